This design comes from an exercise in tuning for small area on the open sky130 flow, not from production work.
Where RTL was checked, it was by simulation tests only, not by an equivalence proof against the original.
Runs are listed by start time; runs that overlapped did not see each other's results, and the first one shown may already differ from the original design.
Not every run is shown, and edits may drop behaviour that the tests do not exercise.
No functional check of the RTL was part of runs 4 and 13.
Power figures rest on the tool's default switching activity, not on a simulated workload.

==> run.sh <==
#!/bin/bash
# synth_recipe.tcl (not shown) runs the flow's synth.tcl, then flattens the netlist and writes it again
# the make line also repeats each setting of config.mk as NAME=value (left out here)
make -C /OpenROAD-flow-scripts/flow DESIGN_CONFIG=/design/flow/config.mk WORK_HOME=/design/flow/orfs CLKGATE_MAP_FILE= SYNTH_SCRIPT=/design/flow/synth_recipe.tcl finish
==> config.mk <==
export PLATFORM = sky130hd
export DESIGN_NAME = sync_manager
export DESIGN_NICKNAME = sync_manager
export VERILOG_FILES = /design/flow/design.v
export SDC_FILE = /design/flow/constraint.sdc
export NUM_CORES = 4
export LEC_CHECK = 0
export CAP_MARGIN = 20
export CORE_MARGIN = 2
export CORE_UTILIZATION = 40
export SLEW_MARGIN = 20
==> constraint.sdc <==
create_clock -name core_clock -period 10.0 [get_ports {aclk}]
set_input_delay 2.0000 -clock core_clock [delete_from_list [all_inputs] [get_ports {aclk}]]
set_output_delay 2.0000 -clock core_clock [all_outputs]
set_load 0.01 [all_outputs]
==> design.v <==
`timescale 1ns / 1ps
module sync_manager #
(
    parameter integer                       MM_ADDR_WIDTH       = 32,
    parameter integer                       DATA_WIDTH          = 32
)
(
    input  wire                             aclk,
    input  wire                             aresetn,
    output wire [3:0]                       combination,
    input  wire                             request,
    input  wire [4:0]                       log_length,
    input  wire [MM_ADDR_WIDTH-1:0]         base_address,
    input  wire                             reading,
    input  wire                             writing,
    output wire [MM_ADDR_WIDTH-1:0]         read_buffer,
    output wire [MM_ADDR_WIDTH-1:0]         write_buffer
);
    function [MM_ADDR_WIDTH-1:0] buffer_to_factor (input [3:0] value);
        begin
            if (value[0])
                buffer_to_factor = 0;
            else if (value[1])
                buffer_to_factor = 1;
            else if (value[2])
                buffer_to_factor = 2;
            else
                buffer_to_factor = 3;
        end
    endfunction
    localparam                              buffer_1            = 4'b0001, 
                                            buffer_2            = 4'b0010,
                                            buffer_3            = 4'b0100,
                                            buffer_4            = 4'b1000;
    logic  [3:0]                            state_read,         state_read_next;
    logic  [3:0]                            state_ready,        state_ready_next;
    logic  [3:0]                            state_lock,         state_lock_next;
    logic  [3:0]                            state_write,        state_write_next;
    logic  [MM_ADDR_WIDTH-1:0]              read_count,         read_count_next;
    logic  [MM_ADDR_WIDTH-1:0]              write_count,        write_count_next;
    logic                                   lock,               lock_next;
    logic  [MM_ADDR_WIDTH-1:0]              write_factor,       write_factor_next;
    logic  [31:0]                           write_buffer_tmp,   write_buffer_tmp_next;
    wire   [31:0]                           length;
    assign combination                      = state_read | state_ready | state_lock | state_write;
    assign length                           = 1 << log_length;
    assign read_buffer                      = base_address + ((buffer_to_factor(state_read) * (DATA_WIDTH / 8)) << log_length);
    assign write_buffer                     = write_buffer_tmp + ((write_factor * (DATA_WIDTH / 8)) << log_length);
    always_ff @(posedge aclk) begin
        if (~aresetn) begin
            state_read          <= buffer_1;
            state_ready         <= buffer_2;
            state_lock          <= buffer_3;
            state_write         <= buffer_3;
            read_count          <= 0;
            write_count         <= 0;
            lock                <= 0;
            write_factor        <= 0;
            write_buffer_tmp    <= 0;
        end else begin
            state_read          <= state_read_next;
            state_ready         <= state_ready_next;
            state_lock          <= state_lock_next;
            state_write         <= state_write_next;
            read_count          <= read_count_next;
            write_count         <= write_count_next;
            lock                <= lock_next;
            write_factor        <= write_factor_next;
            write_buffer_tmp    <= write_buffer_tmp_next;
        end
    end
    always_comb begin 
        lock_next               = request;
        read_count_next         = read_count;
        write_count_next        = write_count;
        state_read_next         = state_read;
        state_ready_next        = state_ready;
        state_lock_next         = state_lock;
        state_write_next        = state_write;
        if (reading) begin
            if (read_count + 1 >= length) begin
                read_count_next     = 0;
                if (combination[0] == 1'b0)
                    state_write_next = buffer_1;
                else if (combination[1] == 1'b0)
                    state_write_next = buffer_2;
                else if (combination[2] == 1'b0)
                    state_write_next = buffer_3;
                else if (combination[3] == 1'b0)
                    state_write_next = buffer_4;
                else begin
                    state_write_next = state_ready;
                    state_ready_next = state_read;
                end
            end else begin
                read_count_next = read_count + 1;
            end
        end
        write_factor_next       = buffer_to_factor(state_write_next);
        write_buffer_tmp_next   = base_address + read_count_next * (DATA_WIDTH / 8);
        if (writing) begin
            if (write_count + 1 >= length) begin
                write_count_next    = 0;
                state_lock_next     = state_write;
                state_ready_next    = state_lock;
            end else begin
                write_count_next    = write_count + 1;
            end
        end
        if (request) begin
            if (~lock) begin
                state_read_next = state_ready_next;
            end
        end
    end
endmodule
==> impl_results.md, run 1 <==
- Status: no timing/DRC/antenna violations
- Seq/Total Area, Yosys: 19.33%
- Max cap viols: 0
- Fmax achieved: 107.2 MHz
- Hold Violations, Final: 0
- GR Util met1: 32.27%
- Lkg Pwr: slightly above 6 nW
- Latest clock arrival within the worst-skew pair: approximately 0.42 ns
- I/O Pins: 110
- Hold Crit Class: register to register
- Net Count, Synth: ~1,800
- Vias in the first global route: between 10,000 and 15,000
- FFs w/ async S/R, synth: 0%
- Final critical-path share of the clock period: between 90% and 100%
- Core Area: between 20,000 and 30,000 um2
- Critical Path RT: ~8 ns
- Synth warnings: 1
- Global-route wire length before repair: about 57,000 um
- Clk root buf: clkbuf_16
- Final setup viols: 0
- Mean routed wirelength per cell: approximately 18 um
- Ys flop type: dfxtp_1
- Fin nets: 1,851
- Critical Path AT: between 7 and 8 ns
- Max Root-Sink Buffers: 2
- Via Count: 11,630
- Vias per inst: 5.661
- Mapped Area: about 12,000 um2
- Chip Width: between 150 and 200 um
- Syn_area_per_cell: 7.548 um2
- WL final: roughly 36,000 um
- Crit Path Class: input pin to primary output
- RSZ-0062 raised after global routing: no
- Synthesized instance count: 1,578
- # fillers: about 3,000
- Initial core utilization: about two fifths
- Layout cells sized above 1: 4.084%
- Post-detail-place hpwl: about 28,000 um
- VDD IR max: between 80 and 90 uV
- Grt met2 use: approximately 37%
- H-tree level count: 4
- N_diodes: 0
- CTS tree: done
- CTS resizes: 0
- Initial DRC Count: 967
- Min cycle time layout: between 9 and 10 ns
- Crit end category: primary output
- RD Place Congestion: roughly 0.9
- Die Footprint: slightly above 30,000 um2
- Most used routing layer: met2
- Total CTS buffers: 17
- PortBufs: about 110
- Critical path peak fanout: 12
- Grt ovf: 0
- Setup ws final: 0.6673 ns
- Placement Setup Slack: 0.8267 ns
- Met3 Usage GRT: about 3.5%
- Largest net degree at the start of global routing: 65
- Clock transition at the registers of the reported paths: roughly 0.050 ns
- Sink Count: roughly 120
- Pwr/cell area: 109.6 nW/um2
- Drt pass-1 iters: 5
- Antenna violations before repair: 0
- Worst slew pin tran: between 0.7 and 0.8 ns
- CTS Hold Bufs: 0
- TNS Setup: 0 ns
- Distinct cells, synth: 81
- EDFF count, synth: 0
- R2R Setup Slk: 2.19 ns
- Fin. max-slew vios: 0
- Synth-to-layout area growth: 16.96%
- Setup Buffers After CTS: 0
- Site Rows: 63
- Final ANT Viol Nets: 0
- Total track usage: between 20% and 30%
- DRC violation count after routing: 0
- CP startpoint kind: input pin
- Die H: ~180 um
- Layout Skew: ~0.012 ns
- #FFs+latches synth: between 100 and 150
- Slew Limit Headroom: 47.12%
-- layout by cell type (no fill, tap or decap), types with 6 or more instances in the layout --
cell type / n
nor2_1: 169
ha_1: 153
nand2_1: 149
dfxtp_1: 115
a21oi_1: 109
clkdlybuf4s50_1: 108
xnor2_1: 88
o21ai_0: 77
nand3_1: 61
a21o_1: 53
and2_1: 53
xor2_1: 42
nand2b_1: 40
inv_1: 34
and3_1: 26
nand4_1: 26
nor3_1: 26
nor2b_1: 24
o21a_1: 22
or3_1: 20
o31ai_1: 18
clkbuf_16: 17
mux2i_1: 14
a21boi_0: 13
o22ai_1: 13
buf_4: 13
a31oi_1: 10
a211oi_1: 10
o21bai_1: 10
o211ai_1: 9
nor4_1: 9
nand3b_1: 9
or2_2: 8
nor3b_1: 7
or4_1: 6
o2bb2ai_1: 6
-- layer usage --
layer	part of all wire [%]	vias up
met2	45	306
li1	-	5847
met5	0	-
met4	1.4	0
met3	5.4	30
met1	48	5451
-- sequential cells by signal (all words and copies together), names as in the netlist --
name / count
lock: 1
write_buffer_tmp: 32
state_write: 4
state_read: 4
write_factor: 2
write_count: 32
state_lock: 4
read_count: 32
state_ready: 4
-- synth_stat cells (all sizes together), types with 8 or more instances --
library cell  count  area (um2)
a211oi           10       75.07
a21boi           14       105.1
a21o             53       397.9
a21oi           110       554.3
a31oi            10       62.56
and2             53       331.6
and3             27       173.9
buf              12       66.32
clkbuf           55       210.2
dfxtp           115        2302
ha              153        1914
inv              35       131.4
mux2i            14       140.1
nand2           149       559.3
nand2b           40       250.2
nand3            61       305.3
nand3b            9       67.56
nand4            27       183.9
nor2            169       634.4
nor2b            24       150.1
nor3             26       130.1
nor4              9       56.30
o211ai            9       67.56
o21a             22       165.2
o21ai            81       405.4
o21bai           10       75.07
o22ai            13       81.33
o31ai            18       135.1
or2               8       50.05
or3              20       125.1
or4               8       67.56
xnor2            88       770.7
xor2             42       367.9
-- through the flow --
step | utilization (%) | cells | hold WS, ns | cell area [um2] | power, mW
floorplan | - | 1578 | 0.4436 | 11910 | 0.7296
global placement | 45.13 | 2023 | 0.4562 | 13310 | 0.8709
detailed placement | 45.13 | 2023 | 0.4619 | 13310 | 0.8724
CTS | 47.22 | 2054 | 0.4727 | 13920 | 1.534
global route | 47.25 | 2055 | 0.5062 | 13930 | 1.594
finish | 47.25 | 2055 | 0.4707 | 13930 | 1.526
-- worst paths after layout --
check,startpoint,endpoint,cells after the start
max reg2reg,read_count[0],write_buffer_tmp[31],26
max,log_length[2],read_buffer[31],18
min reg2reg,state_write[3],state_write[3],2
min,state_write[3],state_write[3],2
-- kinds of logic after synthesis --
group / after synthesis / synth area share (%)
AND/OR/NAND/NOR: 650 / 27.33
AO/OA/AOI/OAI: 408 / 22.31
XOR/XNOR: 130 / 9.560
multiplexers: 17 / 1.460
buffers and inverters: 102 / 3.425
flip-flops: 115 / 19.33
adder cells (fa/ha/maj): 156 / 16.58
-- worst max-delay path: stages --
cell and delay, ns:
clkdlybuf4s50_1 0.69, nor2b_1 0.28, nor2b_1 0.51, inv_1 0.08, o22ai_1 0.15, nand2b_1 0.16, nor2_1 0.19, ha_1 0.30
o211ai_1 0.18, nand2_1 0.10, a41oi_1 0.50, o211ai_1 0.29, o21ai_1 0.27, a21oi_1 0.14, o41ai_2 0.37, mux2i_1 0.16
a2111oi_2 0.36, clkdlybuf4s50_1 0.60
-- area by class of cell --
cell class | instances | area [um2] | share of cell area [%]
Tap cell | 390 | 488.0 | 3.503
Clock buffer | 21 | 460.4 | 3.305
Inverter | 35 | 131.4 | 0.9431
Timing Repair Buffer | 123 | 1191 | 8.551
Multi-Input combinational cell | 1361 | 9200 | 66.05
Sequential cell | 115 | 2302 | 16.53
Clock inverter | 10 | 156.4 | 1.123
-- power breakdown --
group	internal [mW]	switching, mW
registers	0.478	0.0180
logic	0.158	0.213
clock network	0.427	0.231
==> inputs of run 2 (changes only) <==
==> design.v (replaced) <==
`timescale 1ns / 1ps
module sync_manager #
(
    parameter integer                       MM_ADDR_WIDTH       = 32,
    parameter integer                       DATA_WIDTH          = 32
)
(
    input  wire                             aclk,
    input  wire                             aresetn,
    output wire [3:0]                       combination,
    input  wire                             request,
    input  wire [4:0]                       log_length,
    input  wire [MM_ADDR_WIDTH-1:0]         base_address,
    input  wire                             reading,
    input  wire                             writing,
    output wire [MM_ADDR_WIDTH-1:0]         read_buffer,
    output wire [MM_ADDR_WIDTH-1:0]         write_buffer
);
    logic [1:0]  idx_read, idx_ready, idx_lock, idx_write;
    logic [1:0]  idx_read_n, idx_ready_n, idx_lock_n, idx_write_n;
    logic [30:0] read_count, read_count_n;
    logic [30:0] write_count, write_count_n;
    logic        lock, lock_n;
    logic [1:0]  write_factor, write_factor_n;
    logic [31:0] write_buffer_tmp, write_buffer_tmp_n;
    logic [31:0] therm, onehot;
    always_comb
        for (int i = 0; i < 32; i++) begin
            therm[i]  = (log_length <= i);
            onehot[i] = (log_length == i);
        end
    function automatic [3:0] dec (input [1:0] v);
        dec = 4'b0001 << v;
    endfunction
    assign combination = dec(idx_read) | dec(idx_ready) | dec(idx_lock) | dec(idx_write);
    function automatic [31:0] add_at (input [31:0] base, input [1:0] f, input [31:0] oh);
        logic c, t, g, k;
        begin
            add_at[1:0] = base[1:0];
            c = 1'b0;
            for (int i = 2; i < 32; i++) begin
                t = (f[0] & oh[i-2]) | ((i >= 3) ? (f[1] & oh[i-3]) : 1'b0);
                k = (i >= 3) ? (f[0] & f[1] & oh[i-3] & base[i-1]) : 1'b0;
                g = (t & base[i]) | k;
                add_at[i] = base[i] ^ (t ^ c);
                c = (c & base[i]) | g;
            end
        end
    endfunction
    assign read_buffer  = add_at(base_address, idx_read, onehot);
    assign write_buffer = add_at(write_buffer_tmp, write_factor, onehot);
    logic [31:0] rinc, winc;
    logic        rwrap, wwrap;
    always_comb begin
        logic a;
        a = 1'b1;
        for (int i = 0; i < 31; i++) begin
            rinc[i] = read_count[i] ^ a;
            a = a & read_count[i];
        end
        rinc[31] = a;
        a = 1'b1;
        for (int i = 0; i < 31; i++) begin
            winc[i] = write_count[i] ^ a;
            a = a & write_count[i];
        end
        winc[31] = a;
        rwrap = |(rinc & therm);
        wwrap = |(winc & therm);
    end
    logic rturn, wturn, all_named;
    logic [1:0] free_idx;
    assign rturn     = reading & rwrap;
    assign wturn     = writing & wwrap;
    assign all_named = &combination;
    assign free_idx  = ~combination[0] ? 2'd0 : ~combination[1] ? 2'd1 : ~combination[2] ? 2'd2 : 2'd3;
    always_comb begin
        logic [1:0] ready1;
        idx_write_n = rturn ? (all_named ? idx_ready : free_idx) : idx_write;
        ready1      = (rturn & all_named) ? idx_read : idx_ready;
        idx_lock_n  = wturn ? idx_write : idx_lock;
        idx_ready_n = wturn ? idx_lock : ready1;
        idx_read_n  = (request & ~lock) ? idx_ready_n : idx_read;
        lock_n      = request;
        write_factor_n = idx_write_n;
        read_count_n  = rturn ? 31'd0 : reading ? rinc[30:0] : read_count;
        write_count_n = wturn ? 31'd0 : writing ? winc[30:0] : write_count;
        write_buffer_tmp_n[1:0] = base_address[1:0];
        begin
            logic c;
            c = reading;
            for (int i = 2; i < 32; i++) begin
                write_buffer_tmp_n[i] = base_address[i] ^ (~rturn & (read_count[i-2] ^ c));
                c = (base_address[i] & read_count[i-2]) | ((base_address[i] | read_count[i-2]) & c);
            end
        end
    end
    always_ff @(posedge aclk) begin
        if (~aresetn) begin
            idx_read         <= 2'd0;
            idx_ready        <= 2'd1;
            idx_lock         <= 2'd2;
            idx_write        <= 2'd2;
            read_count       <= 0;
            write_count      <= 0;
            lock             <= 0;
            write_factor     <= 0;
            write_buffer_tmp <= 0;
        end else begin
            idx_read         <= idx_read_n;
            idx_ready        <= idx_ready_n;
            idx_lock         <= idx_lock_n;
            idx_write        <= idx_write_n;
            read_count       <= read_count_n;
            write_count      <= write_count_n;
            lock             <= lock_n;
            write_factor     <= write_factor_n;
            write_buffer_tmp <= write_buffer_tmp_n;
        end
    end
endmodule
--- a/config.mk
+++ b/config.mk
@@ -7,5 +7,6 @@
 export LEC_CHECK = 0
+export ABC_AREA = 1
 export CAP_MARGIN = 20
 export CORE_MARGIN = 2
-export CORE_UTILIZATION = 40
+export CORE_UTILIZATION = 60
 export SLEW_MARGIN = 20
==> run 2 against run 1 <==
Global-route usage grew 7.4 points. Largest cell class unchanged. Cell area decreased by 23%. Synthesized area decreased by 22%. Core utilization increased by 24 points. First-iteration DRC count decreased by 28%. Critical endpoint unchanged. Die area shrank 47%. Combinational power is 6.7% higher. Largest power group is now sequential cells.
==> impl_results.md, run 2 <==
- Layout Skew: 0.01084 ns (-0.001208 ns)
- H-tree level count: 3 (-1)
- Clock transition at the registers of the reported paths: 0.08 ns (+0.03 ns)
- Fin nets: 1,516 (-18%)
- Pwr/cell area: 116.2 nW/um2 (+6.1%)
- Critical Path AT: 7.42 ns (+0.09 ns)
- Grt ovf: 0 (unchanged)
- TNS Setup: 0 ns (unchanged)
- Hold Crit Class: register to register
- Top post-synthesis cells by count: inv_1, nand2_1, nor2_1, dfxtp_1, nand2_2
- Max Root-Sink Buffers: 2 (unchanged)
- Top-count cell post-synth: inv_1
- Hold Slack: 0.4927 ns (+0.02207 ns)
- Synth top area cells: dfxtp_1, ha_1, xnor2_1
- Synth area leader: dfxtp_1
- Net Count, Synth: 1,430 (-19%)
- Largest reg by FF count: write_buffer_tmp
- Synthesized instance count: 1,326 (-16%)
- CTS tree: done
- Ys flop type: dfxtp_1
- Synth top area share: 22.54% (+3.2 points)
- EDFF count, synth: 0 (unchanged)
- DRC violation count after routing: 0 (unchanged)
- PortBufs: 109 (unchanged)
- Min cycle time layout: 9.418 ns (+0.08530 ns)
- Synth-to-layout area growth: 16.54%
- Seq/Total Area, Yosys: 22.54% (+3.2 points)
- FFs w/ async S/R, synth: 0% (unchanged)
- Chip Width: 128.1 um (-27%)
- Die Footprint: 16,410 um2 (-47%)
- CTS Hold Bufs: 0 (unchanged)
- Placed insts: 1,586 (-22%)
- Crit end category: primary output
- Critical path peak fanout: 9 (-3)
- Lkg Pwr: 4.817 nW (-21%)
- Clk root buf: clkbuf_16
- Status: no timing/DRC/antenna violations
- Largest regs: write_buffer_tmp (32), read_count (31), write_count (31)
- Die H: 128.1 um (-27%)
- RD Place Congestion: 0.9024 (-2.1%)
- Fmax achieved: 106.2 MHz (-0.91%)
- Site Rows: 45 (-29%)
- Most frequent cells in the layout: inv_1, nand2_1, nor2_1
- Initial core utilization: 61.00% (+21 points)
- Slew Limit Headroom: 32.50% (-15 points)
- Syn_area_per_cell: 6.967 um2 (-7.7%)
- Total track usage: 30.30% (+7.4 points)
- Layout Cell Area excl Fill: 10,770 um2 (-23%)
- Drt pass-1 iters: 7 (+2)
- RSZ-0062 raised after global routing: no
- Distinct cells, synth: 41 (-49%)
- Hold Violations, Final: 0 (unchanged)
- Core Area: 15,150 um2 (-49%)
- Mapped Area: 9239 um2 (-22%)
- Cell repeated most along the worst path: nand2_2
- Sink Count: 104 (-9.6%)
- Vias per inst: 5.765 (+1.8%)
- Total CTS buffers: 9 (-8)
- Commonest non-fill, non-tap cell in the layout: inv_1
- Worst slew pin tran: 1.013 ns (+0.2266 ns)
- WL final: 25,120 um (-30%)
- Slowest cell on crit path: clkdlybuf4s50_1
- VDD IR max: 92.67 uV (+9.6%)
- CP startpoint kind: input pin
- Global-route wire length before repair: 40,250 um (-29%)
- Max FFs per register: 32
- Fin. max-slew vios: 0 (unchanged)
- Final setup viols: 0 (unchanged)
- Final critical-path share of the clock period: 94.18% (+0.85 points)
- Crit Path Class: input pin to primary output
- Post-Layout Cell Count: 1,607 (-22%)
- Latest clock arrival within the worst-skew pair: 0.37 ns (-0.05 ns)
- Max stage delay on crit path: 0.53 ns (-0.16 ns)
- Vias in the first global route: 8,279 (-21%)
- Mean routed wirelength per cell: 15.63 um (-11%)
- Largest net degree at the start of global routing: 52 (-20%)
- Placed cell area: 10,410 um2 (-22%)
- Antenna violations before repair: 3 (+3)
- Via Count: 9,264 (-20%)
- Layout cells sized above 1: 11.79% (+7.7 points)
- Max cap viols: 0 (unchanged)
- Synth warnings: 1 (unchanged)
- #FFs+latches synth: 104 (-9.6%)
- Critical Path RT: 8.00 ns (about the same)
- Final ANT Viol Nets: 0 (unchanged)
- Final Util: 71.09% (+24 points)
- Initial DRC Count: 692 (-28%)
- Post-detail-place hpwl: 18,470 um (-35%)
- I/O Pins: 110 (unchanged)
## run 2: worst max-delay path: cells and delay by family
family | cells | cell delay, ns
simple gates | 53 | 3.90
compound gates | 2 | 0.36
buf+inv | 3 | 1.10
## run 2: final timing paths
kind / slack, ns / depth (start not counted) / end / startpoint
setup reg to reg: 1.60 / 41 / idx_ready[0] / read_count[0]
hold reg to reg: 0.49 / 2 / write_count[14] / write_count[14]
hold / removal: 0.49 / 2 / write_count[14] / write_count[14]
setup / recovery: 0.58 / 58 / read_buffer[31] / log_length[2]
## run 2: cell families (layout without fill, tap and decap cells)
group                      after synthesis  after routing  synth area share [%]
and+or+nand+nor                        498            498                 25.24
buffers and inverters                  225            316                 10.04
other                                    0              2                     0
AOI/OAI and AO/OA                      306            306                 21.21
DFF                                    104            104                 22.54
muxes                                   11             11                 1.192
adders and majority gates               63             63                 8.505
xor gates and xnor gates               119            119                 11.28
## run 2: routing by layer
metal	vias up	share of wire, %	GRT usage, %
met5	-	0.028	0
met4	2	1.2	7.498
met3	31	6.1	4.758
met2	297	46	49.10
met1	4244	47	42.27
li1	4690	-	-
## run 2: final cells by class
class	instances	area [um2]
antenna	2	5.005
clock buffer	9	225.2
clock inverter	7	83.83
fill	1331	4379
inverter	170	638.1
multi-input combinational	997	6237
sequential	104	2082
tap	188	235.2
timing repair buffer	130	1260
## run 2: where the power goes
| group | internal [mW] | leakage (nW) | total, mW | switching [mW] |
|---|---|---|---|---|
| registers | 0.445 | 0.855 | 0.480 | 0.0354 |
| clock network | 0.180 | 0.151 | 0.374 | 0.194 |
| logic | 0.162 | 3.81 | 0.397 | 0.234 |
| total | 0.787 | 4.82 | 1.25 | 0.464 |
## run 2: metrics by stage
step | setup slack [ns] | power [mW]
4_1_cts | 0.1795 | 1.249
6_report | 0.5820 | 1.251
3_3_place_gp | 0.3242 | 0.8719
5_1_grt | 0.01455 | 1.311
3_5_place_dp | 0.1896 | 0.8777
2_1_floorplan | 1.805 | 0.7281
## run 2: repair_timing
action                                  CTS  global route
endpoints found under the setup margin    0             6
buffers inserted                          0             3
gates resized for setup                   0             7
==> inputs of run 3 (changes only) <==
==> flow/run.sh (new file) <==
#!/bin/bash
# The standard layout, with the ports buffered by the smallest buffer
# (sky130_fd_sc_hd__buf_1) instead of the flow's default pick.
set -euo pipefail
export BUFFER_PORTS_ARGS="-buffer_cell sky130_fd_sc_hd__buf_1"
bash standard.sh > standard.log 2>&1
test -s out/final.def
==> standard.sh (new file) <==
#!/bin/bash
# synth_recipe.tcl (not shown) runs the flow's synth.tcl, then flattens the netlist and writes it again
# the make line also repeats each setting of config.mk as NAME=value (left out here)
make -C /OpenROAD-flow-scripts/flow DESIGN_CONFIG=/design/flow/config.mk WORK_HOME=/design/flow/orfs CLKGATE_MAP_FILE= SYNTH_SCRIPT=/design/flow/synth_recipe.tcl "${@:-finish}"
removed: run.sh
==> run 3 against run 2 <==
Sequential cell count stayed put. Critical endpoint unchanged. Die area stayed put. Non-clock buffer count is 6 lower. Global-route usage is 0.52 points lower. First-iteration DRC count is 4.0% higher. Clock skew is 0.0012 ns higher.
==> impl_results.md, run 3 <==
- Drt pass-1 iters: 5 (-2)
- EDFF count, synth: 0 (unchanged)
- N_diodes: 0 (-2)
- Synth area leader: dfxtp_1
- Fmax achieved: 109.5 MHz (+3.2%)
- Antenna violations before repair: 0 (-3)
- Top post-synthesis cells by count: inv_1, nand2_1, nor2_1, dfxtp_1, nand2_2
- Clk root buf: clkbuf_16
- Placement Setup Slack: 0.7295 ns (+0.5400 ns)
- Site Rows: 45 (unchanged)
- Layout cells sized above 1: 11.55% (-0.23 points)
- CP startpoint kind: input pin
- Chip Width: 128.1 um (unchanged)
- Largest reg by FF count: write_buffer_tmp
- Commonest non-fill, non-tap cell in the layout: inv_1
- Critical path peak fanout: 9 (unchanged)
- Via Count: 9,118 (-1.6%)
- Hold Slack: 0.4945 ns (+0.001765 ns)
- Slew Limit Headroom: 41.57% (+9.1 points)
- Die H: 128.1 um (unchanged)
- FFs w/ async S/R, synth: 0% (unchanged)
- Cell repeated most along the worst path: nand2_2
- Final setup viols: 0 (unchanged)
- Most frequent cells in the layout: inv_1, nand2_1, nor2_1
- Initial DRC Count: 720 (+4.0%)
- Total power: 1.202 mW (-3.9%)
- Setup ws final: 0.8705 ns (+0.2885 ns)
- Critical Path AT: 7.13 ns (-0.29 ns)
- Crit Path Class: input pin to primary output
- Lkg Pwr: 4.464 nW (-7.3%)
- Ys flop type: dfxtp_1
- Total CTS buffers: 9 (unchanged)
- #FFs+latches synth: 104 (unchanged)
- Min cycle time layout: 9.130 ns (-0.2885 ns)
- H-tree level count: 3 (unchanged)
- Net Count, Synth: 1,430 (unchanged)
- Mapped Area: 9239 um2 (unchanged)
- Top-count cell post-synth: inv_1
- Fin nets: 1,510 (-0.40%)
- Vias in the first global route: 7,750 (-6.4%)
- Max cap viols: 0 (unchanged)
- TNS Setup: 0 ns (unchanged)
- Max FFs per register: 32 (unchanged)
- Largest net degree at the start of global routing: 52 (unchanged)
- Syn_area_per_cell: 6.967 um2 (unchanged)
- Global-route wire length before repair: 39,230 um (-2.5%)
- Mean routed wirelength per cell: 15.44 um (-1.2%)
- Total track usage: 29.79% (-0.52 points)
- CTS Hold Bufs: 0 (unchanged)
- Seq/Total Area, Yosys: 22.54% (unchanged)
- Latest clock arrival within the worst-skew pair: 0.37 ns (about the same)
- Post-detail-place hpwl: 18,390 um (-0.44%)
- Max Root-Sink Buffers: 2 (unchanged)
- Hold Violations, Final: 0 (unchanged)
- Synth warnings: 1 (unchanged)
- Initial core utilization: 61.00% (unchanged)
- CTS tree: done
- Critical Path RT: 8.00 ns (about the same)
- Worst slew pin tran: 0.8764 ns (-0.1361 ns)
- Slowest cell on crit path: nor2_4
- Synth top area share: 22.54% (unchanged)
- Synth-to-layout area growth: 8.546%
- Hold Crit Class: register to register
- Pwr/cell area: 119.9 nW/um2 (+3.2%)
- WL final: 24,690 um (-1.7%)
- Vias per inst: 5.702 (-1.1%)
- Fin. max-slew vios: 0 (unchanged)
- Final critical-path share of the clock period: 91.30% (-2.9 points)
- Synthesized instance count: 1,326 (unchanged)
- Crit end category: primary output
- DRC violation count after routing: 0 (unchanged)
- Sink Count: 104 (unchanged)
- Clock transition at the registers of the reported paths: 0.08 ns (about the same)
- Core Area: 15,150 um2 (unchanged)
- RSZ-0062 raised after global routing: no
- Layout Skew: 0.01201 ns (+0.001173 ns)
- Status: no timing/DRC/antenna violations
- Largest regs: write_buffer_tmp (32), read_count (31), write_count (31)
- Die Footprint: 16,410 um2 (unchanged)
- RD Place Congestion: 0.8971 (-0.59%)
- Final Util: 66.21% (-4.9 points)
- Final ANT Viol Nets: 0 (unchanged)
- Distinct cells, synth: 41 (unchanged)
- Grt ovf: 0 (unchanged)
- VDD IR max: 83.33 uV (-10%)
- PortBufs: 109 (unchanged)
- Max stage delay on crit path: 0.28 ns (-0.25 ns)
- I/O Pins: 110 (unchanged)
- Synth top area cells: dfxtp_1, ha_1, xnor2_1
## run 3: cell counts after synthesis
No cell type changed its count.
## run 3: final timing paths
path | from | end | slack [ns] | cells after the start
setup / recovery | log_length[4] | read_buffer[31] | 0.87 | 66
hold reg to reg | write_count[5] | write_count[5] | 0.49 | 2
hold / removal | write_count[5] | write_count[5] | 0.49 | 2
setup reg to reg | read_count[0] | write_buffer_tmp[22] | 1.04 | 41
## run 3: layout make-up
| class | count | area, um2 |
|---|---|---|
| clock buffer | 9 | 225.2 |
| clock inverter | 7 | 91.34 |
| fill | 1435 | 5117 |
| inverter | 170 | 638.1 |
| multi-input combinational | 997 | 6230 |
| sequential | 104 | 2082 |
| tap | 188 | 235.2 |
| timing repair buffer | 124 | 526.8 |
## run 3: through the flow
step / std cells / cell area, um2
after detailed placement: 1579 / 9679
after global placement: 1579 / 9679
after floorplan: 1326 / 9239
after global routing: 1599 / 10030
after CTS: 1595 / 9996
final: 1599 / 10030
## run 3: layer usage
layer	vias to the layer above	wire [um]	global-route usage, %
li1	4683	-	-
met1	4136	11730	42.06
met2	274	11010	47.09
met3	25	1583	5.593
met4	0	362	7.046
met5	-	0	0
## run 3: power breakdown
part | internal [mW] | switching, mW | leakage, nW | total [mW]
clock network | 0.182 | 0.195 | 0.154 | 0.377
logic | 0.114 | 0.231 | 3.45 | 0.345
registers | 0.445 | 0.0354 | 0.855 | 0.480
## run 3: cell families after synthesis
logic type / count (synthesis) / synth area share [%]
simple gates: 498 / 25.24
compound gates: 306 / 21.21
buf+inv: 225 / 10.04
xor+xnor: 119 / 11.28
flops: 104 / 22.54
fa+ha+maj: 63 / 8.505
mux: 11 / 1.192
## run 3: critical path, delay by kind of cell
family | cells | cell delay [ns]
adders and majority gates | 1 | 0.17
and+or+nand+nor | 62 | 4.40
buffers and inverters | 3 | 0.43
## run 3: timing repair
item,4_1_cts,5_1_grt
setup buffers,0,4
gates resized for setup,0,2
endpoints found under the setup margin,0,1
==> inputs of run 4 (changes only) <==
--- a/design.v
+++ b/design.v
@@ -29,3 +29,3 @@
             therm[i]  = (log_length <= i);
-            onehot[i] = (log_length == i);
+            onehot[i] = ({1'b0, log_length} + 6'd2 == i);
         end
@@ -35,13 +35,26 @@
     assign combination = dec(idx_read) | dec(idx_ready) | dec(idx_lock) | dec(idx_write);
+    localparam int SPLIT = 17;
     function automatic [31:0] add_at (input [31:0] base, input [1:0] f, input [31:0] oh);
-        logic c, t, g, k;
+        logic bp, bp1, x, cy, r, q, rs, pb;
         begin
-            add_at[1:0] = base[1:0];
-            c = 1'b0;
-            for (int i = 2; i < 32; i++) begin
-                t = (f[0] & oh[i-2]) | ((i >= 3) ? (f[1] & oh[i-3]) : 1'b0);
-                k = (i >= 3) ? (f[0] & f[1] & oh[i-3] & base[i-1]) : 1'b0;
-                g = (t & base[i]) | k;
-                add_at[i] = base[i] ^ (t ^ c);
-                c = (c & base[i]) | g;
+            bp  = |(base & oh);
+            bp1 = |(base & (oh << 1));
+            x   = f[1] ^ (f[0] & bp);
+            cy  = (f[1] & bp1) | ((f[1] | bp1) & f[0] & bp);
+            r   = 1'b0;
+            q   = 1'b0;
+            rs  = 1'b0;
+            pb  = 1'b1;
+            for (int i = 0; i < 32; i++) begin
+                if (i < 2) begin
+                    r = 1'b0;
+                end else if (i <= SPLIT) begin
+                    r = (r & base[i-1]) | (oh[i-2] & cy);
+                    if (i == SPLIT) rs = r;
+                end else begin
+                    q  = (q & base[i-1]) | (oh[i-2] & cy);
+                    pb = pb & base[i-1];
+                    r  = q | (rs & pb);
+                end
+                add_at[i] = base[i] ^ (r | (oh[i] & f[0]) | ((i >= 1) ? (oh[i-1] & x) : 1'b0));
             end
@@ -51,18 +64,17 @@
     assign write_buffer = add_at(write_buffer_tmp, write_factor, onehot);
-    logic [31:0] rinc, winc;
+    logic [31:0] rinc, winc, ra, wa;
     logic        rwrap, wwrap;
     always_comb begin
-        logic a;
-        a = 1'b1;
+        ra[0] = 1'b1;
+        wa[0] = 1'b1;
         for (int i = 0; i < 31; i++) begin
-            rinc[i] = read_count[i] ^ a;
-            a = a & read_count[i];
+            ra[i+1] = ra[i] & read_count[i];
+            wa[i+1] = wa[i] & write_count[i];
         end
-        rinc[31] = a;
-        a = 1'b1;
         for (int i = 0; i < 31; i++) begin
-            winc[i] = write_count[i] ^ a;
-            a = a & write_count[i];
+            rinc[i] = read_count[i] ^ (reading & ra[i]);
+            winc[i] = write_count[i] ^ (writing & wa[i]);
         end
-        winc[31] = a;
+        rinc[31] = reading & ra[31];
+        winc[31] = writing & wa[31];
         rwrap = |(rinc & therm);
@@ -85,4 +97,4 @@
         write_factor_n = idx_write_n;
-        read_count_n  = rturn ? 31'd0 : reading ? rinc[30:0] : read_count;
-        write_count_n = wturn ? 31'd0 : writing ? winc[30:0] : write_count;
+        read_count_n  = rturn ? 31'd0 : rinc[30:0];
+        write_count_n = wturn ? 31'd0 : winc[30:0];
         write_buffer_tmp_n[1:0] = base_address[1:0];
==> flow/run.sh (replaced) <==
#!/bin/bash
# The standard layout (standard.sh) with two changes:
#  - synthesis: the standard flow's own synthesis script, but ABC maps with flow/abc.script
#    (area-oriented mapping under a delay target) instead of ORFS's area script;
#  - the ports are buffered with the smallest buffer, sky130_fd_sc_hd__buf_1.
# Each tool's full output stays in this folder: standard.log (make) and ORFS's
# per-step logs under orfs/logs/.
set -euo pipefail
W=$(pwd)
cat flow/abc_override.tcl synth_recipe.tcl > my_synth.tcl
export MY_ABC_SCRIPT=$W/flow/abc.script
export BUFFER_PORTS_ARGS="-buffer_cell sky130_fd_sc_hd__buf_1"
bash standard.sh SYNTH_SCRIPT=$W/my_synth.tcl finish > standard.log 2>&1
test -s out/final.def
==> flow/abc.script (new file) <==
strash
dc2
dch -f
map -D 4500
topo
stime -c
==> flow/abc_override.tcl (new file) <==
# Run ABC with this flow's mapping script (MY_ABC_SCRIPT) in place of ORFS's
# abc_area.script; every other argument the standard flow's synthesis gives it is kept.
proc abc {args} {
  set i [lsearch -exact $args -script]
  if {$i >= 0} { lset args [expr {$i + 1}] $::env(MY_ABC_SCRIPT) }
  yosys abc {*}$args
}
==> run 4 against run 3 <==
Clock skew is 0.0022 ns lower. Synthesized cell count is 4.2% higher. Critical path type unchanged. Cell area is 1.2% lower. Still clean. Via count is 20% higher. Core utilization is 5.4 points higher. Non-clock buffer count is 47 higher. Sequential cell count stayed put. Largest power group unchanged. Synthesized area is 8.4% lower.
==> impl_results.md, run 4 <==
- Status: no timing/DRC/antenna violations
- DRC violation count after routing: 0 (unchanged)
- VDD IR max: 107.3 uV (+29%)
- Max stage delay on crit path: 0.28 ns (about the same)
- Mean routed wirelength per cell: 18.83 um (+22%)
- Die Footprint: 15,070 um2 (-8.1%)
- Seq/Total Area, Yosys: 24.60% (+2.1 points)
- Hold Slack: 0.5199 ns (+0.02538 ns)
- Fin nets: 1,613 (+6.8%)
- Clk root buf: clkbuf_16
- CP top delay family: compound AO/OA/AOI/OAI gates
- Placed cell area: 9555 um2 (-1.3%)
- PortBufs: 109 (unchanged)
- Synth warnings: 1 (unchanged)
- Core Area: 13,830 um2 (-8.7%)
- Commonest non-fill, non-tap cell in the layout: nand2_1
- Die H: 122.8 um (-4.2%)
- Placed insts: 1,732 (+9.7%)
- N_diodes: 0 (unchanged)
- Vias in the first global route: 9,616 (+24%)
- Synth top area cells: dfxtp_1, nand2_1, clkinv_1
- Hold Violations, Final: 0 (unchanged)
- Fmax achieved: 103.9 MHz (-5.1%)
- Drt pass-1 iters: 8 (+3)
- Final setup viols: 0 (unchanged)
- I/O Pins: 110 (unchanged)
- Min cycle time layout: 9.625 ns (+0.4956 ns)
- Top-count cell post-synth: nand2_1
- Mapped Area: 8463 um2 (-8.4%)
- Initial core utilization: 61.21% (+0.21 points)
- Vias per inst: 6.261 (+9.8%)
- Setup Buffers After CTS: 0 (unchanged)
- Post-detail-place hpwl: 25,780 um (+40%)
- Total track usage: 43.25% (+13 points)
- Net Count, Synth: 1,431 (+0.070%)
- Pwr/cell area: 107.1 nW/um2 (-11%)
- Max FFs per register: 32 (unchanged)
- Largest regs: write_buffer_tmp (32), read_count (31), write_count (31)
- CTS Hold Bufs: 0 (unchanged)
- H-tree level count: 3 (unchanged)
- Layout Skew: 0.009855 ns (-0.002159 ns)
- Clock transition at the registers of the reported paths: 0.07 ns (about the same)
- Main combinational cell family by area after synthesis: simple AND/OR/NAND/NOR gates
- Final ANT Viol Nets: 0 (unchanged)
- WL final: 32,940 um (+33%)
- Synth top area share: 24.60% (+2.1 points)
- Ys flop type: dfxtp_1
- FFs w/ async S/R, synth: 0% (unchanged)
- Worst slew pin tran: 0.7923 ns (-0.08410 ns)
- Distinct cells, synth: 38 (-7.3%)
- EDFF count, synth: 0 (unchanged)
- Adder-Cell Fraction of Synth Area: 1.035% (-7.5 points)
- CTS tree: done
- Slew Limit Headroom: 46.85% (+5.3 points)
- Setup ws final: 0.3749 ns (-0.4956 ns)
- Chip Width: 122.8 um (-4.2%)
- Critical Path RT: 8.00 ns (about the same)
- Layout cells sized above 1: 6.119% (-5.4 points)
- Synth area leader: dfxtp_1
- Most frequent cells in the layout: nand2_1, clkinv_1, nor2_1
- Slowest cell on crit path: ha_1
- Site Rows: 43 (-4.4%)
- Lkg Pwr: 3.764 nW (-16%)
- Sink Count: 104 (unchanged)
- Via Count: 10,950 (+20%)
- Synth-to-layout area growth: 17.02%
- Layout Cell Area excl Fill: 9903 um2 (-1.2%)
- Total CTS buffers: 9 (unchanged)
- WP buf/inv: 5 (+2)
- Simple-gate area share of the yosys netlist: 29.73% (+4.5 points)
- Crit Path Class: input pin to primary output
- Critical path peak fanout: 5 (-4)
- Largest reg by FF count: write_buffer_tmp
- Initial DRC Count: 1,351 (+88%)
- Crit end category: primary output
- Largest net degree at the start of global routing: 38 (-27%)
- Multiplexer area fraction after synthesis: 0% (-1.2 points)
- Synth Area in Compound Gates: 26.14% (+4.9 points)
- Hold Crit Class: register to register
- Max Root-Sink Buffers: 2 (unchanged)
- Synthesized instance count: 1,382 (+4.2%)
- CP startpoint kind: input pin
- Critical Path AT: 7.63 ns (+0.50 ns)
- #FFs+latches synth: 104 (unchanged)
- Top post-synthesis cells by count: nand2_1, clkinv_1, nor2_1, dfxtp_1, a21oi_1
- Post-synthesis xor/xnor area fraction: 8.072% (-3.2 points)
- Antenna violations before repair: 0 (unchanged)
- RD Place Congestion: 1.119 (+25%)
- Final critical-path share of the clock period: 96.25% (+5.0 points)
- Placement Setup Slack: 0.3249 ns (-0.4047 ns)
- Fin. max-slew vios: 0 (unchanged)
- Grt ovf: 0 (unchanged)
- Max cap viols: 0 (unchanged)
- Global-route wire length before repair: 49,910 um (+27%)
- Syn_area_per_cell: 6.124 um2 (-12%)
- Post-Layout Cell Count: 1,749 (+9.4%)
- Latest clock arrival within the worst-skew pair: 0.37 ns (about the same)
==> run 4: cell types whose count changed after synthesis, sizes merged, moves of 49 or more <==
cell / before / now
nor2: 142 / 211
inv: 168 / 0
xnor2: 82 / 6
clkinv: 2 / 235
ha: 62 / 7
a32oi: 50 / 1
==> run 4: final cells by class <==
cell class / instances / area [um2]
Clock buffer: 11 / 252.7
Clock inverter: 5 / 58.81
Fill cell: 1270 / 3924
Inverter: 235 / 882.1
Multi-Input combinational cell: 1043 / 5508
Sequential cell: 104 / 2082
Tap cell: 180 / 225.2
Timing Repair Buffer: 171 / 894.6
==> run 4: stage by stage <==
step	power (mW)	setup TNS, ns	utilization [%]
floorplan	0.5773	0	-
global placement	0.6801	0	69.11
detailed placement	0.6808	0	69.11
CTS	1.046	0	71.36
global route	1.092	-0.06730	71.62
finish	1.061	0	71.62
==> run 4: cell families after synthesis <==
group,Yosys count
DFF,104
xor gates and xnor gates,78
and+or+nand+nor,613
adders and majority gates,7
buffers and inverters,235
AOI/OAI and AO/OA,345
==> run 4: what timing repair did <==
| action | CTS | global route |
|---|---|---|
| endpoints found under the hold margin | 0 | 0 |
| gates resized for setup | 0 | 7 |
| endpoints found under the setup margin | 0 | 5 |
==> run 4: path summary, 6_finish.rpt <==
path | startpoint | to | slack [ns] | cells past startpoint
max reg2reg | write_count[1] | write_count[8] | 2.75 | 45
min | idx_lock[0] | idx_lock[0] | 0.52 | 2
min reg2reg | idx_lock[0] | idx_lock[0] | 0.52 | 2
max | log_length[1] | read_buffer[31] | 0.37 | 35
==> run 4: routing by layer <==
layer	part of all wire [%]	global-route usage (%)	vias to the layer above
met1	37	53.61	4813
met4	7.5	25.93	0
li1	-	-	5148
met2	43	66.71	762
met3	12	11.85	227
met5	0	0	-
==> run 4: power by group <==
part           internal [mW]  switching [mW]  leakage (nW)
combinational         0.0710           0.174          2.76
sequential             0.425          0.0158         0.849
clock                  0.191           0.184         0.154
==> run 4: worst reg2reg max path: cells and delay by family (launching register included) <==
| family | cells | cell delay, ns |
|---|---|---|
| flops | 1 | 0.38 |
| buf+inv | 13 | 1.70 |
| compound gates | 2 | 0.43 |
| simple gates | 30 | 4.66 |
==> inputs of run 5 (changes only) <==
--- a/design.v
+++ b/design.v
@@ -23,3 +23,4 @@
     logic        lock, lock_n;
-    logic [1:0]  write_factor, write_factor_n;
+    logic        fresh;           
+    logic [1:0]  write_factor;    
     logic [31:0] write_buffer_tmp, write_buffer_tmp_n;
@@ -29,3 +30,3 @@
             therm[i]  = (log_length <= i);
-            onehot[i] = ({1'b0, log_length} + 6'd2 == i);
+            onehot[i] = (i >= 2) && (log_length == 5'(i - 2));
         end
@@ -35,5 +36,4 @@
     assign combination = dec(idx_read) | dec(idx_ready) | dec(idx_lock) | dec(idx_write);
-    localparam int SPLIT = 17;
     function automatic [31:0] add_at (input [31:0] base, input [1:0] f, input [31:0] oh);
-        logic bp, bp1, x, cy, r, q, rs, pb;
+        logic bp, bp1, x, cy, run;
         begin
@@ -43,18 +43,6 @@
             cy  = (f[1] & bp1) | ((f[1] | bp1) & f[0] & bp);
-            r   = 1'b0;
-            q   = 1'b0;
-            rs  = 1'b0;
-            pb  = 1'b1;
+            run = 1'b0;
             for (int i = 0; i < 32; i++) begin
-                if (i < 2) begin
-                    r = 1'b0;
-                end else if (i <= SPLIT) begin
-                    r = (r & base[i-1]) | (oh[i-2] & cy);
-                    if (i == SPLIT) rs = r;
-                end else begin
-                    q  = (q & base[i-1]) | (oh[i-2] & cy);
-                    pb = pb & base[i-1];
-                    r  = q | (rs & pb);
-                end
-                add_at[i] = base[i] ^ (r | (oh[i] & f[0]) | ((i >= 1) ? (oh[i-1] & x) : 1'b0));
+                run = (i >= 3) ? ((run & base[i-1]) | oh[i-2]) : 1'b0;
+                add_at[i] = base[i] ^ ((cy & run) | ((i >= 1) ? (oh[i-1] & x) : 1'b0) | (oh[i] & f[0]));
             end
@@ -62,2 +50,3 @@
     endfunction
+    assign write_factor = {idx_write[1] & ~fresh, idx_write[0]};
     assign read_buffer  = add_at(base_address, idx_read, onehot);
@@ -96,3 +85,2 @@
         lock_n      = request;
-        write_factor_n = idx_write_n;
         read_count_n  = rturn ? 31'd0 : rinc[30:0];
@@ -118,3 +106,3 @@
             lock             <= 0;
-            write_factor     <= 0;
+            fresh            <= 1'b1;
             write_buffer_tmp <= 0;
@@ -128,3 +116,3 @@
             lock             <= lock_n;
-            write_factor     <= write_factor_n;
+            fresh            <= 1'b0;
             write_buffer_tmp <= write_buffer_tmp_n;
==> run 5 against run 4 <==
Clock power hardly changed. Sequential cell count stayed put. Global-route usage is 0.89 points higher. Setup slack better by 0.21 ns. Combinational power is about 20% lower. Count of clock-buffer cells in the layout is 2 lower. Critical endpoint is now write_buffer[31]. Highest routed layer unchanged.
==> impl_results.md, run 5 <==
- Most used routing layer: met2
- Top post-synthesis cells by count: nand2_1, clkinv_1, nor2_1, dfxtp_1, a21oi_1
- Crit. path cell count: 33 (-5.7%)
- Lkg Pwr: 3.541 nW (-5.9%)
- I/O Pins: 110 (unchanged)
- Mapped Area: 7868 um2 (-7.0%)
- Final critical-path share of the clock period: 94.15% (-2.1 points)
- Hold Violations, Final: 0 (unchanged)
- CP startpoint kind: input pin
- Status: no timing/DRC/antenna violations
- Largest reg by FF count: write_buffer_tmp
- Met3 Usage GRT: 10.67% (-1.2 points)
- Net Count, Synth: 1,321 (-7.7%)
- Initial core utilization: 61.84% (+0.63 points)
- Slowest cell on crit path: nor3_1
- Most frequent cells in the layout: nand2_1, clkinv_1, nor2_1
- Placed cell area: 8905 um2 (-6.8%)
- Placed insts: 1,613 (-6.9%)
- Global-route wire length before repair: 48,530 um (-2.8%)
- Fin. max-slew vios: 0 (unchanged)
- Max FFs per register: 32 (unchanged)
- Ys flop type: dfxtp_1
- Distinct cells, synth: 30 (-21%)
- R2R Setup Slk: 2.63 ns (-0.12 ns)
- Largest net degree at the start of global routing: 37 (-2.6%)
- Total CTS buffers: 9 (unchanged)
- Setup ws final: 0.5848 ns (+0.2100 ns)
- Vias per inst: 6.223 (-0.61%)
- Placement Setup Slack: -0.05128 ns (-0.3762 ns)
- Grt ovf: 0 (unchanged)
- Crit Path Class: input pin to primary output
- Synth area leader: dfxtp_1
- FFs w/ async S/R, synth: 0% (unchanged)
- Initial DRC Count: 1,195 (-12%)
- Fin nets: 1,498 (-7.1%)
- Grt met2 use: 69.91% (+3.2 points)
- Reg-to-reg startpoint: write_count[0]
- Commonest non-fill, non-tap cell in the layout: nand2_1
- Max Root-Sink Buffers: 2 (unchanged)
- Critical Path RT: 8.00 ns (about the same)
- N_diodes: 0 (unchanged)
- Layout cells sized above 1: 6.374% (+0.26 points)
- Syn_area_per_cell: 6.161 um2 (+0.61%)
- Critical path peak fanout: 13 (+8)
- Site Rows: 41 (-4.7%)
- Drt pass-1 iters: 6 (-2)
- CP startpoint: log_length[3]
- Worst slew pin tran: 1.011 ns (+0.2185 ns)
- Die H: 118.5 um (-3.5%)
- TNS Setup: 0 ns (unchanged)
- Layout Cell Area excl Fill: 9243 um2 (-6.7%)
- Max cap viols: 0 (unchanged)
- Synth top area share: 26.46% (+1.9 points)
- Top-count cell post-synth: nand2_1
- Synth top area cells: dfxtp_1, nand2_1, clkinv_1
- Critical Path AT: 7.42 ns (-0.21 ns)
- R2R cell count: 41 (-8.9%)
- Die Footprint: 14,040 um2 (-6.8%)
- Synth warnings: 1 (unchanged)
- CTS Hold Bufs: 0 (unchanged)
- WL final: 31,730 um (-3.7%)
- Mean routed wirelength per cell: 19.46 um (+3.3%)
- Synth-to-layout area growth: 17.48%
- H-tree level count: 3 (unchanged)
- EDFF count, synth: 0 (unchanged)
- Largest regs: write_buffer_tmp (32), read_count (31), write_count (31)
- Vias in the first global route: 9,324 (-3.0%)
- Pwr/cell area: 109.5 nW/um2 (+2.2%)
- Chip Width: 118.5 um (-3.5%)
- Seq/Total Area, Yosys: 26.46% (+1.9 points)
- Via Count: 10,150 (-7.3%)
- Max stage delay on crit path: 0.46 ns (+0.18 ns)
- CP top delay family: compound AO/OA/AOI/OAI gates
- Layout Skew: 0.01550 ns (+0.005644 ns)
- Total track usage: 44.14% (+0.89 points)
- Post-Layout Cell Count: 1,631 (-6.7%)
- Crit end category: primary output
- Clk root buf: clkbuf_16
- Slew Limit Headroom: 32.52% (-14 points)
- PortBufs: 109 (unchanged)
- Min cycle time layout: 9.415 ns (-0.2100 ns)
- CP endpoint: write_buffer[31]
- Post-detail-place hpwl: 24,700 um (-4.2%)
- #FFs+latches synth: 104 (unchanged)
- Final ANT Viol Nets: 0 (unchanged)
- RD Place Congestion: 1.093 (-2.4%)
- Fmax achieved: 106.2 MHz (+2.2%)
- DRC violation count after routing: 0 (unchanged)
- WP buf/inv: 5 (unchanged)
- Clock transition at the registers of the reported paths: 0.07 ns (about the same)
- Antenna violations before repair: 1 (+1)
- GR Util met1: 54.39% (+0.78 points)
- # fillers: 1,155 (-9.1%)
- CTS tree: done
- Final setup viols: 0 (unchanged)
- VDD IR max: 133.4 uV (+24%)
- Hold Crit Class: register to register
- Latest clock arrival within the worst-skew pair: 0.37 ns (about the same)
- Sink Count: 104 (unchanged)
- Synthesized instance count: 1,277 (-7.6%)
- Core Area: 12,720 um2 (-8.0%)
- RR Endpoint: write_count[18]
-- run 5: cell types whose count changed after synthesis, moves of 6 or more --
cell | before | now
o22ai_1 | 57 | 48
nand2_1 | 269 | 232
o2111ai_1 | 13 | 5
o21ai_0 | 78 | 94
nand3_1 | 77 | 67
clkinv_1 | 235 | 216
nor2_1 | 211 | 198
xnor2_1 | 6 | 12
a21oi_1 | 87 | 95
-- run 5: worst min-delay path, cell delays in order, from the launching register on --
cell     delay [ns]
dfxtp_1        0.33
nand2_1        0.07
a21oi_1        0.05
-- run 5: repair_timing --
| item | 4_1_cts | 5_1_grt |
|---|---|---|
| resized for setup | 1 | 28 |
| endpoints found under the setup margin | 1 | 17 |
| buffers inserted | 0 | 2 |
| pin swaps | 0 | 3 |
-- run 5: cell type report --
type	instances	area [um2]	area share [%]
Clock inverter	7	81.33	0.8799
Timing Repair Buffer	170	867.1	9.381
Multi-Input combinational cell	953	4961	53.68
Clock buffer	9	225.2	2.437
Tap cell	172	215.2	2.328
Sequential cell	104	2082	22.53
Inverter	216	810.8	8.772
-- run 5: metrics by stage --
stage	power [mW]	util (%)	hold WS [ns]
floorplan	0.5468	-	0.4567
global placement	0.6341	69.99	0.4776
detailed placement	0.6356	69.99	0.4822
CTS	0.9969	72.40	0.4927
global route	1.032	72.65	0.5492
finish	1.012	72.65	0.4927
-- run 5: worst min-delay path by stage --
stage | startpoint | to | depth (start not counted)
after floorplan | idx_ready[0] | idx_write[0] | 2
final | idx_ready[0] | idx_write[0] | 2
after global placement | idx_ready[0] | idx_write[0] | 2
after CTS | idx_ready[0] | idx_write[0] | 2
after global routing | idx_ready[0] | idx_write[0] | 2
after detailed placement | idx_ready[0] | idx_write[0] | 2
-- run 5: power by group --
group          internal (mW)  switching (mW)
clock network          0.179           0.195
registers              0.425          0.0166
logic                 0.0570           0.140
-- run 5: metal layers --
layer  share of wire, %  up-vias  wire length (um)
li1                   -     4679                 -
met3                 12      157              3955
met1                 38     4561             12000
met4                6.3        0              2012
met5                  0        -                 0
met2                 43      752             13770
-- run 5: logic make-up (layout without fill, tap and decap cells) --
group	Yosys count	after routing	synth area share, %
compound gates	325	325	25.21
xor+xnor	79	79	8.794
fa+ha+maj	2	2	0.3180
buf+inv	220	402	10.69
flops	104	104	26.46
simple gates	547	547	28.53
==> inputs of run 6 (changes only) <==
==> flow/run.sh (replaced) <==
#!/bin/bash
# The standard layout, with the ports buffered by the smallest buffer
# (sky130_fd_sc_hd__buf_1) instead of the flow's default pick.
set -euo pipefail
export BUFFER_PORTS_ARGS="-buffer_cell sky130_fd_sc_hd__buf_1"
bash standard.sh > standard.log 2>&1
test -s out/final.def
removed: flow/abc.script
removed: flow/abc_override.tcl
==> run 6 against run 5 <==
Sequential power down 1%. Via count down 3.8%. Highest routed layer unchanged. Synthesized area up 9.5%. Die area up 9.1%. Critical path type unchanged. First-iteration DRC count down 4.7%. Core utilization down 5.4 points. Global-route usage down 8.2 points.
==> impl_results.md, run 6 <==
- Status: no timing/DRC/antenna violations
- WL final: 27,410 um (-14%)
- DRC violation count after routing: 0 (unchanged)
- CTS tree: done
- Site Rows: 43 (+4.9%)
- WHS Endpoint: idx_lock[1]
- Worst slew pin tran: 1.003 ns (-0.007919 ns)
- Commonest non-fill, non-tap cell in the layout: nand2_1
- Hold path depth: 2 (unchanged)
- Chip Width: 123.8 um (+4.5%)
- Final ANT Viol Nets: 0 (unchanged)
- Post-detail-place hpwl: 21,170 um (-14%)
- Die Footprint: 15,330 um2 (+9.1%)
- CP top delay family: simple AND/OR/NAND/NOR gates
- Total power: 0.9788 mW (-3.3%)
- Mapped Area: 8612 um2 (+9.5%)
- Total track usage: 35.94% (-8.2 points)
- I/O Pins: 110 (unchanged)
- Clk root buf: clkbuf_16
- Max FFs per register: 32 (unchanged)
- Total CTS buffers: 9 (unchanged)
- Synth area leader: dfxtp_1
- Syn_area_per_cell: 6.134 um2 (-0.44%)
- TNS Setup: 0 ns (unchanged)
- Seq/Total Area, Yosys: 24.18% (-2.3 points)
- Largest net degree at the start of global routing: 40 (+8.1%)
- Hold Crit Class: register to register
- Drt pass-1 iters: 7 (+1)
- Hold Slack: 0.5582 ns (+0.06545 ns)
- CTS Hold Bufs: 0 (unchanged)
- Clock transition at the registers of the reported paths: 0.07 ns (about the same)
- Pwr/cell area: 104.5 nW/um2 (-4.6%)
- Synth warnings: 1 (unchanged)
- Largest regs: write_buffer_tmp (32), read_count (31), write_count (31)
- Latest clock arrival within the worst-skew pair: 0.37 ns (about the same)
- EDFF count, synth: 0 (unchanged)
- Max cap viols: 0 (unchanged)
- Most frequent cells in the layout: nand2_1, inv_1, nor2_1
- Crit end category: primary output
- Critical Path AT: 7.10 ns (-0.32 ns)
- Synth-to-layout area growth: 8.790%
- Layout Skew: 0.009463 ns (-0.006036 ns)
- RSZ-0062 raised after global routing: no
- Via Count: 9,767 (-3.8%)
- Lkg Pwr: 4.287 nW (+21%)
- Global-route wire length before repair: 42,560 um (-12%)
- Layout cells sized above 1: 7.775% (+1.4 points)
- Final setup viols: 0 (unchanged)
- Max stage delay on crit path: 0.24 ns (-0.22 ns)
- Slew Limit Headroom: 32.74% (+0.23 points)
- Slowest cell on crit path: buf_1
- Worst Min Path Start: idx_lock[1]
- Mean routed wirelength per cell: 16.40 um (-16%)
- Largest reg by FF count: write_buffer_tmp
- Net Count, Synth: 1,448 (+9.6%)
- Die H: 123.8 um (+4.5%)
- Min cycle time layout: 9.104 ns (-0.3111 ns)
- Vias per inst: 5.842 (-6.1%)
- Layout Cell Area excl Fill: 9369 um2 (+1.4%)
- Grt ovf: 0 (unchanged)
- Hold Violations, Final: 0 (unchanged)
- Placed cell area: 9037 um2 (+1.5%)
- RR Endpoint: read_count[29]
- Ys flop type: dfxtp_1
- Cell repeated most along the worst path: nand2_1
- Top-count cell post-synth: nand2_1
- Synth top area cells: dfxtp_1, nand2_1, xor2_1
- PortBufs: 109 (unchanged)
- #FFs+latches synth: 104 (unchanged)
- N_diodes: 0 (unchanged)
- FFs w/ async S/R, synth: 0% (unchanged)
- Fin nets: 1,531 (+2.2%)
- Critical Path RT: 8.00 ns (about the same)
- RD Place Congestion: 1.006 (-7.9%)
- Vias in the first global route: 8,327 (-11%)
- Setup Buffers After CTS: 0 (unchanged)
- R2R Setup Slk: 4.39 ns (+1.76 ns)
- Synthesized instance count: 1,404 (+9.9%)
- Fin. max-slew vios: 0 (unchanged)
- Core Area: 13,930 um2 (+9.5%)
- WP buf/inv: 5 (unchanged)
- Max Root-Sink Buffers: 2 (unchanged)
- Initial DRC Count: 1,139 (-4.7%)
- Crit Path Class: input pin to primary output
- Top post-synthesis cells by count: nand2_1, inv_1, nor2_1, dfxtp_1, xor2_1
- Sink Count: 104 (unchanged)
- Fmax achieved: 109.8 MHz (+3.4%)
- Final Util: 67.24% (-5.4 points)
- CTS resizes: 0 (-1)
- Initial core utilization: 61.80% (about the same)
- VDD IR max: 107.5 uV (-19%)
- Distinct cells, synth: 52 (+73%)
- R2R cell count: 41 (unchanged)
- Final critical-path share of the clock period: 91.04% (-3.1 points)
- Antenna violations before repair: 0 (-1)
- Critical path peak fanout: 10 (-3)
- CP startpoint kind: input pin
- Reg-to-reg startpoint: read_count[1]
- H-tree level count: 3 (unchanged)
- Synth top area share: 24.18% (-2.3 points)
[run 6: routing by layer]
layer  share of wire, %  wire length [um]  vias up  GRT usage [%]
li1                   -                 -     4766              -
met1                 43             11820     4384          49.87
met2                 43             11770      526          56.46
met3                 10              2800       91          5.082
met4                3.7              1022        0          13.71
met5                  0                 0        -              0
[run 6: cell type report]
type	count	area [um2]
clock inverters	6	61.31
fillers	1353	4566
repair buffers	116	479.2
inverters	205	774.5
flip-flops and latches	104	2082
clock buffers	10	229.0
well taps	180	225.2
multi-input cells	1051	5518
[run 6: cell families after synthesis]
family / Yosys count / share of synthesized area (%)
simple gates: 700 / 35.04
fa+ha+maj: 2 / 0.2905
compound gates: 263 / 19.83
flops: 104 / 24.18
xor+xnor: 86 / 8.746
buf+inv: 249 / 11.91
[run 6: power breakdown]
group	leakage [nW]	internal (mW)	switching (mW)
clock	0.139	0.176	0.184
sequential	0.849	0.425	0.0120
combinational	3.30	0.0503	0.132
total	4.29	0.651	0.327
[run 6: through the flow]
step / worst slack, ns / instances
after CTS: 0.9509 / 1670
final: 0.8960 / 1672
after global placement: 1.077 / 1654
after detailed placement: 1.003 / 1654
after global routing: 0.04444 / 1672
after floorplan: 2.125 / 1404
[run 6: worst register-to-register path: cells and delay by family (launching register included)]
family	cells	cell delay, ns
AOI/OAI and AO/OA	1	0.12
and+or+nand+nor	32	4.23
buffers and inverters	8	0.79
DFF	1	0.42
[run 6: worst max-delay path by stage]
stage	startpoint	end	slack, ns	cells after the start
final	log_length[4]	read_buffer[31]	0.90	59
after global routing	log_length[4]	read_buffer[31]	0.04	59
after CTS	log_length[0]	read_buffer[31]	0.95	60
after detailed placement	log_length[0]	read_buffer[31]	1.00	60
after global placement	log_length[0]	read_buffer[31]	1.08	60
after floorplan	log_length[4]	read_buffer[30]	2.12	55
==> inputs of run 7 (changes only) <==
==> flow/run.sh (replaced) <==
#!/bin/bash
# The standard layout (standard.sh) with two changes:
#  - synthesis: the standard flow's own synthesis script, but ABC maps with flow/abc.script
#    (area-oriented mapping under a delay target) instead of ORFS's area script;
#  - the ports are buffered with the smallest buffer, sky130_fd_sc_hd__buf_1.
# Each tool's full output stays in this folder: standard.log (make) and ORFS's
# per-step logs under orfs/logs/.
set -euo pipefail
W=$(pwd)
cat flow/abc_override.tcl synth_recipe.tcl > my_synth.tcl
export MY_ABC_SCRIPT=$W/flow/abc.script
export BUFFER_PORTS_ARGS="-buffer_cell sky130_fd_sc_hd__buf_1"
bash standard.sh SYNTH_SCRIPT=$W/my_synth.tcl finish > standard.log 2>&1
test -s out/final.def
==> flow/abc.script (new file) <==
strash
dc2
dch -f
map -D 4500
topo
stime -c
==> flow/abc_override.tcl (new file) <==
# Run ABC with this flow's mapping script (MY_ABC_SCRIPT) in place of ORFS's
# abc_area.script; every other argument the standard flow's synthesis gives it is kept.
proc abc {args} {
  set i [lsearch -exact $args -script]
  if {$i >= 0} { lset args [expr {$i + 1}] $::env(MY_ABC_SCRIPT) }
  yosys abc {*}$args
}
--- a/config.mk
+++ b/config.mk
@@ -11,2 +11,4 @@
 export CORE_UTILIZATION = 60
+export CTS_BUF_LIST = sky130_fd_sc_hd__clkbuf_8
+export GPL_TIMING_DRIVEN = 0
 export SLEW_MARGIN = 20
==> run 7 against run 6 <==
Largest power group unchanged. Register-to-register slack worse by 1.7 ns. Critical path depth is 28 lower. Critical endpoint is now write_buffer[31]. Clock power is 27% lower. First-iteration DRC count is 17% higher. Still clean. Largest cell class unchanged. Maximum frequency is 6.0% lower. Highest routed layer unchanged. Non-clock buffer count is 12 higher.
==> impl_results.md, run 7 <==
- Sequential share of power: 49.2% (+4.5 points)
- Core Area: 12,720 um2 (-8.7%)
- Clock transition at the registers of the reported paths: 0.10 ns (+0.03 ns)
- Ys flop type: dfxtp_1
- Hold path depth: 2 (unchanged)
- Critical path peak fanout: 7 (-3)
- Worst slew pin tran: 1.031 ns (+0.02841 ns)
- Fmax achieved: 103.3 MHz (-6.0%)
- Switching Share: 36.28% (+2.8 points)
- Initial core utilization: 61.84% (about the same)
- Top sig layer: met4
- Met3 Routed Length: 3985 um (+42%)
- Crit Path Class: input pin to primary output
- Total track usage: 41.70% (+5.8 points)
- PortBufs: 109 (unchanged)
- VDD IR max: 108.0 uV (+0.45%)
- Die Footprint: 14,040 um2 (-8.4%)
- CP top delay family: compound AO/OA/AOI/OAI gates
- Clk network pwr share: 29.4% (-7.3 points)
- Final ANT Viol Nets: 0 (unchanged)
- Grt ovf: 0 (unchanged)
- Vias per inst: 6.223 (+6.5%)
- EDFF count, synth: 0 (unchanged)
- Site Rows: 41 (-4.7%)
- Commonest non-fill, non-tap cell in the layout: nand2_1
- Critical Path AT: 7.68 ns (+0.58 ns)
- Most frequent cells in the layout: nand2_1, clkinv_1, nor2_1
- Mean routed wirelength per cell: 19.04 um (+16%)
- FFs w/ async S/R, synth: 0% (unchanged)
- Latest clock arrival within the worst-skew pair: 0.41 ns (+0.04 ns)
- Final setup viols: 0 (unchanged)
- Synth top area cells: dfxtp_1, nand2_1, clkinv_1
- H-tree level count: 3 (unchanged)
- #FFs+latches synth: 104 (unchanged)
- Layout cells sized above 1: 6.845% (-0.93 points)
- Largest reg by FF count: write_buffer_tmp
- Vias in the first global route: 8,801 (+5.7%)
- Slew Limit Headroom: 31.15% (-1.6 points)
- Fin nets: 1,456 (-4.9%)
- Max stage delay on crit path: 0.49 ns (+0.25 ns)
- Total CTS buffers: 9 (unchanged)
- Status: no timing/DRC/antenna violations
- Initial DRC Count: 1,336 (+17%)
- DR WL met2: 13,090 um (+11%)
- Final critical-path share of the clock period: 96.83% (+5.8 points)
- Final Util: 70.55% (+3.3 points)
- Fin. max-slew vios: 0 (unchanged)
- Via Count: 9,889 (+1.2%)
- Synth-to-layout area growth: 14.09%
- Largest net degree at the start of global routing: 37 (-7.5%)
- Synth warnings: 1 (unchanged)
- Hold Violations, Final: 0 (unchanged)
- Layout Skew: 0.01262 ns (+0.003159 ns)
- Internal Power: 0.5723 mW (-12%)
- Hold Crit Class: register to register
- Antenna violations before repair: 0 (unchanged)
- Chip Width: 118.5 um (-4.3%)
- RD Place Congestion: 1.071 (+6.4%)
- WL final: 30,260 um (+10%)
- Met1 Wirelength: 11,590 um (-2.0%)
- Die H: 118.5 um (-4.3%)
- CTS tree: done
- Sink Count: 104 (unchanged)
- Min cycle time layout: 9.683 ns (+0.5793 ns)
- Clk root buf: clkbuf_8
- Max cap viols: 0 (unchanged)
- Cell repeated most along the worst path: o21ai_1
- Drt pass-1 iters: 7 (unchanged)
- NetSw: 0.3258 mW (-0.46%)
- WP buf/inv: 5 (unchanged)
- Hold Slack: 0.4877 ns (-0.07052 ns)
- Syn_area_per_cell: 6.161 um2 (+0.44%)
- Post-detail-place hpwl: 22,820 um (+7.8%)
- Max Root-Sink Buffers: 2 (unchanged)
- Largest regs: write_buffer_tmp (32), read_count (31), write_count (31)
- CTS Hold Bufs: 0 (unchanged)
- Max FFs per register: 32 (unchanged)
- # fillers: 1,156 (-15%)
- Top post-synthesis cells by count: nand2_1, clkinv_1, nor2_1, dfxtp_1, a21oi_1
- Seq/Total Area, Yosys: 26.46% (+2.3 points)
- Critical Path RT: 8.00 ns (about the same)
- Net Count, Synth: 1,321 (-8.8%)
- N_diodes: 0 (unchanged)
- Comb power frac: 21.4% (+2.8 points)
- CP startpoint kind: input pin
- Pwr/cell area: 100.1 nW/um2 (-4.2%)
- Top-count cell post-synth: nand2_1
- Synthesized instance count: 1,277 (-9.0%)
- Distinct cells, synth: 30 (-42%)
- Synth top area share: 26.46% (+2.3 points)
- Slowest cell on crit path: nor2_2
- Synth area leader: dfxtp_1
- R2R cell count: 38 (-7.3%)
- Mapped Area: 7868 um2 (-8.6%)
- I/O Pins: 110 (unchanged)
- Crit. path cell count: 31 (-47%)
- DRC violation count after routing: 0 (unchanged)
- Lkg Pwr: 3.358 nW (-22%)
- Crit end category: primary output
- Global-route wire length before repair: 45,810 um (+7.6%)
run 7: cell count changes in the layout (fill, tap and decap cells not counted), moves of 13 or more:
cell | before | now
o221ai_1 | 54 | 33
nand2_2 | 16 | 3
inv_2 | 16 | 3
buf_4 | 5 | 19
a21oi_1 | 66 | 85
nor2_1 | 141 | 187
a22oi_1 | 1 | 20
nand2_1 | 398 | 229
nor2_2 | 29 | 6
inv_1 | 183 | 1
clkinv_1 | 5 | 208
run 7: per-layer routing:
| metal | vias to the layer above | GRT usage [%] |
|---|---|---|
| met5 | - | 0 |
| met4 | 0 | 21.13 |
| met3 | 152 | 11.29 |
| met2 | 722 | 64.60 |
| met1 | 4407 | 53.22 |
| li1 | 4608 | - |
run 7: what timing repair did:
action,4_1_cts,5_1_grt
cloned,0,0
resized for setup,29,55
pin swaps,0,32
setup buffers,2,12
setup endpoints to repair,17,10
run 7: layout make-up:
cell class | instances | area, um2 | share of cell area [%]
Timing Repair Buffer | 124 | 531.8 | 5.924
Tap cell | 172 | 215.2 | 2.398
Buffer | 4 | 30.03 | 0.3345
Clock buffer | 9 | 123.9 | 1.380
Sequential cell | 104 | 2082 | 23.19
Clock inverter | 7 | 66.31 | 0.7388
Inverter | 216 | 820.8 | 9.144
Multi-Input combinational cell | 953 | 5106 | 56.89
run 7: kinds of logic (layout without fill, tap and decap cells):
family	after synthesis	after routing	share of synthesized area, %
AOI/OAI and AO/OA	325	325	25.21
xor gates and xnor gates	79	79	8.794
adders and majority gates	2	2	0.3180
buffers and inverters	220	360	10.69
DFF	104	104	26.46
and+or+nand+nor	547	547	28.53
run 7: metrics by stage:
step	instance area (um2)	TNS [ns]	power, mW	std cells	setup slack, ns
floorplan	7868	0	0.5468	1277	0.8717
global placement	8492	-13.11	0.6213	1558	-1.284
detailed placement	8511	-11.15	0.6239	1559	-1.264
CTS	8760	0	0.8823	1577	0.03937
global route	8976	-0.1177	0.9220	1589	-0.05126
finish	8976	0	0.8981	1589	0.3167
run 7: path summary, 6_finish.rpt:
path	startpoint	to	slack [ns]
worst max-delay path	log_length[0]	write_buffer[31]	0.32
worst min register to register	idx_ready[0]	idx_write[0]	0.49
worst max register to register	write_count[1]	write_count[6]	2.70
worst min-delay path	idx_ready[0]	idx_write[0]	0.49
run 7: worst min-delay path: stages, from the launching register on:
cell     delay [ns]
dfxtp_1        0.34
nand2_1        0.06
a21oi_1        0.05
run 7: power by group through the flow:
stage                     Clock, mW  Sequential, mW  Combinational, mW
after detailed placement          0           0.450              0.174
after CTS                     0.265           0.440              0.177
after global routing          0.277           0.442              0.203
final                         0.264           0.442              0.192
after floorplan                   0           0.444              0.103
after global placement            0           0.450              0.172
==> inputs of run 8 (changes only) <==
==> flow/abc.script (replaced) <==
strash
dc2
dch -f
&get -n
&nf -R 1000
&put
topo
upsize -D 4500
dnsize -D 4500
stime -c
==> run 8 against run 7 <==
The layout now fails its checks (setup timing). Routed wire length fell by 6.9%. Clock skew is 0.010 ns higher. Global-route usage is 0.80 points lower. Maximum frequency decreased by 11%. Via count fell by 9.4%. Largest cell class unchanged. Highest routed layer unchanged.
==> impl_results.md, run 8 <==
- Fin nets: 1,198 (-18%)
- Via Count: 8,957 (-9.4%)
- Mapped Area: 7596 um2 (-3.5%)
- Antenna violations before repair: 0 (unchanged)
- Setup ws final: -0.8543 ns (-1.171 ns)
- Worst Min Path Start: write_count[30]
- Grt ovf: 0 (unchanged)
- Vias in the first global route: 7,879 (-10%)
- #FFs+latches synth: 104 (unchanged)
- Site Rows: 41 (unchanged)
- Fmax achieved: 92.13 MHz (-11%)
- Distinct cells, synth: 57 (+90%)
- Register area: 2085 um2 (+0.12%)
- R2R Setup Slk: 0.45 ns (-2.25 ns)
- VDD IR max: 104.6 uV (-3.1%)
- H-tree level count: 3 (unchanged)
- Pwr/cell area: 101.4 nW/um2 (+1.4%)
- Fin. max-slew vios: 0 (unchanged)
- Post-detail-place hpwl: 19,870 um (-13%)
- Critical Path RT: 10.35 ns (+2.35 ns)
- Total track usage: 40.90% (-0.80 points)
- WHS Endpoint: write_count[30]
- Total CTS buffers: 9 (unchanged)
- Max Root-Sink Buffers: 2 (unchanged)
- Ys flop type: dfxtp_1
- N_diodes: 0 (unchanged)
- Crit Path Class: input pin to register
- Synth warnings: 1 (unchanged)
- Max stage delay on crit path: 0.35 ns (-0.14 ns)
- Mean routed wirelength per cell: 21.16 um (+11%)
- Worst slew pin tran: 1.121 ns (+0.08963 ns)
- Violated checks: setup timing
- Top post-synthesis cells by count: nor2_1, dfxtp_1, nand2_1, xnor2_1, a21oi_1
- Synthesized instance count: 990 (-22%)
- CTS tree: done
- Area of the multi-input gates: 5525 um2 (+8.2%)
- Synth-to-layout area growth: 20.31%
- Clk root buf: clkbuf_8
- FFs w/ async S/R, synth: 0% (unchanged)
- Seq/Total Area, Yosys: 27.41% (+0.95 points)
- Initial DRC Count: 1,492 (+12%)
- Placement Setup Slack: -1.390 ns (-0.1265 ns)
- CTS Hold Bufs: 0 (unchanged)
- Most frequent cells in the layout: nor2_1, dfxtp_1, buf_1
- Largest regs: write_buffer_tmp (32), read_count (31), write_count (31)
- RSZ-0062 raised after global routing: yes
- Final ANT Viol Nets: 0 (unchanged)
- Cell repeated most along the worst path: maj3_2
- Synth top area share: 27.41% (+0.95 points)
- Largest reg by FF count: write_buffer_tmp
- WL final: 28,160 um (-6.9%)
- Synth area leader: dfxtp_1
- Core Area: 12,470 um2 (-2.0%)
- Final setup viols: 5 (+5)
- Slew Limit Headroom: 24.99% (-6.2 points)
- Critical path peak fanout: 3 (-4)
- Layout Cell Area excl Fill: 9139 um2 (+1.8%)
- Placed cell area: 8418 um2 (-1.1%)
- Slowest cell on crit path: maj3_2
- Final critical-path share of the clock period: 108.5% (+12 points)
- RD Place Congestion: 0.9916 (-7.4%)
- Hold path depth: 2 (unchanged)
- Max cap viols: 0 (unchanged)
- Net Count, Synth: 1,034 (-22%)
- Critical Path AT: 11.21 ns (+3.53 ns)
- Reg-to-reg startpoint: read_count[0]
- Syn_area_per_cell: 7.673 um2 (+25%)
- Commonest non-fill, non-tap cell in the layout: nor2_1
- Die Footprint: 13,580 um2 (-3.3%)
- CP startpoint: reading
- RR Endpoint: write_buffer_tmp[31]
- Post-Layout Cell Count: 1,331 (-16%)
- EDFF count, synth: 0 (unchanged)
- CP startpoint kind: input pin
- Die H: 116.5 um (-1.7%)
- Initial core utilization: 60.94% (-0.91 points)
- Min cycle time layout: 10.85 ns (+1.171 ns)
- Global-route wire length before repair: 42,210 um (-7.8%)
- Layout Skew: 0.02284 ns (+0.01022 ns)
- I/O Pins: 110 (unchanged)
- Sink Count: 104 (unchanged)
- Crit end category: register
- Layout cells sized above 1: 13.89% (+7.0 points)
- Hold Crit Class: register to register
- # fillers: 1,031 (-11%)
- DRC violation count after routing: 0 (unchanged)
- Chip Width: 116.5 um (-1.7%)
- Clock transition at the registers of the reported paths: 0.11 ns (about the same)
- Vias per inst: 6.730 (+8.1%)
- Synth top area cells: dfxtp_1, xnor2_1, nor2_1
- Max FFs per register: 32 (unchanged)
- Total power: 0.9271 mW (+3.2%)
- Hold Violations, Final: 0 (unchanged)
- Placed insts: 1,281 (-18%)
- Status: complete, but fails checks
- Latest clock arrival within the worst-skew pair: 0.41 ns (about the same)
- Drt pass-1 iters: 13 (+6)
- Lkg Pwr: 3.509 nW (+4.5%)
- PortBufs: 109 (unchanged)
- R2R cell count: 46 (+21%)
- Largest net degree at the start of global routing: 39 (+5.4%)
- Top-count cell post-synth: nor2_1
## run 8: routing by layer
| metal | vias up | GRT usage (%) | routed length, um |
|---|---|---|---|
| met4 | 0 | 19.68 | 1506 |
| met2 | 703 | 62.64 | 12200 |
| met3 | 132 | 8.147 | 3526 |
| met5 | - | 0 | 0 |
| li1 | 4056 | - | - |
| met1 | 4066 | 55.33 | 10930 |
## run 8: report_power, final
part	switching (mW)	total (mW)	internal, mW
clock	0.166	0.287	0.121
combinational	0.125	0.193	0.0676
sequential	0.0220	0.447	0.425
## run 8: critical path: cells and delay by family
family	cells	cell delay (ns)
fa+ha+maj	16	5.32
simple gates	16	1.91
compound gates	14	1.88
buf+inv	1	0.10
## run 8: cells by family (layout without fill, tap and decap cells)
logic type	after synthesis	count (layout)	share of synthesized area (%)
and+or+nand+nor	369	369	22.25
AOI/OAI and AO/OA	326	326	30.92
xor gates and xnor gates	116	116	13.38
DFF	104	104	27.41
buffers and inverters	53	222	2.817
adders and majority gates	18	18	2.701
muxes	4	4	0.5271
## run 8: final cells by class
type / instances / area share [%]
clock buffers: 9 / 1.355
well taps: 172 / 2.355
plain buffers: 4 / 0.3286
inverters: 49 / 2.040
flip-flops and latches: 104 / 22.81
multi-input cells: 833 / 60.46
clock inverters: 7 / 0.9721
repair buffers: 153 / 9.680
## run 8: worst max-delay path by stage
stage                                      end  slack, ns  cells after the start
after CTS                 write_buffer_tmp[31]      -0.77                     47
after detailed placement  write_buffer_tmp[31]      -1.39                     47
after global routing      write_buffer_tmp[31]      -1.31                     47
final                     write_buffer_tmp[31]      -0.85                     47
after global placement         read_buffer[30]      -1.72                     18
after floorplan           write_buffer_tmp[31]      -0.63                     46
## run 8: timing repair
item,in CTS,in global routing
gates resized for setup,47,42
buffers inserted,18,17
pin swaps,20,46
setup endpoints to repair,17,16
## run 8: per-stage QoR
step	util [%]	hold slack [ns]	setup TNS (ns)
4_1_cts	71.16	0.5566	-1.411
3_3_place_gp	65.96	0.5149	-33.83
5_1_grt	73.31	0.6064	-4.603
3_5_place_dp	67.53	0.5321	-10.83
6_report	73.31	0.5614	-1.953
2_1_floorplan	-	0.4763	-0.9354
==> inputs of run 9 (changes only) <==
==> flow/abc.script (replaced) <==
strash
dc2
dch -f
map -D 4500
topo
stime -c
--- a/config.mk
+++ b/config.mk
@@ -10,3 +10,3 @@
 export CORE_MARGIN = 2
-export CORE_UTILIZATION = 60
+export CORE_UTILIZATION = 70
 export CTS_BUF_LIST = sky130_fd_sc_hd__clkbuf_8
==> run 9 against run 8 <==
The run now finishes clean. Critical path type is now input pin to primary output. Clock power increased by 5%. Sequential power fell by 1%. Global-route usage increased by 6.9 points. Via count increased by 13%. Clock skew down 0.010 ns. Combinational power fell by 2%. Setup slack better by 1.2 ns. Non-clock buffer count decreased by 34. Largest power group unchanged. Cell area fell by 2.8%. Hold slack worse by 0.061 ns.
==> impl_results.md, run 9 <==
- Sink Count: 104 (unchanged)
- Seq/Total Area, Yosys: 26.46% (-0.95 points)
- Mapped Area: 7868 um2 (+3.6%)
- Hold Crit Class: register to register
- #FFs+latches synth: 104 (unchanged)
- PortBufs: 109 (unchanged)
- Layout Skew: 0.01272 ns (-0.01013 ns)
- Die H: 110.0 um (-5.6%)
- Total power: 0.9322 mW (+0.55%)
- Synth top area cells: dfxtp_1, nand2_1, clkinv_1
- Clk network pwr share: 32.3% (+1.3 points)
- Die Footprint: 12,100 um2 (-11%)
- Comb power frac: 20.3% (-0.5 points)
- H-tree level count: 3 (unchanged)
- Largest net degree at the start of global routing: 37 (-5.1%)
- Slowest cell on crit path: nor2_1
- Min cycle time layout: 9.660 ns (-1.195 ns)
- Largest regs: write_buffer_tmp (32), read_count (31), write_count (31)
- Max stage delay on crit path: 0.47 ns (+0.12 ns)
- Layout cells sized above 1: 5.595% (-8.3 points)
- Total CTS buffers: 9 (unchanged)
- Critical Path RT: 8.00 ns (-2.35 ns)
- Core Area: 10,890 um2 (-13%)
- R2R Setup Slk: 2.56 ns (+2.11 ns)
- Chip Width: 110.0 um (-5.6%)
- WP buf/inv: 4 (+3)
- Global-route wire length before repair: 43,890 um (+4.0%)
- Antenna violations before repair: 0 (unchanged)
- Top post-synthesis cells by count: nand2_1, clkinv_1, nor2_1, dfxtp_1, a21oi_1
- Syn_area_per_cell: 6.161 um2 (-20%)
- Fin. max-slew vios: 0 (unchanged)
- Critical path peak fanout: 18 (+15)
- Fmax achieved: 103.5 MHz (+12%)
- Fin nets: 1,451 (+21%)
- Latest clock arrival within the worst-skew pair: 0.42 ns (about the same)
- CTS tree: done
- Max cap viols: 0 (unchanged)
- Top-count cell post-synth: nand2_1
- Worst slew pin tran: 1.184 ns (+0.06295 ns)
- RD Place Congestion: 1.157 (+17%)
- RSZ-0062 raised after global routing: yes
- Lkg Pwr: 3.338 nW (-4.9%)
- Internal Power: 0.5992 mW (-2.5%)
- Mean routed wirelength per cell: 18.75 um (-11%)
- Commonest non-fill, non-tap cell in the layout: nand2_1
- WL final: 29,130 um (+3.4%)
- Max FFs per register: 32 (unchanged)
- Final ANT Viol Nets: 0 (unchanged)
- Slew Limit Headroom: 20.88% (-4.1 points)
- Largest reg by FF count: write_buffer_tmp
- Critical Path AT: 7.66 ns (-3.55 ns)
- Distinct cells, synth: 30 (-47%)
- Hold Violations, Final: 0 (unchanged)
- Ys flop type: dfxtp_1
- Crit end category: primary output
- Grt ovf: 0 (unchanged)
- FFs w/ async S/R, synth: 0% (unchanged)
- Post-detail-place hpwl: 21,380 um (+7.6%)
- Site Rows: 38 (-7.3%)
- EDFF count, synth: 0 (unchanged)
- Initial DRC Count: 1,862 (+25%)
- Final Util: 81.54% (+8.2 points)
- Initial core utilization: 72.26% (+11 points)
- Switching Share: 35.72% (+2.0 points)
- Total track usage: 47.81% (+6.9 points)
- Synth area leader: dfxtp_1
- Clk root buf: clkbuf_8
- NetSw: 0.3330 mW (+6.5%)
- VDD IR max: 155.6 uV (+49%)
- Status: no timing/DRC/antenna violations
- Vias per inst: 6.521 (-3.1%)
- Synth warnings: 1 (unchanged)
- Synthesized instance count: 1,277 (+29%)
- Drt pass-1 iters: 12 (-1)
- CTS Hold Bufs: 0 (unchanged)
- Most frequent cells in the layout: nand2_1, clkinv_1, nor2_1
- I/O Pins: 110 (unchanged)
- CP startpoint kind: input pin
- Sequential share of power: 47.3% (-1.0 points)
- Vias in the first global route: 8,673 (+10%)
- # fillers: 807 (-22%)
- Synth-to-layout area growth: 12.85%
- Clock transition at the registers of the reported paths: 0.10 ns (about the same)
- Via Count: 10,130 (+13%)
- Crit Path Class: input pin to primary output
- CP top delay family: compound AO/OA/AOI/OAI gates
- Pwr/cell area: 105.0 nW/um2 (+3.5%)
- Cell repeated most along the worst path: a21oi_1
- Max Root-Sink Buffers: 2 (unchanged)
- Synth top area share: 26.46% (-0.95 points)
- Final critical-path share of the clock period: 96.60% (-12 points)
- DRC violation count after routing: 0 (unchanged)
- Net Count, Synth: 1,321 (+28%)
- Final setup viols: 0 (-5)
==> run 9: changes by cell type in the layout (fill, tap and decap cells not counted), sizes merged, moves of 31 or more <==
cell / previous run / this run
a21oi: 57 / 95
nor2: 133 / 198
nand3: 32 / 67
buf: 157 / 119
xor2: 21 / 67
a22oi: 55 / 22
nand2: 97 / 232
clkinv: 43 / 211
o22ai: 5 / 48
xnor2: 95 / 12
o221ai: 3 / 34
a222oi: 38 / 0
==> run 9: worst paths after layout <==
kind                  start         endpoint  depth (start not counted)
max           log_length[4]  read_buffer[31]                         34
min reg2reg    idx_ready[0]     idx_write[0]                          2
min            idx_ready[0]     idx_write[0]                          2
max reg2reg  write_count[0]   write_count[5]                         39
==> run 9: cell type report <==
| class | instances | area [um2] | share of cell area, % |
|---|---|---|---|
| multi-input cells | 953 | 5059 | 56.98 |
| flip-flops and latches | 104 | 2082 | 23.45 |
| inverters | 216 | 818.3 | 9.216 |
| repair buffers | 119 | 493.0 | 5.552 |
| well taps | 140 | 175.2 | 1.973 |
| clock buffers | 9 | 123.9 | 1.395 |
| clock inverters | 7 | 95.09 | 1.071 |
| plain buffers | 4 | 30.03 | 0.3382 |
| diodes | 1 | 2.502 | 0.02818 |
==> run 9: through the flow <==
stage | setup TNS (ns) | worst slack, ns | cell area, um2 | instances | hold WS (ns)
detailed placement | -7.155 | -0.9810 | 8468 | 1527 | 0.4837
global placement | -6.321 | -0.8984 | 8452 | 1526 | 0.4699
global route | -0.1391 | -0.08473 | 8876 | 1552 | 0.5191
floorplan | 0 | 0.8717 | 7868 | 1277 | 0.4567
finish | 0 | 0.3403 | 8879 | 1553 | 0.5007
CTS | 0 | 0.02699 | 8723 | 1543 | 0.4976
==> run 9: repair_timing <==
action                                  CTS  global route
gates resized for setup                  23            48
setup buffers                             0             9
pin swaps                                 0            18
endpoints found under the setup margin   14            11
==> run 9: logic make-up (layout without fill, tap and decap cells) <==
kind of cell    Yosys count  count (layout)  share of synthesized area (%)
compound gates          325             325                          25.21
fa+ha+maj                 2               2                         0.3180
simple gates            547             547                          28.53
xor+xnor                 79              79                          8.794
buf+inv                 220             355                          10.69
flops                   104             104                          26.46
other cells               0               1                              0
==> run 9: routing by layer <==
| metal | wire (um) | track usage (%) | part of all wire [%] |
|---|---|---|---|
| met1 | 10440 | 59.27 | 36 |
| met2 | 12340 | 73.31 | 42 |
| met3 | 4527 | 17.11 | 16 |
| met4 | 1822 | 23.78 | 6.3 |
| met5 | 0 | 0 | 0 |
==> run 9: power by group through the flow <==
stage               combinational (mW)  clock [mW]  sequential, mW
floorplan                        0.103           0           0.444
global placement                 0.168           0           0.449
detailed placement               0.171           0           0.449
CTS                              0.173       0.297           0.440
global route                     0.201       0.310           0.442
finish                           0.189       0.302           0.441
==> run 9: tightest hold or removal path, stage by stage, from the launching register on <==
cell and delay, ns:
dfxtp_1 0.34, nand2_1 0.07, a21oi_1 0.05
==> inputs of run 10 (changes only) <==
--- a/config.mk
+++ b/config.mk
@@ -10,4 +10,5 @@
 export CORE_MARGIN = 2
-export CORE_UTILIZATION = 70
+export CORE_UTILIZATION = 60
 export CTS_BUF_LIST = sky130_fd_sc_hd__clkbuf_8
+export CTS_CLUSTER_SIZE = 30
 export GPL_TIMING_DRIVEN = 0
==> run 10 against run 9 <==
Global-route usage is 6.1 points lower. Die area increased by 16%. Highest routed layer unchanged. Non-clock buffer count increased by 5. Hold slack got worse by 0.013 ns. Largest cell class unchanged. Via count decreased by 2.4%. Clock skew is essentially flat. Register-to-register slack improved by 0.14 ns. Still clean. Cell area grew 1.1%. Power shrank 3.7%. Sequential cell count is the same. Synthesized cell count stayed put.
==> impl_results.md, run 10 <==
- Status: no timing/DRC/antenna violations
- Critical Path AT: 7.68 ns (+0.02 ns)
- Total CTS buffers: 9 (unchanged)
- #FFs+latches synth: 104 (unchanged)
- Initial core utilization: 61.84% (-10 points)
- TNS Setup: 0 ns (unchanged)
- Vias in the first global route: 8,801 (+1.5%)
- Placed cell area: 8511 um2 (+0.50%)
- Fin nets: 1,456 (+0.34%)
- Chip Width: 118.5 um (+7.7%)
- Reg-to-reg startpoint: write_count[1]
- WL final: 30,260 um (+3.9%)
- Vias per inst: 6.223 (-4.6%)
- Clk network pwr share: 29.4% (-2.9 points)
- Net Count, Synth: 1,321 (unchanged)
- Worst slew pin tran: 1.031 ns (-0.1526 ns)
- Final critical-path share of the clock period: 96.83% (+0.24 points)
- Placement Setup Slack: -1.264 ns (-0.2829 ns)
- Slowest cell on crit path: nor2_2
- Fin. max-slew vios: 0 (unchanged)
- Total power: 0.8981 mW (-3.7%)
- Min cycle time layout: 9.683 ns (+0.02361 ns)
- VDD IR max: 108.0 uV (-31%)
- Latest clock arrival within the worst-skew pair: 0.41 ns (about the same)
- Clk root buf: clkbuf_8
- NetSw: 0.3258 mW (-2.2%)
- R2R Setup Slk: 2.70 ns (+0.14 ns)
- R2R cell count: 38 (-2.6%)
- Max Root-Sink Buffers: 2 (unchanged)
- Max FFs per register: 32 (unchanged)
- Clock transition at the registers of the reported paths: 0.10 ns (about the same)
- Synth warnings: 1 (unchanged)
- Mean routed wirelength per cell: 19.04 um (+1.5%)
- PortBufs: 109 (unchanged)
- Via Count: 9,889 (-2.4%)
- Sequential share of power: 49.2% (+1.9 points)
- N_diodes: 0 (-1)
- Hold Violations, Final: 0 (unchanged)
- Synthesized instance count: 1,277 (unchanged)
- Hold Crit Class: register to register
- Die H: 118.5 um (+7.7%)
- I/O Pins: 110 (unchanged)
- CTS Hold Bufs: 0 (unchanged)
- Largest reg by FF count: write_buffer_tmp
- Ys flop type: dfxtp_1
- Top post-synthesis cells by count: nand2_1, clkinv_1, nor2_1, dfxtp_1, a21oi_1
- Commonest non-fill, non-tap cell in the layout: nand2_1
- CP startpoint kind: input pin
- Max cap viols: 0 (unchanged)
- Synth area leader: dfxtp_1
- Initial DRC Count: 1,336 (-28%)
- Hold Slack: 0.4877 ns (-0.01300 ns)
- Slew Limit Headroom: 31.15% (+10 points)
- Cell repeated most along the worst path: o21ai_1
- Lkg Pwr: 3.358 nW (+0.62%)
- Syn_area_per_cell: 6.161 um2 (unchanged)
- H-tree level count: 3 (unchanged)
- CP endpoint: write_buffer[31]
- WP buf/inv: 5 (+1)
- Crit end category: primary output
- Global-route wire length before repair: 45,810 um (+4.4%)
- CP top delay family: compound AO/OA/AOI/OAI gates
- DRC violation count after routing: 0 (unchanged)
- Sink Count: 104 (unchanged)
- Setup ws final: 0.3167 ns (-0.02361 ns)
- Distinct cells, synth: 30 (unchanged)
- Critical path peak fanout: 7 (-11)
- Core Area: 12,720 um2 (+17%)
- Top-count cell post-synth: nand2_1
- RD Place Congestion: 1.071 (-7.4%)
- Fmax achieved: 103.3 MHz (-0.24%)
- Switching Share: 36.28% (+0.56 points)
- Max stage delay on crit path: 0.49 ns (+0.02 ns)
- Synth top area share: 26.46% (unchanged)
- Crit. path cell count: 31 (-8.8%)
- Die Footprint: 14,040 um2 (+16%)
- Antenna violations before repair: 0 (unchanged)
- Seq/Total Area, Yosys: 26.46% (unchanged)
- Critical Path RT: 8.00 ns (about the same)
- Crit Path Class: input pin to primary output
- Post-Layout Cell Count: 1,589 (+2.3%)
- Post-detail-place hpwl: 22,820 um (+6.7%)
- Final setup viols: 0 (unchanged)
- Layout Skew: 0.01262 ns (-0.00009830 ns)
- Synth top area cells: dfxtp_1, nand2_1, clkinv_1
- Mapped Area: 7868 um2 (unchanged)
- Final ANT Viol Nets: 0 (unchanged)
- RR Endpoint: write_count[6]
- Internal Power: 0.5723 mW (-4.5%)
- CTS tree: done
- Most frequent cells in the layout: nand2_1, clkinv_1, nor2_1
- Layout cells sized above 1: 6.845% (+1.3 points)
- EDFF count, synth: 0 (unchanged)
- Pwr/cell area: 100.1 nW/um2 (-4.7%)
- Placed insts: 1,559 (+2.1%)
- Largest regs: write_buffer_tmp (32), read_count (31), write_count (31)
- Layout Cell Area excl Fill: 8976 um2 (+1.1%)
- CP startpoint: log_length[0]
- Final Util: 70.55% (-11 points)
- Drt pass-1 iters: 7 (-5)
- Total track usage: 41.70% (-6.1 points)
- Comb power frac: 21.4% (+1.1 points)
- Site Rows: 41 (+7.9%)
- Grt ovf: 0 (unchanged)
- Largest net degree at the start of global routing: 37 (unchanged)
- Synth-to-layout area growth: 14.09%
- FFs w/ async S/R, synth: 0% (unchanged)
==> run 10: cell types whose count changed in the layout (fill, tap and decap cells not counted), moves of 3 or more <==
cell / delta
clkinv_2: +3
buf_4: +5
a21oi_2: +5
a21oi_1: -5
==> run 10: repair_timing <==
| item | 4_1_cts | 5_1_grt |
|---|---|---|
| setup buffers | 2 | 12 |
| pin swaps | 0 | 32 |
| setup endpoints to repair | 17 | 10 |
| gates resized for setup | 29 | 55 |
==> run 10: cell families after synthesis <==
group	synth area share [%]
and+or+nand+nor	28.53
DFF	26.46
buffers and inverters	10.69
adders and majority gates	0.3180
AOI/OAI and AO/OA	25.21
xor gates and xnor gates	8.794
==> run 10: how the worst min path moves through the flow <==
stage	from	to	slack (ns)	cells after the start
floorplan	idx_ready[0]	idx_write[0]	0.46	2
global placement	idx_ready[0]	idx_write[0]	0.47	2
detailed placement	idx_ready[0]	idx_write[0]	0.47	2
CTS	idx_ready[0]	idx_write[0]	0.49	2
global route	idx_ready[0]	idx_write[0]	0.53	2
finish	idx_ready[0]	idx_write[0]	0.49	2
==> run 10: tightest hold or removal path, cell delays in order (launching register included) <==
cell and delay [ns]:
dfxtp_1 0.34, nand2_1 0.06, a21oi_1 0.05
==> run 10: power groups by stage <==
stage	Sequential, mW	Clock [mW]	Combinational [mW]
after CTS	0.440	0.265	0.177
after global routing	0.442	0.277	0.203
after global placement	0.450	0	0.172
final	0.442	0.264	0.192
after detailed placement	0.450	0	0.174
after floorplan	0.444	0	0.103
==> run 10: per-layer routing <==
metal | up-vias | global-route usage (%) | wire, um
li1 | 4608 | - | -
met1 | 4407 | 53.22 | 11590
met2 | 722 | 64.60 | 13090
met3 | 152 | 11.29 | 3985
met4 | 0 | 21.13 | 1600
met5 | - | 0 | 0
==> run 10: cell type report <==
| cell class | count | area (um2) |
|---|---|---|
| inverters | 216 | 820.8 |
| flip-flops and latches | 104 | 2082 |
| repair buffers | 124 | 531.8 |
| multi-input cells | 953 | 5106 |
| fillers | 1156 | 3746 |
| plain buffers | 4 | 30.03 |
| well taps | 172 | 215.2 |
| clock buffers | 9 | 123.9 |
| clock inverters | 7 | 66.31 |
==> inputs of run 11 (changes only) <==
--- a/flow/run.sh
+++ b/flow/run.sh
@@ -4,3 +4,4 @@
 #    (area-oriented mapping under a delay target) instead of ORFS's area script;
-#  - the ports are buffered with the smallest buffer, sky130_fd_sc_hd__buf_1.
+#  - the ports are buffered with the smallest buffer, sky130_fd_sc_hd__buf_1;
+#  - clock tree synthesis inserts no dummy loads.
 # Each tool's full output stays in this folder: standard.log (make) and ORFS's
@@ -12,2 +13,4 @@
 export BUFFER_PORTS_ARGS="-buffer_cell sky130_fd_sc_hd__buf_1"
+# clock tree: ORFS's default arguments and buffer list, without dummy loads
+export CTS_ARGS="-sink_clustering_enable -repair_clock_nets -buf_list sky130_fd_sc_hd__clkbuf_8 -dont_use_dummy_load"
 bash standard.sh SYNTH_SCRIPT=$W/my_synth.tcl finish > standard.log 2>&1
--- a/config.mk
+++ b/config.mk
@@ -10,5 +10,4 @@
 export CORE_MARGIN = 2
-export CORE_UTILIZATION = 60
+export CORE_UTILIZATION = 70
 export CTS_BUF_LIST = sky130_fd_sc_hd__clkbuf_8
-export CTS_CLUSTER_SIZE = 30
 export GPL_TIMING_DRIVEN = 0
==> run 11 against run 10 <==
Cell count shrank 2.7%. Cell area down 2.0%. First-iteration DRC count rose by 50%. Hold slack better by 0.012 ns. Global-route usage grew 5.8 points. Maximum frequency is 0.45% higher.
==> impl_results.md, run 11 <==
- Worst Min Path Start: idx_ready[0]
- Reg-to-reg startpoint: write_count[0]
- Final Util: 80.79% (+10 points)
- Cell repeated most along the worst path: o21ai_1
- Largest regs: write_buffer_tmp (32), read_count (31), write_count (31)
- Seq/Total Area, Yosys: 26.46% (unchanged)
- Total CTS buffers: 9 (unchanged)
- # fillers: 823 (-29%)
- Critical Path AT: 7.64 ns (-0.04 ns)
- Sink Count: 104 (unchanged)
- Die H: 110.0 um (-7.2%)
- PortBufs: 109 (unchanged)
- Synth top area share: 26.46% (unchanged)
- Clk root buf: clkbuf_8
- Global-route wire length before repair: 43,610 um (-4.8%)
- Critical path peak fanout: 8 (+1)
- Pwr/cell area: 96.80 nW/um2 (-3.3%)
- Setup ws final: 0.3602 ns (+0.04351 ns)
- CP startpoint kind: input pin
- Total track usage: 47.53% (+5.8 points)
- Placed cell area: 8468 um2 (-0.50%)
- Largest reg by FF count: write_buffer_tmp
- Via Count: 10,110 (+2.2%)
- FFs w/ async S/R, synth: 0% (unchanged)
- Max Root-Sink Buffers: 2 (unchanged)
- Distinct cells, synth: 30 (unchanged)
- Vias in the first global route: 8,626 (-2.0%)
- RR Endpoint: write_count[5]
- Final critical-path share of the clock period: 96.40% (-0.44 points)
- Synth top area cells: dfxtp_1, nand2_1, clkinv_1
- Min cycle time layout: 9.640 ns (-0.04351 ns)
- H-tree level count: 3 (unchanged)
- Status: no timing/DRC/antenna violations
- Synthesized instance count: 1,277 (unchanged)
- R2R Setup Slk: 2.56 ns (-0.14 ns)
- Layout cells sized above 1: 5.192% (-1.7 points)
- Total power: 0.8515 mW (-5.2%)
- Hold Crit Class: register to register
- Layout Skew: 0.02884 ns (+0.01622 ns)
- Slew Limit Headroom: 32.81% (+1.7 points)
- Final setup viols: 0 (unchanged)
- Crit Path Class: input pin to primary output
- Site Rows: 38 (-7.3%)
- Fmax achieved: 103.7 MHz (+0.45%)
- #FFs+latches synth: 104 (unchanged)
- Mean routed wirelength per cell: 18.62 um (-2.2%)
- Die Footprint: 12,100 um2 (-14%)
- R2R cell count: 39 (+2.6%)
- N_diodes: 0 (unchanged)
- TNS Setup: 0 ns (unchanged)
- Top post-synthesis cells by count: nand2_1, clkinv_1, nor2_1, dfxtp_1, a21oi_1
- Max stage delay on crit path: 0.25 ns (-0.24 ns)
- Clock transition at the registers of the reported paths: 0.08 ns (-0.02 ns)
- Latest clock arrival within the worst-skew pair: 0.40 ns (about the same)
- Core Area: 10,890 um2 (-14%)
- Post-detail-place hpwl: 21,380 um (-6.3%)
- Synth area leader: dfxtp_1
- CTS Hold Bufs: 0 (unchanged)
- Slowest cell on crit path: xor2_1
- Crit end category: primary output
- WHS Endpoint: idx_write[0]
- DRC violation count after routing: 0 (unchanged)
- Initial core utilization: 72.26% (+10 points)
- Lkg Pwr: 3.299 nW (-1.8%)
- Syn_area_per_cell: 6.161 um2 (unchanged)
- Initial DRC Count: 2,001 (+50%)
- Most frequent cells in the layout: nand2_1, clkinv_1, nor2_1
- Antenna violations before repair: 0 (unchanged)
- Grt ovf: 0 (unchanged)
- RD Place Congestion: 1.157 (+8.0%)
- Final ANT Viol Nets: 0 (unchanged)
- Vias per inst: 6.538 (+5.1%)
- CTS tree: done
- Layout Cell Area excl Fill: 8796 um2 (-2.0%)
- WL final: 28,790 um (-4.9%)
- Fin nets: 1,452 (-0.27%)
- Commonest non-fill, non-tap cell in the layout: nand2_1
- Synth-to-layout area growth: 11.80%
- Worst slew pin tran: 1.006 ns (-0.02491 ns)
- Ys flop type: dfxtp_1
- Hold Violations, Final: 0 (unchanged)
- Net Count, Synth: 1,321 (unchanged)
- Mapped Area: 7868 um2 (unchanged)
- I/O Pins: 110 (unchanged)
- Critical Path RT: 8.00 ns (about the same)
- Hold path depth: 2 (unchanged)
- Placement Setup Slack: -0.9810 ns (+0.2829 ns)
- Register area: 2082 um2 (unchanged)
- Largest net degree at the start of global routing: 37 (unchanged)
- Drt pass-1 iters: 10 (+3)
- Max FFs per register: 32 (unchanged)
- Chip Width: 110.0 um (-7.2%)
- Fin. max-slew vios: 0 (unchanged)
- Synth warnings: 1 (unchanged)
- Area of the multi-input gates: 5059 um2 (-0.93%)
- EDFF count, synth: 0 (unchanged)
- VDD IR max: 162.9 uV (+51%)
- Max cap viols: 0 (unchanged)
- Top-count cell post-synth: nand2_1
==> run 11: critical path: cells and delay by family <==
family,cells,cell delay [ns]
AOI/OAI and AO/OA,28,4.34
buffers and inverters,2,0.34
and+or+nand+nor,4,0.70
xor gates and xnor gates,1,0.25
==> run 11: per-layer routing <==
layer  global-route usage [%]  up-vias  routed length, um
met2                    71.65      892              12080
li1                         -     4609                  -
met4                    23.96        0               1929
met1                    59.71     4381              10260
met3                    17.17      226               4520
met5                        0        -                  0
==> run 11: cell type report <==
| type | instances | area share, % |
|---|---|---|
| multi-input combinational | 953 | 57.51 |
| sequential | 104 | 23.67 |
| inverter | 216 | 9.303 |
| timing repair buffer | 120 | 5.775 |
| tap | 140 | 1.991 |
| clock buffer | 9 | 1.408 |
| buffer | 4 | 0.3414 |
==> run 11: worst max path at each step <==
| stage | startpoint | end | slack (ns) | cells past startpoint |
|---|---|---|---|---|
| after CTS | log_length[3] | write_buffer[31] | 0.03 | 36 |
| after global placement | log_length[4] | read_buffer[31] | -0.90 | 36 |
| after floorplan | log_length[3] | write_buffer[31] | 0.87 | 34 |
| after global routing | log_length[4] | read_buffer[31] | -0.05 | 36 |
| final | log_length[2] | write_buffer[30] | 0.36 | 35 |
| after detailed placement | log_length[4] | read_buffer[31] | -0.98 | 36 |
==> run 11: report_power, final <==
group | leakage, nW | internal, mW | total, mW | switching (mW)
Clock | 0.0647 | 0.0812 | 0.220 | 0.139
Sequential | 0.849 | 0.425 | 0.441 | 0.0157
Combinational | 2.39 | 0.0501 | 0.190 | 0.140
Total | 3.30 | 0.557 | 0.851 | 0.295
==> run 11: metrics by stage <==
stage,hold WS [ns],instances
floorplan,0.4567,1277
detailed placement,0.4837,1527
global route,0.5155,1546
finish,0.4996,1546
global placement,0.4699,1526
CTS,0.4943,1536
==> run 11: logic make-up after synthesis <==
kind of cell / Yosys count / share of synthesized area (%)
compound gates: 325 / 25.21
fa+ha+maj: 2 / 0.3180
xor+xnor: 79 / 8.794
flops: 104 / 26.46
simple gates: 547 / 28.53
buf+inv: 220 / 10.69
==> run 11: repair_timing <==
item	4_1_cts	5_1_grt
gates resized for setup	23	48
pin swaps	0	18
buffers inserted	0	9
endpoints found under the setup margin	14	11
==> inputs of run 12 (changes only) <==
--- a/flow/run.sh
+++ b/flow/run.sh
@@ -1,3 +1,3 @@
 #!/bin/bash
-# The standard layout (standard.sh) with two changes:
+# The standard layout (standard.sh) with these changes:
 #  - synthesis: the standard flow's own synthesis script, but ABC maps with flow/abc.script
==> run 12 against run 11 <==
Sequential cell count did not move. Critical path depth did not move. Power did not move. Sequential share of layout area did not move. Synthesized cell count did not move. Hold slack did not move. Count of clock-buffer cells in the layout did not move.
==> impl_results.md, run 12 <==
- Layout cells sized above 1: 5.192% (unchanged)
- Latest clock arrival within the worst-skew pair: 0.40 ns (about the same)
- Cell repeated most along the worst path: o21ai_1
- Reg-to-reg startpoint: write_count[0]
- CP startpoint kind: input pin
- # fillers: 823 (unchanged)
- Clk network pwr share: 25.9% (about the same)
- Critical Path RT: 8.00 ns (about the same)
- Max cap viols: 0 (unchanged)
- Fin nets: 1,452 (unchanged)
- Sequential share of power: 51.8% (about the same)
- Comb power frac: 22.3% (about the same)
- Syn_area_per_cell: 6.161 um2 (unchanged)
- Min cycle time layout: 9.640 ns (unchanged)
- R2R Setup Slk: 2.56 ns (about the same)
- Net Count, Synth: 1,321 (unchanged)
- Clock transition at the registers of the reported paths: 0.08 ns (about the same)
- Die Footprint: 12,100 um2 (unchanged)
- I/O Pins: 110 (unchanged)
- Total CTS buffers: 9 (unchanged)
- Hold path depth: 2 (unchanged)
- PortBufs: 109 (unchanged)
- Top post-synthesis cells by count: nand2_1, clkinv_1, nor2_1, dfxtp_1, a21oi_1
- Max FFs per register: 32 (unchanged)
- Mean routed wirelength per cell: 18.62 um (unchanged)
- Core Area: 10,890 um2 (unchanged)
- Synth-to-layout area growth: 11.80% (unchanged)
- Initial core utilization: 72.26% (unchanged)
- Initial DRC Count: 2,001 (unchanged)
- Mapped Area: 7868 um2 (unchanged)
- R2R cell count: 39 (unchanged)
- #FFs+latches synth: 104 (unchanged)
- EDFF count, synth: 0 (unchanged)
- Switching Share: 34.62% (unchanged)
- Drt pass-1 iters: 10 (unchanged)
- Max stage delay on crit path: 0.25 ns (about the same)
- Pwr/cell area: 96.80 nW/um2 (unchanged)
- Final ANT Viol Nets: 0 (unchanged)
- Hold Violations, Final: 0 (unchanged)
- Synth top area cells: dfxtp_1, nand2_1, clkinv_1
- Synthesized instance count: 1,277 (unchanged)
- Total track usage: 47.53% (unchanged)
- WHS Endpoint: idx_write[0]
- Distinct cells, synth: 30 (unchanged)
- Lkg Pwr: 3.299 nW (unchanged)
- DRC violation count after routing: 0 (unchanged)
- Layout Skew: 0.02884 ns (unchanged)
- Post-detail-place hpwl: 21,380 um (unchanged)
- Hold Crit Class: register to register
- Vias per inst: 6.538 (unchanged)
- RR Endpoint: write_count[5]
- Worst slew pin tran: 1.006 ns (unchanged)
- Fmax achieved: 103.7 MHz (unchanged)
- Top-count cell post-synth: nand2_1
- Crit end category: primary output
- Final Util: 80.79% (unchanged)
- CP top delay family: compound AO/OA/AOI/OAI gates
- Sink Count: 104 (unchanged)
- Critical path peak fanout: 8 (unchanged)
- WP buf/inv: 2 (unchanged)
- Internal Power: 0.5567 mW (unchanged)
- Final setup viols: 0 (unchanged)
- Vias in the first global route: 8,626 (unchanged)
- N_diodes: 0 (unchanged)
- Final critical-path share of the clock period: 96.40% (unchanged)
- WL final: 28,790 um (unchanged)
- Status: no timing/DRC/antenna violations
- TNS Setup: 0 ns (unchanged)
- Site Rows: 38 (unchanged)
- FFs w/ async S/R, synth: 0% (unchanged)
- Total power: 0.8515 mW (unchanged)
- Via Count: 10,110 (unchanged)
- H-tree level count: 3 (unchanged)
- Global-route wire length before repair: 43,610 um (unchanged)
- CTS tree: done
- Most frequent cells in the layout: nand2_1, clkinv_1, nor2_1
- Max Root-Sink Buffers: 2 (unchanged)
- Antenna violations before repair: 0 (unchanged)
- Synth area leader: dfxtp_1
- Largest net degree at the start of global routing: 37 (unchanged)
- RD Place Congestion: 1.157 (unchanged)
- Slowest cell on crit path: xor2_1
- Clk root buf: clkbuf_8
- Critical Path AT: 7.64 ns (about the same)
- Seq/Total Area, Yosys: 26.46% (unchanged)
- VDD IR max: 162.9 uV (unchanged)
- Largest regs: write_buffer_tmp (32), read_count (31), write_count (31)
- Worst Min Path Start: idx_ready[0]
- Commonest non-fill, non-tap cell in the layout: nand2_1
- Fin. max-slew vios: 0 (unchanged)
- Largest reg by FF count: write_buffer_tmp
- Ys flop type: dfxtp_1
- Synth warnings: 1 (unchanged)
- Chip Width: 110.0 um (unchanged)
- Synth top area share: 26.46% (unchanged)
- Crit Path Class: input pin to primary output
- NetSw: 0.2948 mW (unchanged)
- Slew Limit Headroom: 32.81% (unchanged)
- Grt ovf: 0 (unchanged)
- Die H: 110.0 um (unchanged)
-- run 12: cell counts in the layout (fill, tap and decap cells not counted) --
Identical to the previous run, type by type.
-- run 12: logic make-up after synthesis --
kind of cell	Yosys count	share of synthesized area, %
DFF	104	26.46
buffers and inverters	220	10.69
and+or+nand+nor	547	28.53
xor gates and xnor gates	79	8.794
AOI/OAI and AO/OA	325	25.21
adders and majority gates	2	0.3180
-- run 12: stage by stage --
stage / cells / hold WS [ns] / area (um2) / setup slack (ns)
floorplan: 1277 / 0.4567 / 7868 / 0.8717
global placement: 1526 / 0.4699 / 8452 / -0.8984
detailed placement: 1527 / 0.4837 / 8468 / -0.9810
CTS: 1536 / 0.4943 / 8628 / 0.02699
global route: 1546 / 0.5155 / 8796 / -0.04651
finish: 1546 / 0.4996 / 8796 / 0.3602
-- run 12: metal layers --
metal / routed length, um / track usage, % / up-vias
met2: 12080 / 71.65 / 892
met3: 4520 / 17.17 / 226
met5: 0 / 0 / -
li1: - / - / 4609
met4: 1929 / 23.96 / 0
met1: 10260 / 59.71 / 4381
-- run 12: power by group through the flow --
| stage | Clock [mW] | Combinational, mW | Sequential (mW) |
|---|---|---|---|
| 2_1_floorplan | 0 | 0.103 | 0.444 |
| 3_3_place_gp | 0 | 0.168 | 0.449 |
| 3_5_place_dp | 0 | 0.171 | 0.449 |
| 4_1_cts | 0.217 | 0.173 | 0.439 |
| 5_1_grt | 0.229 | 0.202 | 0.442 |
| 6_report | 0.220 | 0.190 | 0.441 |
-- run 12: cell type report --
type                       count  area, um2  area share (%)
buffer                         4      30.03          0.3414
tap                          140      175.2           1.991
clock buffer                   9      123.9           1.408
inverter                     216      818.3           9.303
multi-input combinational    953       5059           57.51
timing repair buffer         120      508.0           5.775
sequential                   104       2082           23.67
-- run 12: tightest hold or removal path, stage by stage, from the launching register on --
cell and delay, ns:
dfxtp_1 0.34, nand2_1 0.07, a21oi_1 0.05
-- run 12: how the worst max path moves through the flow --
stage | start | end | cells past startpoint
after detailed placement | log_length[4] | read_buffer[31] | 36
final | log_length[2] | write_buffer[30] | 35
after global routing | log_length[4] | read_buffer[31] | 36
after global placement | log_length[4] | read_buffer[31] | 36
after floorplan | log_length[3] | write_buffer[31] | 34
after CTS | log_length[3] | write_buffer[31] | 36
-- run 12: timing repair --
item | CTS | global route
hold buffers | 0 | 0
setup endpoints to repair | 14 | 11
buffers inserted | 0 | 9
gates resized for setup | 23 | 48
pin swaps | 0 | 18
==> inputs of run 13 (changes only) <==
--- a/design.v
+++ b/design.v
@@ -37,3 +37,4 @@
     function automatic [31:0] add_at (input [31:0] base, input [1:0] f, input [31:0] oh);
-        logic bp, bp1, x, cy, run;
+        logic bp, bp1, x, cy;
+        logic [31:0] run_v;
         begin
@@ -43,6 +44,10 @@
             cy  = (f[1] & bp1) | ((f[1] | bp1) & f[0] & bp);
-            run = 1'b0;
             for (int i = 0; i < 32; i++) begin
-                run = (i >= 3) ? ((run & base[i-1]) | oh[i-2]) : 1'b0;
-                add_at[i] = base[i] ^ ((cy & run) | ((i >= 1) ? (oh[i-1] & x) : 1'b0) | (oh[i] & f[0]));
+                if (i < 3)
+                    run_v[i] = 1'b0;
+                else if (i % 2 == 1)
+                    run_v[i] = (run_v[i-1] & base[i-1]) | oh[i-2];
+                else
+                    run_v[i] = (run_v[i-2] & (base[i-2] & base[i-1])) | (oh[i-3] & base[i-1]) | oh[i-2];
+                add_at[i] = base[i] ^ ((cy & run_v[i]) | ((i >= 1) ? (oh[i-1] & x) : 1'b0) | (oh[i] & f[0]));
             end
==> flow/abc.script (replaced) <==
strash
dc2
dch -f
map -D 4500
strash
dch -f
map -D 4500
strash
dch -f
map -D 4500
topo
stime -c
--- a/config.mk
+++ b/config.mk
@@ -13,2 +13,3 @@
 export GPL_TIMING_DRIVEN = 0
+export SETUP_SLACK_MARGIN = 0.3
 export SLEW_MARGIN = 20
==> run 13 against run 12 <==
Non-clock buffer count up 22. Critical endpoint is now read_buffer[30]. Sequential power about the same. Routed wire length up 7.6%. Critical path type unchanged.
==> impl_results.md, run 13 <==
- Sink Count: 104 (unchanged)
- Antenna violations before repair: 0 (unchanged)
- PortBufs: 109 (unchanged)
- Mean routed wirelength per cell: 20.09 um (+7.9%)
- Critical Path RT: 8.00 ns (about the same)
- Seq/Total Area, Yosys: 26.74% (+0.27 points)
- Met3 Usage GRT: 23.47% (+6.3 points)
- Distinct cells, synth: 31 (+3.3%)
- Synth warnings: 1 (unchanged)
- FFs w/ async S/R, synth: 0% (unchanged)
- RD Place Congestion: 1.203 (+4.0%)
- Latest clock arrival within the worst-skew pair: 0.41 ns (about the same)
- Slew Limit Headroom: 31.73% (-1.1 points)
- Top post-synthesis cells by count: nand2_1, clkinv_1, nor2_1, dfxtp_1, o21ai_0
- Fmax achieved: 103.7 MHz (about the same)
- Largest regs: write_buffer_tmp (32), read_count (31), write_count (31)
- Crit end category: primary output
- Grt met2 use: 73.19% (+1.5 points)
- Vias in the first global route: 9,065 (+5.1%)
- Synth-to-layout area growth: 15.13%
- Syn_area_per_cell: 6.230 um2 (+1.1%)
- Max cap viols: 0 (unchanged)
- Site Rows: 38 (unchanged)
- Initial DRC Count: 2,002 (+0.050%)
- Status: no timing/DRC/antenna violations
- Crit Path Class: input pin to primary output
- I/O Pins: 110 (unchanged)
- Core Area: 10,840 um2 (-0.44%)
- Area of the multi-input gates: 5082 um2 (+0.47%)
- Fin. max-slew vios: 0 (unchanged)
- Layout Cell Area excl Fill: 8966 um2 (+1.9%)
- H-tree level count: 3 (unchanged)
- Critical Path AT: 7.64 ns (about the same)
- Net Count, Synth: 1,294 (-2.0%)
- Layout cells sized above 1: 7.923% (+2.7 points)
- Layout Skew: 0.01833 ns (-0.01050 ns)
- EDFF count, synth: 0 (unchanged)
- N_diodes: 0 (unchanged)
- Die Footprint: 11,980 um2 (-0.98%)
- Cell repeated most along the worst path: o21ai_1
- Max Root-Sink Buffers: 2 (unchanged)
- Final setup viols: 0 (unchanged)
- Slowest cell on crit path: xor2_1
- Vias per inst: 6.762 (+3.4%)
- Global-route wire length before repair: 45,440 um (+4.2%)
- Largest net degree at the start of global routing: 39 (+5.4%)
- Fin nets: 1,447 (-0.34%)
- Final ANT Viol Nets: 0 (unchanged)
- Synthesized instance count: 1,250 (-2.1%)
- Clock transition at the registers of the reported paths: 0.09 ns (about the same)
- Pwr/cell area: 97.61 nW/um2 (+0.84%)
- Die H: 109.5 um (-0.49%)
- Hold Violations, Final: 0 (unchanged)
- Synth top area share: 26.74% (+0.27 points)
- WL final: 30,960 um (+7.6%)
- Critical path peak fanout: 10 (+2)
- Worst slew pin tran: 1.022 ns (+0.01519 ns)
- VDD IR max: 111.8 uV (-31%)
- CTS tree: done
- Mapped Area: 7787 um2 (-1.0%)
- Synth top area cells: dfxtp_1, nand2_1, clkinv_1
- Ys flop type: dfxtp_1
- Via Count: 10,420 (+3.1%)
- Chip Width: 109.5 um (-0.49%)
- Total track usage: 49.95% (+2.4 points)
- Most used routing layer: met2
- GR Util met1: 57.26% (-2.4 points)
- Top-count cell post-synth: nand2_1
- Most frequent cells in the layout: nand2_1, clkinv_1, nor2_1
- Max stage delay on crit path: 0.29 ns (+0.04 ns)
- Clk root buf: clkbuf_8
- TNS Setup: 0 ns (unchanged)
- Register area: 2082 um2 (unchanged)
- Min cycle time layout: 9.641 ns (+0.0008030 ns)
- Lkg Pwr: 3.398 nW (+3.0%)
- Final Util: 82.71% (+1.9 points)
- Commonest non-fill, non-tap cell in the layout: nand2_1
- Placed cell area: 8403 um2 (-0.77%)
- DRC violation count after routing: 0 (unchanged)
- Synth area leader: dfxtp_1
- Hold Crit Class: register to register
- Max FFs per register: 32 (unchanged)
- Grt ovf: 0 (unchanged)
- #FFs+latches synth: 104 (unchanged)
- RSZ-0062 raised after global routing: no
- Post-detail-place hpwl: 21,690 um (+1.4%)
- Drt pass-1 iters: 7 (-3)
- Largest reg by FF count: write_buffer_tmp
- Final critical-path share of the clock period: 96.41% (about the same)
- CP startpoint kind: input pin
- Total CTS buffers: 9 (unchanged)
- Initial core utilization: 71.84% (-0.42 points)
- # fillers: 766 (-6.9%)
run 13: cell count changes in the layout (fill, tap and decap cells not counted), moves of 6 or more:
| cell | change |
|---|---|
| o221ai_1 | +17 |
| nand3_1 | +6 |
| a21oi_2 | +6 |
| a31oi_1 | +6 |
| buf_4 | +21 |
| a21oi_1 | -19 |
| clkinv_1 | -15 |
| nor3_1 | -13 |
| a221oi_1 | -6 |
| o21ai_1 | -7 |
run 13: final timing paths:
path | startpoint | endpoint | slack, ns | cells after the start
setup / recovery | log_length[4] | read_buffer[30] | 0.36 | 38
hold / removal | read_count[30] | read_count[30] | 0.51 | 2
setup reg to reg | write_count[1] | idx_read[1] | 2.83 | 45
hold reg to reg | read_count[30] | read_count[30] | 0.51 | 2
run 13: critical path: cells and delay by family:
family | cells | cell delay (ns)
buffers and inverters | 5 | 0.72
AOI/OAI and AO/OA | 26 | 3.88
and+or+nand+nor | 6 | 0.72
xor gates and xnor gates | 1 | 0.29
run 13: layout make-up:
class                   count  area share, %
multi-input cells         935          56.68
inverters                 207          8.973
flip-flops and latches    104          23.22
well taps                 140          1.954
repair buffers            142          7.452
plain buffers               4         0.3349
clock buffers               9          1.382
run 13: routing by layer:
| metal | wire length (um) | vias up |
|---|---|---|
| li1 | - | 4592 |
| met1 | 10610 | 4538 |
| met3 | 4934 | 333 |
| met5 | 0 | - |
| met2 | 12790 | 958 |
| met4 | 2629 | 0 |
run 13: cells by family (layout without fill, tap and decap cells):
logic type | after synthesis | in the layout | synth area share (%)
flip-flops | 104 | 104 | 26.74
AO/OA/AOI/OAI | 326 | 326 | 26.22
adder cells (fa/ha/maj) | 2 | 2 | 0.3213
XOR/XNOR | 80 | 80 | 8.997
buffers and inverters | 211 | 362 | 10.36
AND/OR/NAND/NOR | 527 | 527 | 27.36
run 13: stage by stage:
stage / hold slack [ns] / std cells / worst slack, ns / total power [mW]
3_3_place_gp: 0.4797 / 1499 / -0.8941 / 0.6180
3_5_place_dp: 0.4836 / 1501 / -0.8487 / 0.6230
2_1_floorplan: 0.4615 / 1250 / 1.156 / 0.5476
6_report: 0.5130 / 1541 / 0.3594 / 0.8752
4_1_cts: 0.5051 / 1524 / 0.3069 / 0.8381
5_1_grt: 0.5511 / 1541 / 0.03083 / 0.8937
run 13: power breakdown:
| group | total (mW) | switching, mW | internal (mW) | leakage [nW] |
|---|---|---|---|---|
| logic | 0.204 | 0.148 | 0.0561 | 2.48 |
| clock network | 0.228 | 0.147 | 0.0812 | 0.0647 |
| registers | 0.443 | 0.0172 | 0.425 | 0.849 |
run 13: what timing repair did:
| action | CTS | global route |
|---|---|---|
| hold buffers | 0 | 0 |
| buffers inserted | 14 | 17 |
| pin swaps | 2 | 21 |
| resized for setup | 28 | 58 |
| setup endpoints to repair | 15 | 30 |

==> static timing again, ports no longer ideal <==
The flow's constraints put no driver on any port. The routed layouts listed below were extracted and timed again, unchanged, in two steps. Step 1: set_driving_cell puts a clkbuf_16 on aclk and a buf_2 on each other input, an assumption about the parent block. Step 2 adds t to the input delays and takes it off the output delays; t is the mean of the earliest and latest rising clock arrival at the registers after step 1. Input paths then give back, and output paths get back, about the clock's delay inside the block. a / b / c = ideal / step 1 / step 2; a / b = the first two.
run	t, ns	setup WS [ns]	hold slack, ns
run 1	0.465	0.667 / 0.616 / 0.616	0.471 / 0.471 / 0.471
run 2	0.410	0.582 / 0.522 / 0.522	0.493 / 0.493 / 0.493
run 3	0.407	0.870 / 0.798 / 0.798	0.494 / 0.494 / 0.494
run 4	0.405	0.375 / 0.353 / 0.353	0.520 / 0.520 / 0.520
run 5	0.413	0.585 / 0.564 / 0.564	0.493 / 0.493 / 0.493
run 6	0.409	0.896 / 0.850 / 0.850	0.558 / 0.558 / 0.558
run 7	0.439	0.317 / 0.296 / 0.296	0.488 / 0.488 / 0.488
run 8	0.434	-0.854 / -0.864 / -1.298	0.561 / 0.561 / 0.561
run 9	0.456	0.340 / 0.320 / 0.320	0.501 / 0.501 / 0.501
run 10	0.439	0.317 / 0.296 / 0.296	0.488 / 0.488 / 0.488
run 11	0.426	0.360 / 0.340 / 0.340	0.500 / 0.500 / 0.500
run 12	0.426	0.360 / 0.340 / 0.340	0.500 / 0.500 / 0.500
run 13	0.443	0.359 / 0.338 / 0.338	0.513 / 0.513 / 0.513
For run 8, which loses most, drivers alone change the setup slack by -0.010 ns; drivers and shift together by -0.444 ns.
